Background: an optimization exercise with open tools, aiming at small area, a short achievable clock period and few clock cycles. Do not read the settings as production practice. Where RTL was checked, it was by simulation tests only, not by an equivalence proof against the original. Runs are listed by start time; runs that overlapped did not see each other's results, and the first one shown may already differ from the original design. Some runs may be left out. An edit can pass the tests and still lose a function that they never use. No functional check of the RTL was part of runs 3 and 4. Power figures rest on the tool's default switching activity, not on a simulated workload.

<file path="flow/run.sh">
#!/bin/bash
# synth_recipe.tcl (not shown) runs the flow's synth.tcl, then flattens the netlist and writes it again
# the make line also repeats each setting of config.mk as NAME=value (left out here)
make -C /OpenROAD-flow-scripts/flow DESIGN_CONFIG=/design/flow/config.mk WORK_HOME=/design/flow/orfs CLKGATE_MAP_FILE= SYNTH_SCRIPT=/design/flow/synth_recipe.tcl finish
</file>
<file path="flow/config.mk">
export PLATFORM = sky130hd
export DESIGN_NAME = alu
export DESIGN_NICKNAME = alu
export VERILOG_FILES = /design/flow/design.v
export SDC_FILE = /design/flow/constraint.sdc
export NUM_CORES = 4
export LEC_CHECK = 0
export CAP_MARGIN = 20
export CORE_MARGIN = 2
export CORE_UTILIZATION = 40
export SLEW_MARGIN = 20
</file>
<file path="flow/constraint.sdc">
create_clock -name core_clock -period 11.0 [get_ports {clk}]
set_input_delay 2.2000 -clock core_clock [delete_from_list [all_inputs] [get_ports {clk}]]
set_output_delay 2.2000 -clock core_clock [all_outputs]
set_load 0.01 [all_outputs]
</file>
<file path="flow/design.v">
module alu(
    output[16 - 1:0] data_out,
	 output 							  valid_out,
	 output 							  cmd_out,
	 input [16 - 1:0] data_in,
	 input 							  valid_in,
	 input 							  cmd_in,
	 output 									 amm_read,
	 output[8 - 1:0] amm_address,
	 input [8 - 1:0] amm_readdata,
	 input 									 amm_waitrequest,
	 input[1:0] 							 amm_response,
	 input clk,
	 input rst_n
    );
	reg amm_read_reg;
	reg[8 - 1:0] amm_address_reg;
	reg[3:0] opcode;
	reg[1:0] mod[0:62];       
	reg error;
	reg[11:0] result;
	reg[16 - 1:0] data_out_reg;
	reg[7:0] operands[0:62];  
	reg[5:0] nr_Operands;
	reg[5:0] operand_in;
	reg[5:0] operand_proc;
	reg[5:0] operand_cal;
	reg valid_out_reg;
	reg cmd_out_reg;
	reg[3:0] state;
	wire[3:0] hdr_opcode = data_in[11:8];
	wire[5:0] hdr_nr     = data_in[5:0];
	wire hdr_error = (hdr_nr == 0) ||
	                 (hdr_opcode >= 4 && hdr_opcode <= 7 && hdr_nr != 1) ||
	                 (hdr_opcode >= 8 && hdr_opcode <= 9 && hdr_nr != 2) ||
	                 (hdr_opcode > 9);
	wire[7:0] op_a = operands[operand_cal];
	wire[7:0] op_b = operands[operand_cal + 6'd1];
	always @(posedge clk) begin
		if (rst_n == 0) begin
			state        <= 2;
			error        <= 0;
			opcode       <= 0;
			nr_Operands  <= 0;
			result       <= 0;
			operand_in   <= 0;
			operand_proc <= 0;
			operand_cal  <= 0;
		end
		else begin
			case (state)
			2: begin
				result       <= 0;
				error        <= 0;
				operand_in   <= 0;
				operand_proc <= 0;
				operand_cal  <= 0;
				if (valid_in == 1 && cmd_in == 1) begin
					opcode      <= hdr_opcode;
					nr_Operands <= hdr_nr;
					if (hdr_error) begin
						error <= 1;
						state <= 10;
					end
					else
						state <= 4;
				end
			end
			4: begin
				if (valid_in == 1) begin
					mod[operand_in]      <= data_in[9:8];
					operands[operand_in] <= data_in[7:0];
					operand_in           <= operand_in + 1;
				end
				else if (operand_in == nr_Operands)
					state <= 6;
			end
			6: begin
				if (operand_proc == nr_Operands)
					state <= 8;
				else if (mod[operand_proc] == 2'b01)
					state <= 6 + 1;
				else
					operand_proc <= operand_proc + 1;
			end
			6 + 1: begin
				if (amm_waitrequest == 0) begin
					if (amm_response == 2'b00) begin
						operands[operand_proc] <= amm_readdata;
						operand_proc           <= operand_proc + 1;
						state                  <= 6;
					end
					else begin
						error <= 1;
						state <= 10;
					end
				end
			end
			8: begin
				if (operand_cal == nr_Operands)
					state <= 10;
				else begin
					case (opcode)
					'h0: begin
						result      <= result + op_a;
						operand_cal <= operand_cal + 1;
					end
					'h1: begin
						if (operand_cal == 0)
							result[7:0] <= op_a;
						else
							result[7:0] <= result[7:0] & op_a;
						operand_cal <= operand_cal + 1;
					end
					'h2: begin
						result[7:0] <= result[7:0] | op_a;
						operand_cal <= operand_cal + 1;
					end
					'h3: begin
						result[7:0] <= result[7:0] ^ op_a;
						operand_cal <= operand_cal + 1;
					end
					'h4: begin
						result[7:0] <= ~op_a;
						operand_cal <= operand_cal + 1;
					end
					'h5: begin
						result[7:0] <= op_a + 8'd1;
						operand_cal <= operand_cal + 1;
					end
					'h6: begin
						result[7:0] <= op_a - 8'd1;
						operand_cal <= operand_cal + 1;
					end
					'h7: begin
						result[7:0] <= -op_a;
						operand_cal <= operand_cal + 1;
					end
					'h8: begin
						result[7:0] <= op_a >> op_b;
						operand_cal <= operand_cal + 2;
					end
					'h9: begin
						result[7:0] <= op_a << op_b;
						operand_cal <= operand_cal + 2;
					end
					default: ;
					endcase
				end
			end
			10:
				state <= 10 + 1;
			10 + 1:
				state <= 2;
			default:
				state <= 2;
			endcase
		end
	end
	always @(*) begin
		amm_read_reg    = 0;
		amm_address_reg = 0;
		data_out_reg    = 0;
		cmd_out_reg     = 0;
		valid_out_reg   = 0;
		case (state)
		6: begin
			if (operand_proc != nr_Operands && mod[operand_proc] == 2'b01) begin
				amm_read_reg    = 1;
				amm_address_reg = operands[operand_proc];
			end
		end
		6 + 1: begin
			amm_read_reg    = 1;
			amm_address_reg = operands[operand_proc];
		end
		10: begin
			valid_out_reg = 1;
			cmd_out_reg   = 1;
			data_out_reg  = {11'b0, error, opcode};
		end
		10 + 1: begin
			valid_out_reg = 1;
			if (error)
				data_out_reg = {4'b0, 12'hBAD};
			else
				data_out_reg = {4'b0, result};
		end
		default: ;
		endcase
	end
	assign amm_read    = amm_read_reg;
	assign amm_address = amm_address_reg;
	assign data_out  = data_out_reg;
	assign valid_out = valid_out_reg;
	assign cmd_out   = cmd_out_reg;
endmodule
</file>
==> results of run 1 <==
final cells by class:
type	count	area [sq um]	share of cell area, %
clock buffers	89	1970	4.79
well taps	1186	1480	3.61
inverters	74	283	0.687
repair buffers	92	831	2.02
multi-input cells	1550	15900	38.6
clock inverters	47	626	1.52
flip-flops and latches	687	20100	48.8
cell usage in the layout (no fill, tap or decap), types with 28 or more instances in the layout:
master	synthesis	layout
clkbuf_16	0	77
inv_1	65	65
mux4_2	369	369
buf_4	18	42
clkdlybuf4s50_1	0	47
edfxtp_1	630	630
a21oi_1	83	83
nor4_1	48	48
nand3_1	37	37
nor2_1	237	229
o21ai_0	59	59
o32a_1	31	31
nor3_1	28	28
dfxtp_1	57	49
nand2_1	173	173
mux2i_1	64	62
state kept, by name (all words and copies together) (netlist names), 4 cells and up, named ones only:
name and flops:
operand_in 6, opcode 4, operand_proc 6, mod 126, result 12, nr_Operands 6, operand_cal 6, state 4
operands 504
layer usage:
layer / up-vias / wire length [microns]
met2: 1669 / 53200
met5: - / 38
met1: 12800 / 43400
met3: 297 / 13700
li1: 10100 / -
met4: 6 / 4880
cells in the mapped netlist (5+ instances only):
cell,instances,area [sq um]
nand4_1,9,56.3
xor2_1,27,236
nand3_1,37,185
nor3_1,28,140
mux4_1,8,210
buf_4,18,135
a22oi_1,19,143
mux2i_1,64,641
edfxtp_1,630,18900
clkbuf_1,74,278
a31oi_1,17,106
or3_1,8,50.1
a21o_1,5,37.5
a21oi_1,83,415
a221oi_1,13,114
nor3b_1,6,45.0
a211oi_1,15,113
o32a_1,31,310
nand2_1,173,649
mux4_2,369,8310
mux2_2,23,259
o31ai_1,8,60.1
and3_1,10,62.6
nor2_1,237,890
buf_6,14,158
inv_1,65,244
ha_1,28,350
buf_1,22,82.6
o21ai_1,5,25.0
o22ai_1,8,50.1
o2111ai_1,6,52.6
or2_2,7,43.8
nand3b_1,8,60.1
nand2b_1,23,144
nor2b_1,28,175
o21ai_0,59,295
nor4_1,48,300
inv_2,6,22.5
xnor2_1,23,201
o221ai_1,10,87.6
buf_2,43,215
o211ai_1,12,90.1
dfxtp_1,57,1140
and2_1,11,68.8
worst max-delay path: stages (launching register included):
cell             delay [ps]
dfxtp_4                1010
buf_4                   710
buf_4                   620
mux4_2                  600
mux4_2                  600
mux4_2                  570
nor2b_1                 190
clkdlybuf4s50_1         490
worst min path at each step:
stage                          start         end  slack, ps  depth (start not counted)
after CTS                  result[8]   result[8]        550                          2
after floorplan           result[11]  result[11]        480                          2
final                     result[11]  result[11]        550                          2
after global routing       result[8]   result[8]        570                          2
after detailed placement  result[11]  result[11]        540                          2
after global placement    result[11]  result[11]        500                          2
power by group:
part / total [uW] / switching, uW / internal (uW) / leakage [uW]
clock network: 2670 / 1090 / 1580 / 0.00125
logic: 1190 / 667 / 527 / 0.00502
registers: 2950 / 88.9 / 2860 / 0.00613
total: 6820 / 1850 / 4970 / 0.0124
kinds of logic after synthesis:
family          Yosys count
xor+xnor                 53
mux                     465
compound gates          347
buf+inv                 247
fa+ha+maj                30
other cells               1
simple gates            651
flops                   687
metrics by stage:
stage                     hold WS (ps)  total power [uW]  util, %  setup slack, ps
after global placement             505              4170     42.0             3810
after floorplan                    480              3850        -             5610
final                              552              6820     44.9             3230
after CTS                          549              6830     44.8             3180
after global routing               574              7030     44.9             2970
after detailed placement           535              4180     42.0             3630
==> summary.txt, run 1 <==
Routing
  – DR vias/cell: 6.66
  – DR vias: 24.8k
  – Antenna-violating nets left: 0
  – DRT Wirelength: 115000 microns
  – Drt initial violations: between 3k and 4k
  – Pre-antenna DRT Iters: 6
  – Routed length per instance: 30.9 microns
  – DR DRC count: 0

Logic synthesis
  – Register bit total from synthesis: approximately 690
  – Top_reg_cell synth: edfxtp_1
  – Largest family of logic cells by synthesized area: multiplexers
  – Post-synthesis compound-gate area fraction: 6.65%
  – Synth Area in Adders: 1.05%
  – Post-synthesis simple-gate area fraction: 8.13%
  – Yosys warning total: 1
  – Post-synthesis mux area share: 25.5%
  – Post-synthesis async set-or-reset flop share: 0%
  – Yosys cell types: 92
  – Gate Count Post-Synth: 2481
  – Mapped Area: 0.0370 sq mm
  – Avg Inst Size Synth: 14.9 sq um
  – Seq/Total Area, Yosys: 54.2%
  – Post-synth EDFFs: 630
  – Xor/xnor share of the synthesized area: 1.31%

Global route
  – Gr ovfl total: 0
  – Met3 usage: 6.51%
  – Routing usage on met2: 37.9%
  – Overall global routing resource usage: 24.2%
  – GR Util met1: 32.5%
  – Initial antenna violation count: 2
  – First-pass GRT wire length: between 150000 and 200000 microns
  – GRT Max-Usage Layer: met2
  – Vias in the first global route: ~24k
  – Largest net degree at the start of global routing: between 100 and 150

Finish
  – Fillers: 7997
  – Final Non-Filler Cells: 3725
  – Synthesis-to-layout area growth: 11.1%
  – Fin area: 0.0411 sq mm
  – Ratio of cells with drive above 1 in the final layout: 23.4%
  – Diode count: 0
  – # nets final: roughly 2.5k

Placed design
  – # placed instances: 3588
  – Placed Area: 0.0385 sq mm
  – IO Port Bufs: 49
  – Final HPWL DP: 75400 microns
  – Routability congestion estimate: 0.951

Critical path
  – Reg2reg path depth: 16
  – Worst setup SP type: register
  – CP Class: register to primary output
  – Data required time of the worst path: 8800 ps
  – R2R Path End: result[5]
  – Crit. End Element: primary output
  – Worst Path Arrival: 5570 ps
  – FF-to-FF setup slack: 5150 ps
  – CP Capture Point: amm_address[3]
  – Max FO, Critical Path: 72

Run
  – Total of max-cap violations: 0

Power
  – LEAKAGE: 0.0124 uW
  – Max VDD drop: 0.110 mV
  – Power Dens Cells: about 170 mW/mm^2

STA
  – Worst-Margin Slew: 1230 ps
  – TNS Setup: 0 ps
  – Final Setup Violations: 0
  – Fmax: 129 MHz
  – Minimum clock period: 7770 ps
  – Max-slew violations: 0
  – Relative slew slack: ~18%
  – Clk_skew: 67.0 ps
  – RSZ-0062 raised after global routing: false
  – Hold Vio Cnt, Final: 0
  – Final Cycle Share: 70.6%

CTS
  – Cts repair resizes: 0
  – Total CTS buffers: 76
  – Clock transition at path regs: 70 ps
  – CTS tree: built
  – Later-pin clock latency in the skew report: 670 ps
  – Hold-fix buffers at CTS: 0
  – H-Tree Level Count: 3
  – Root buf cell: clkbuf_16
  – Num Clock Sinks: 687
  – Clk buf depth: 3
  – Postcts setup bufs: 0

Die
  – Die height: 308 microns
  – Core area: 0.0917 sq mm
  – Die Width: 308 microns
  – I/O pins: 58
  – Rows: 111
  – Die ar.: 0.0950 sq mm
  – Initial core utilization: 40.4%

Worst hold path
  – Worst hold path class: register to register

Outcome
  – Status: finished clean
Testbench counts, summed over its fixed seeds: cycles 21,528.
==> run 2, diff against run 1 <==
==> flow/design.v (replaced) <==
module alu(
    output [15:0] data_out,
    output        valid_out,
    output        cmd_out,
    input  [15:0] data_in,
    input         valid_in,
    input         cmd_in,
    output        amm_read,
    output [7:0]  amm_address,
    input  [7:0]  amm_readdata,
    input         amm_waitrequest,
    input  [1:0]  amm_response,
    input clk,
    input rst_n
    );
	localparam QD = 61;               
	localparam ST_IDLE = 2'd0;
	localparam ST_PAY  = 2'd1;
	localparam ST_RES  = 2'd2;
	reg [1:0]  st;
	reg [3:0]  opcode;
	reg [5:0]  cnt;                   
	reg        err;
	reg [11:0] acc;
	reg [7:0]  opd_r;                 
	reg [7:0]  rd_r;                  
	reg [3:0]  shamt;                 
	reg        pend_v0;               
	reg        rd_q;                  
	reg [7:0]  addr_q;                
	reg [7:0]  stg;                   
	reg        stg_v;
	reg [8*QD-1:0] qv;                
	reg [5:0]  qidx;                  
	reg        qempty;
	reg        vo_q, co_q;
	reg [11:0] do_q;
	wire op_and   = (opcode == 4'd1);
	wire op_or    = (opcode == 4'd2);
	wire op_xor   = (opcode == 4'd3);
	wire op_shr   = (opcode == 4'd8);
	wire op_shl   = (opcode == 4'd9);
	wire op_shift = op_shr | op_shl;
	wire op_inv   = op_and | (opcode == 4'd4) | (opcode == 4'd7);
	wire [3:0] h_op = data_in[11:8];
	wire [5:0] h_n  = data_in[5:0];
	wire h_err = (h_n == 6'd0) ||
	             (h_op >= 4'd4 && h_op <= 4'd7 && h_n != 6'd1) ||
	             (h_op >= 4'd8 && h_op <= 4'd9 && h_n != 6'd2) ||
	             (h_op > 4'd9);
	reg [11:0] h_init;
	always @(*) begin
		case (h_op)
		4'd5, 4'd7: h_init = 12'd1;       
		4'd6:       h_init = 12'd255;     
		default:    h_init = 12'd0;
		endcase
	end
	wire idle = (st == ST_IDLE);
	wire pay  = (st == ST_PAY);
	wire res  = (st == ST_RES);
	wire hdr  = idle & valid_in & cmd_in;
	wire beat = pay & valid_in;
	wire ind  = (data_in[9:8] == 2'b01);
	wire beat_ind = beat & ind;
	wire beat_dir = beat & ~ind;
	wire rd_free = ~rd_q | ~amm_waitrequest;
	wire rd_done = rd_q & ~amm_waitrequest;
	wire memerr  = rd_done & (amm_response != 2'b00);
	wire take_q   = rd_free & ~qempty;
	wire take_stg = rd_free & qempty & stg_v;
	wire take_in  = rd_free & qempty & ~stg_v & beat_ind;
	wire push     = stg_v & ~take_stg;
	wire pop      = take_q;
	wire [7:0] q_head = qv[qidx*8 +: 8];
	wire dir_sh = op_shift & (cnt == 6'd1);
	wire rd_sh  = op_shift & ~pend_v0;
	wire beats_done = (cnt == 6'd0) | ((cnt == 6'd1) & valid_in);
	wire reads_done = rd_free & qempty & ~stg_v & ~beat_ind;
	wire fin_go     = pay & (memerr | (beats_done & reads_done));
	wire hdr_go     = (hdr & h_err) | fin_go;
	wire [11:0] f_sum = acc + {4'd0, opd_r} + {4'd0, rd_r};
	wire [7:0]  f_or  = acc[7:0] | opd_r | rd_r;
	wire [7:0]  f_xor = acc[7:0] ^ opd_r ^ rd_r;
	wire [11:0] fold  = (op_and | op_or) ? {4'd0, f_or} :
	                    op_xor           ? {4'd0, f_xor} : f_sum;
	wire [7:0] b8  = op_and ? ~fold[7:0] : fold[7:0];
	wire [7:0] shr = shamt[3] ? 8'd0 : (fold[7:0] >> shamt[2:0]);
	wire [7:0] shl = shamt[3] ? 8'd0 : (fold[7:0] << shamt[2:0]);
	wire [11:0] R  = (opcode == 4'd0) ? fold :
	                 op_shr ? {4'd0, shr} :
	                 op_shl ? {4'd0, shl} : {4'd0, b8};
	always @(posedge clk) begin
		opd_r <= (beat_dir & ~dir_sh) ? (op_inv ? ~data_in[7:0] : data_in[7:0]) : 8'd0;
		rd_r  <= (rd_done & ~rd_sh) ? (op_inv ? ~amm_readdata : amm_readdata) : 8'd0;
		stg   <= data_in[7:0];
		do_q  <= res ? (err ? 12'hBAD : R) :
		         {7'd0, hdr ? h_err : memerr, hdr ? h_op : opcode};
		if (beat_dir & dir_sh)
			shamt <= {|data_in[7:3], data_in[2:0]};
		else if (rd_done & rd_sh)
			shamt <= {|amm_readdata[7:3], amm_readdata[2:0]};
		if (rd_free)
			addr_q <= ~qempty ? q_head : stg_v ? stg : data_in[7:0];
		if (push)
			qv <= {qv[8*QD-9:0], stg};
		if (!rst_n) begin
			st      <= ST_IDLE;
			opcode  <= 4'd0;
			cnt     <= 6'd0;
			err     <= 1'b0;
			acc     <= 12'd0;
			pend_v0 <= 1'b0;
			rd_q    <= 1'b0;
			stg_v   <= 1'b0;
			qidx    <= 6'd0;
			qempty  <= 1'b1;
			vo_q    <= 1'b0;
			co_q    <= 1'b0;
		end
		else begin
			vo_q <= hdr_go | res;
			co_q <= hdr_go;
			acc  <= hdr ? h_init : fold;
			if (hdr) begin
				opcode <= h_op;
				cnt    <= h_n;
				err    <= h_err;
			end
			else if (beat)
				cnt <= cnt - 6'd1;
			if (fin_go)
				err <= memerr;
			if (hdr)
				pend_v0 <= 1'b0;
			else if (beat_ind & (cnt == 6'd2))
				pend_v0 <= 1'b1;
			else if (rd_done)
				pend_v0 <= 1'b0;
			case (st)
			ST_IDLE: if (hdr) st <= h_err ? ST_RES : ST_PAY;
			ST_PAY:  if (fin_go) st <= ST_RES;
			default: st <= ST_IDLE;
			endcase
			if (memerr) begin
				rd_q   <= 1'b0;
				stg_v  <= 1'b0;
				qidx   <= 6'd0;
				qempty <= 1'b1;
			end
			else begin
				if (rd_free)
					rd_q <= take_q | take_stg | take_in;
				stg_v <= beat_ind & ~take_in;
				if (push & ~pop) begin
					if (!qempty)
						qidx <= qidx + 6'd1;
					qempty <= 1'b0;
				end
				else if (pop & ~push) begin
					if (qidx == 6'd0)
						qempty <= 1'b1;
					else
						qidx <= qidx - 6'd1;
				end
			end
		end
	end
	assign data_out    = {4'd0, do_q};
	assign valid_out   = vo_q;
	assign cmd_out     = co_q;
	assign amm_read    = rd_q;
	assign amm_address = addr_q;
endmodule
==> run 2 against run 1 <==
  * Still clean on timing, DRC and antenna
  * Power down 36%
  * Global-route usage down 9.1 points
  * Combinational power down about 90%
  * Non-clock buffer count down 29
  * Critical endpoint is now qv[197]
==> summary.txt, run 2 <==
STA
  – Clk_skew: 30.4 ps (-36.6 ps)
  – Final Setup Violations: 0 (unchanged)
  – RSZ-0062 raised after global routing: false
  – Final worst-path setup slack: 5370 ps (+2140 ps)
  – Relative slew slack: 25.8% (+7.9 points)
  – Max-slew violations: 0 (unchanged)
  – Fmax: 178 MHz (+38%)
  – TNS Setup: 0 ps (unchanged)
  – Hold Vio Cnt, Final: 0 (unchanged)
  – Worst-Margin Slew: 1110 ps (-117 ps)
  – Fin Hold WS: 431 ps (-121 ps)
  – Minimum clock period: 5630 ps (-2140 ps)
  – Final Cycle Share: 51.2% (-19 points)

CTS
  – Num Clock Sinks: 573 (-17%)
  – Hold-fix buffers at CTS: 0 (unchanged)
  – Cts repair resizes: 0 (unchanged)
  – CTS tree: built
  – Later-pin clock latency in the skew report: 620 ps (-50 ps)
  – Total CTS buffers: 57 (-25%)
  – Root buf cell: clkbuf_16
  – Clk buf depth: 3 (unchanged)
  – H-Tree Level Count: 2 (-1)
  – Clock transition at path regs: 60 ps (about the same)
  – Postcts setup bufs: 0 (unchanged)

Global route
  – Overall global routing resource usage: 15.2% (-9.1 points)
  – Gr ovfl total: 0 (unchanged)
  – Largest net degree at the start of global routing: 203 (+99%)
  – First-pass GRT wire length: 72700 microns (-57%)
  – Vias in the first global route: 12.3k (-49%)
  – Initial antenna violation count: 0 (-2)

Routing
  – Antenna-violating nets left: 0 (unchanged)
  – DRT Wirelength: 46400 microns (-60%)
  – DR vias/cell: 5.54 (-17%)
  – Drt initial violations: 1102 (-68%)
  – Routed length per instance: 20.9 microns (-32%)
  – Pre-antenna DRT Iters: 5 (-1)
  – DR vias: 12.3k (-50%)
  – DR DRC count: 0 (unchanged)

Finish
  – Final Non-Filler Cells: 2217 (-40%)
  – Most frequent cells in the layout: 500 x edfxtp_1, 150 x mux4_2, 70 x dfxtp_1
  – Top Registers: qv: 488 flops, acc: 12 flops, do_q: 12 flops
  – Synthesis-to-layout area growth: 13.0%
  – Largest register FFs: 488 (-3.2%)
  – Fin area: 0.0269 sq mm (-35%)
  – Largest Register: qv
  – # nets final: 1459 (-43%)
  – Ratio of cells with drive above 1 in the final layout: 18.1% (-5.3 points)
  – Commonest non-fill, non-tap cell in the layout: edfxtp_1

Critical path
  – Worst setup SP type: input port
  – CP cell instances: clkdlybuf4s50_1, nand2_1, nand2_1, and2_4, buf_6, buf_12, buf_12
  – Critical path buffer and inverter count: 4 (+1)
  – Delay-heaviest family, CP: buffers and inverters
  – CP Class: input port to register
  – Worst Path Arrival: 5850 ps (+280 ps)
  – Max FO, Critical Path: 202 (+180%)
  – Crit. End Element: register
  – Slowest-stage cell, CP: buf_12
  – Data required time of the worst path: 11220 ps (+2420 ps)
  – Critical Path Max Stage Delay: 790 ps (-220 ps)

Logic synthesis
  – Yosys top cell by area: edfxtp_1
  – Top-count cell post-synth: edfxtp_1
  – Yosys warning total: 1 (unchanged)
  – Register bit total from synthesis: 573 (-17%)
  – Dominant cells by area after synthesis: edfxtp_1 63%, mux4_2 14%, dfxtp_1 6.1%, ha_1 1.3%, nor2_1 1.1%
  – Yosys cell types: 76 (-17%)
  – Mapped Area: 0.0238 sq mm (-36%)
  – Gate Count Post-Synth: 1343 (-46%)
  – Post-synth EDFFs: 500 (-21%)
  – Yosys top cell area share: 63.1% (+12 points)
  – Seq/Total Area, Yosys: 69.2% (+15 points)
  – Post-synth top cells: 500 x edfxtp_1, 150 x mux4_2, 73 x dfxtp_1
  – Avg Inst Size Synth: 17.7 sq um (+19%)
  – Top_reg_cell synth: edfxtp_1
  – Post-synthesis async set-or-reset flop share: 0% (unchanged)

Placed design
  – Dpl ws: 4410 ps (+781 ps)
  – Routability congestion estimate: 0.882 (-7.3%)
  – IO Port Bufs: 49 (unchanged)
  – Final HPWL DP: 27500 microns (-64%)
  – Placed Area: 0.0250 sq mm (-35%)
  – # placed instances: 2108 (-41%)

Die
  – Die ar.: 0.0615 sq mm (-35%)
  – Die height: 248 microns (-20%)
  – Die Width: 248 microns (-20%)
  – Core area: 0.0589 sq mm (-36%)
  – Rows: 89 (-20%)
  – Initial core utilization: 40.4% (about the same)
  – I/O pins: 58 (unchanged)

Power
  – Power Dens Cells: 163 mW/mm^2 (-1.6%)
  – LEAKAGE: 0.00810 uW (-35%)
  – Max VDD drop: 0.132 mV (+21%)

Outcome
  – Status: finished clean

Run
  – Total of max-cap violations: 0 (unchanged)

Worst hold path
  – Worst hold path class: register to register
## run 2: cell count changes after synthesis, moves of 22 or more
cell,previous run,this run
mux4_2,369,150
nor2_1,237,69
edfxtp_1,630,500
nand2_1,173,63
a21oi_1,83,33
mux2i_1,64,19
nor4_1,48,5
o21ai_0,59,20
clkbuf_1,74,40
inv_1,65,34
o32a_1,31,1
nand3_1,37,12
buf_2,43,21
xor2_1,27,5
## run 2: report_power, final
part	internal [uW]	total, uW	leakage [uW]	switching (uW)
Sequential	2340	2350	0.00478	8.83
Clock	1100	1920	0.000899	816
Combinational	52.4	124	0.00242	71.1
Total	3490	4390	0.00810	896
## run 2: stage by stage
stage / power (uW) / util, %
after floorplan: 2470 / -
after CTS: 4450 / 45.7
after global placement: 2520 / 42.5
after detailed placement: 2520 / 42.5
after global routing: 4540 / 45.7
final: 4390 / 45.7
## run 2: final timing paths
check / start / endpoint / slack, ps / depth (start not counted)
min: stg[1] / qv[1] / 430 / 0
min reg2reg: stg[1] / qv[1] / 430 / 0
max: amm_waitrequest / qv[197] / 5370 / 7
max reg2reg: qidx[0] / addr_q[4] / 6650 / 8
## run 2: cell type report
class,count,area (sq um)
Fill cell,4995,32000
Multi-Input combinational cell,661,6830
Tap cell,773,967
Inverter,38,143
Clock inverter,27,263
Sequential cell,573,16500
Antenna cell,1,2.50
Clock buffer,81,1590
Timing Repair Buffer,63,624
## run 2: worst register-to-register path, delay by kind of cell, from the launching register on
kind                   cells  cell delay (ps)
flip-flops                 1              640
AND/OR/NAND/NOR            1              200
multiplexers               2             1120
AO/OA/AOI/OAI              3              780
buffers and inverters      2             1340
## run 2: cells by family after synthesis
kind of cell	Yosys count	share of synthesized area (%)
buffers and inverters	112	2.13
AND/OR/NAND/NOR	243	4.99
multiplexers	176	15.3
flip-flops	573	69.2
AO/OA/AOI/OAI	177	5.21
adder cells (fa/ha/maj)	34	2.10
other	1	0.0158
XOR/XNOR	27	0.994
## run 2: per-layer routing
layer | track usage (%) | vias to the layer above | share of wire (%) | routed length, microns
met3 | 2.41 | 87 | 4.5 | 2070
met1 | 22.5 | 6355 | 47 | 21900
met2 | 22.5 | 327 | 45 | 21000
met5 | 0 | - | 0 | 0
li1 | - | 5515 | - | -
met4 | 5.81 | 0 | 3.2 | 1470
Testbench counts for the RTL of run 2, summed over its fixed seeds: cycles 7,084.
==> run 3, diff against run 2 <==
--- a/flow/design.v
+++ b/flow/design.v
@@ -102,7 +102,7 @@
 			shamt <= {|amm_readdata[7:3], amm_readdata[2:0]};
 		if (rd_free)
 			addr_q <= ~qempty ? q_head : stg_v ? stg : data_in[7:0];
-		if (push)
+		if (stg_v)
 			qv <= {qv[8*QD-9:0], stg};
 		if (!rst_n) begin
 			st      <= ST_IDLE;
--- a/flow/config.mk
+++ b/flow/config.mk
@@ -5,7 +5,9 @@
 export SDC_FILE = /design/flow/constraint.sdc
 export NUM_CORES = 4
 export LEC_CHECK = 0
+export ABC_CLOCK_PERIOD_IN_PS = 3000
 export CAP_MARGIN = 20
 export CORE_MARGIN = 2
 export CORE_UTILIZATION = 40
+export SETUP_SLACK_MARGIN = 5
 export SLEW_MARGIN = 20
==> run 3 against run 2 <==
  * Still clean on timing, DRC and antenna
  * Clock skew decreased by 13 ps
  * Cell count about the same
  * First-iteration DRC count increased by 4.4%
  * Worst hold slack improved by 1.6 ps
  * Core utilization about the same
  * Critical path depth increased by 7
  * Clock power about the same
  * Sequential cell count unchanged
  * Combinational power about the same
  * Wire length increased by 0.20%
  * Critical path type unchanged
  * Critical endpoint is now qidx[5]
==> summary.txt, run 3 <==
Finish
  – Seq. cell area: 0.0165 sq mm (about the same)
  – Area of the multi-input gates: 0.00683 sq mm (about the same)
  – Largest register FFs: 488 (unchanged)
  – Fin area: 0.0269 sq mm (about the same)
  – Commonest non-fill, non-tap cell in the layout: edfxtp_1
  – Diode count: 0 (-1)
  – Largest Register: qv
  – Fillers: 4926 (-1.4%)
  – Ratio of cells with drive above 1 in the final layout: 18.3% (+0.24 points)
  – Most frequent cells in the layout: 500 x edfxtp_1, 150 x mux4_2, 69 x dfxtp_1
  – # nets final: 1462 (+0.21%)
  – Top Registers: qv: 488 flops, acc: 12 flops, do_q: 12 flops
  – Synthesis-to-layout area growth: 13.0% (about the same)

Logic synthesis
  – Post-synthesis async set-or-reset flop share: 0% (unchanged)
  – Post-synth EDFFs: 500 (unchanged)
  – Register bit total from synthesis: 573 (unchanged)
  – Yosys warning total: 1 (unchanged)
  – Top-count cell post-synth: edfxtp_1
  – Dominant cells by area after synthesis: edfxtp_1 63%, mux4_2 14%, dfxtp_1 6.1%, ha_1 1.3%, nor2_1 1.1%
  – Gate Count Post-Synth: 1343 (unchanged)
  – Yosys top cell by area: edfxtp_1
  – Yosys cell types: 76 (unchanged)
  – Yosys top cell area share: 63.1% (unchanged)
  – Seq/Total Area, Yosys: 69.2% (unchanged)
  – Top_reg_cell synth: edfxtp_1
  – Post-synth top cells: 500 x edfxtp_1, 150 x mux4_2, 73 x dfxtp_1
  – Mapped Area: 0.0238 sq mm (unchanged)
  – Avg Inst Size Synth: 17.7 sq um (unchanged)

STA
  – Final Cycle Share: 42.8% (-8.4 points)
  – Fmax: 213 MHz (+20%)
  – Clk_skew: 17.8 ps (-12.6 ps)
  – Worst-Margin Slew: 1000 ps (-112 ps)
  – Final Setup Violations: 0 (unchanged)
  – Relative slew slack: 33.1% (+7.2 points)
  – Minimum clock period: 4710 ps (-923 ps)
  – TNS Setup: 0 ps (unchanged)
  – Hold Vio Cnt, Final: 0 (unchanged)
  – RSZ-0062 raised after global routing: false
  – Max-slew violations: 0 (unchanged)

Placed design
  – IO Port Bufs: 49 (unchanged)
  – Final HPWL DP: 27500 microns (about the same)
  – Routability congestion estimate: 0.889 (+0.85%)
  – Placed Area: 0.0250 sq mm (about the same)

Die
  – Core area: 0.0589 sq mm (unchanged)
  – Die Width: 248 microns (unchanged)
  – Die height: 248 microns (unchanged)
  – Rows: 89 (unchanged)
  – I/O pins: 58 (unchanged)
  – Initial core utilization: 40.4% (unchanged)
  – Die ar.: 0.0615 sq mm (unchanged)

CTS
  – Root buf cell: clkbuf_16
  – Clock transition at path regs: 60 ps (about the same)
  – Total CTS buffers: 59 (+3.5%)
  – Later-pin clock latency in the skew report: 610 ps (about the same)
  – Hold-fix buffers at CTS: 0 (unchanged)
  – Clk buf depth: 3 (unchanged)
  – Num Clock Sinks: 573 (unchanged)
  – CTS tree: built
  – Cts repair resizes: 0 (unchanged)
  – H-Tree Level Count: 2 (unchanged)
  – Postcts setup bufs: 0 (unchanged)

Critical path
  – Max FO, Critical Path: 10 (-95%)
  – CP cell instances: clkdlybuf4s50_1, nand2_1, nand2_1, and2_1, ha_1, inv_1, ha_1, a21o_1, a21oi_2, o21bai_1, a21oi_1, xnor2_1, or3_1, a21oi_1
  – Critical Path Max Stage Delay: 430 ps (-360 ps)
  – Data required time of the worst path: 11530 ps (+310 ps)
  – Critical path origin: amm_waitrequest
  – CP Class: input port to register
  – Worst setup SP type: input port
  – Slowest-stage cell, CP: clkdlybuf4s50_1
  – Worst r2r src: qidx[0]
  – Reg2reg path depth: 7 (-1)
  – Worst Path Arrival: 5240 ps (-610 ps)
  – Crit. End Element: register

Routing
  – Drt initial violations: 1150 (+4.4%)
  – Routed length per instance: 21.0 microns (+0.11%)
  – DR DRC count: 0 (unchanged)
  – DR vias: 12.3k (+0.18%)
  – Pre-antenna DRT Iters: 5 (unchanged)
  – Antenna-violating nets left: 0 (unchanged)
  – DRT Wirelength: 46500 microns (+0.20%)
  – DR vias/cell: 5.55 (about the same)

Worst hold path
  – Hold Crit Depth: 0 (unchanged)
  – HP Start: qv[327]
  – Worst hold path class: register to register

Global route
  – Vias in the first global route: 12.3k (-0.22%)
  – Initial antenna violation count: 1 (+1)
  – First-pass GRT wire length: 72400 microns (-0.33%)
  – Largest net degree at the start of global routing: 214 (+5.4%)
  – Overall global routing resource usage: 15.2% (about the same)
  – Gr ovfl total: 0 (unchanged)

Power
  – LEAKAGE: 0.00811 uW (+0.16%)
  – Max VDD drop: 0.110 mV (-17%)
  – Power Dens Cells: 162 mW/mm^2 (-0.58%)

Run
  – Total of max-cap violations: 0 (unchanged)

Outcome
  – Status: finished clean
## run 3: cell count changes in the layout (fill, tap and decap cells not counted), moves of 5 or more
cell	change
clkbuf_1	-7
clkbuf_8	-5
clkinv_1	+7
clkinv_2	+8
## run 3: routing by layer
layer | vias up | part of all wire [%] | global-route usage (%)
met5 | - | 0 | 0
met4 | 0 | 2.5 | 5.14
met3 | 83 | 4.8 | 2.34
met2 | 328 | 46 | 22.9
met1 | 6389 | 47 | 22.6
li1 | 5506 | - | -
## run 3: worst paths after layout
| kind | slack (ps) | to |
|---|---|---|
| worst max-delay path | 6290 | qidx[5] |
| worst min-delay path | 430 | qv[335] |
| worst max register to register | 6930 | addr_q[3] |
| worst min register to register | 430 | qv[335] |
## run 3: logic make-up after synthesis
logic type	after synthesis	synth area share, %
and+or+nand+nor	243	4.99
buffers and inverters	112	2.13
other	1	0.0158
muxes	176	15.3
adders and majority gates	34	2.10
AOI/OAI and AO/OA	177	5.21
DFF	573	69.2
xor gates and xnor gates	27	0.994
## run 3: layout make-up
cell class,count,area share (%)
tap,773,3.60
timing repair buffer,64,2.38
sequential,573,61.3
inverter,38,0.530
multi-input combinational,661,25.4
clock inverter,40,1.14
clock buffer,70,5.64
## run 3: report_power, final
part           leakage (uW)  switching [uW]  internal, uW  total (uW)
sequential          0.00478            9.47          2340        2350
combinational       0.00243            70.1          52.4         122
clock              0.000903             814          1080        1890
## run 3: metrics by stage
| stage | cells | hold slack [ps] | utilization, % | setup WS, ps | power, uW |
|---|---|---|---|---|---|
| 2_1_floorplan | 1346 | 408 | - | 5010 | 2470 |
| 3_3_place_gp | 2108 | 414 | 42.5 | 5720 | 2520 |
| 3_5_place_dp | 2108 | 419 | 42.5 | 5710 | 2520 |
| 4_1_cts | 2218 | 428 | 45.6 | 6340 | 4430 |
| 5_1_grt | 2219 | 446 | 45.7 | 6100 | 4520 |
| 6_report | 2219 | 432 | 45.7 | 6290 | 4360 |
## run 3: critical path: cells and delay by family
family                   cells  cell delay, ps
AND/OR/NAND/NOR              4            1020
buffers and inverters        2             630
AO/OA/AOI/OAI                5             780
adder cells (fa/ha/maj)      2             500
XOR/XNOR                     1             100
==> run 4, diff against run 3 <==
--- a/flow/config.mk
+++ b/flow/config.mk
@@ -5,7 +5,6 @@
 export SDC_FILE = /design/flow/constraint.sdc
 export NUM_CORES = 4
 export LEC_CHECK = 0
-export ABC_CLOCK_PERIOD_IN_PS = 3000
 export CAP_MARGIN = 20
 export CORE_MARGIN = 2
 export CORE_UTILIZATION = 40
==> run 4 against run 3 <==
  * Still clean
  * Combinational power about the same
  * Worst hold slack unchanged
  * Cell count unchanged
  * Area after synthesis unchanged
  * Register-to-register slack about the same
  * Clock power about the same
  * Sequential cell count unchanged
  * First-iteration DRC count unchanged
  * Maximum frequency unchanged
  * Cell area unchanged
  * Critical path type unchanged
  * Largest cell class unchanged
==> summary.txt, run 4 <==
STA
  – Relative slew slack: 33.1% (unchanged)
  – TNS Setup: 0 ps (unchanged)
  – Fmax: 213 MHz (unchanged)
  – Max-slew violations: 0 (unchanged)
  – Clk_skew: 17.8 ps (unchanged)
  – Final Cycle Share: 42.8% (unchanged)
  – Final Setup Violations: 0 (unchanged)
  – Fin Hold WS: 432 ps (unchanged)
  – RSZ-0062 raised after global routing: false
  – Minimum clock period: 4710 ps (unchanged)
  – Hold Vio Cnt, Final: 0 (unchanged)
  – Worst-Margin Slew: 1000 ps (unchanged)

Power
  – Internal power: 3470 uW (unchanged)
  – Power Dens Cells: 162 mW/mm^2 (unchanged)
  – Switching share of power: 20.5% (unchanged)
  – Seq pwr share: 53.9% (about the same)
  – Comb pwr share: 2.8% (about the same)
  – LEAKAGE: 0.00811 uW (unchanged)
  – Max VDD drop: 0.110 mV (unchanged)
  – Clk pwr share: 43.3% (about the same)
  – NetSw: 893 uW (unchanged)

Routing
  – Pre-antenna DRT Iters: 5 (unchanged)
  – Routed length per instance: 21.0 microns (unchanged)
  – Antenna-violating nets left: 0 (unchanged)
  – DR vias: 12.3k (unchanged)
  – DRT Wirelength: 46500 microns (unchanged)
  – Drt initial violations: 1150 (unchanged)
  – DR vias/cell: 5.55 (unchanged)
  – DR DRC count: 0 (unchanged)

CTS
  – Root buf cell: clkbuf_16
  – Clk buf depth: 3 (unchanged)
  – H-Tree Level Count: 2 (unchanged)
  – CTS tree: built
  – Total CTS buffers: 59 (unchanged)
  – Clock transition at path regs: 60 ps (about the same)
  – Postcts setup bufs: 0 (unchanged)
  – Num Clock Sinks: 573 (unchanged)
  – Hold-fix buffers at CTS: 0 (unchanged)
  – Later-pin clock latency in the skew report: 610 ps (about the same)
  – Cts repair resizes: 0 (unchanged)

Finish
  – Most frequent cells in the layout: 500 x edfxtp_1, 150 x mux4_2, 69 x dfxtp_1
  – Final Non-Filler Cells: 2219 (unchanged)
  – Ratio of cells with drive above 1 in the final layout: 18.3% (unchanged)
  – # nets final: 1462 (unchanged)
  – Fin area: 0.0269 sq mm (unchanged)
  – Largest Register: qv
  – Synthesis-to-layout area growth: 13.0% (unchanged)
  – Final core area utilization: 45.7% (unchanged)
  – Largest register FFs: 488 (unchanged)
  – Fillers: 4926 (unchanged)
  – Commonest non-fill, non-tap cell in the layout: edfxtp_1
  – Top Registers: qv: 488 flops, acc: 12 flops, do_q: 12 flops
  – Diode count: 0 (unchanged)

Logic synthesis
  – Top-count cell post-synth: edfxtp_1
  – Post-synthesis async set-or-reset flop share: 0% (unchanged)
  – Dominant cells by area after synthesis: edfxtp_1 63%, mux4_2 14%, dfxtp_1 6.1%, ha_1 1.3%, nor2_1 1.1%
  – Register bit total from synthesis: 573 (unchanged)
  – Yosys top cell by area: edfxtp_1
  – Post-synth EDFFs: 500 (unchanged)
  – Seq/Total Area, Yosys: 69.2% (unchanged)
  – Mapped Area: 0.0238 sq mm (unchanged)
  – Yosys cell types: 76 (unchanged)
  – Gate Count Post-Synth: 1343 (unchanged)
  – Yosys warning total: 1 (unchanged)
  – Avg Inst Size Synth: 17.7 sq um (unchanged)
  – Post-synth top cells: 500 x edfxtp_1, 150 x mux4_2, 73 x dfxtp_1
  – Top_reg_cell synth: edfxtp_1
  – Yosys top cell area share: 63.1% (unchanged)

Critical path
  – Data required time of the worst path: 11530 ps (about the same)
  – Reg2reg path depth: 7 (unchanged)
  – Worst r2r src: qidx[0]
  – FF-to-FF setup slack: 6930 ps (about the same)
  – Max FO, Critical Path: 10 (unchanged)
  – R2R Path End: addr_q[3]
  – CP Capture Point: qidx[5]
  – Worst setup SP type: input port
  – CP Class: input port to register
  – Worst Path Arrival: 5240 ps (about the same)
  – Critical path origin: amm_waitrequest
  – Crit. End Element: register

Run
  – Total of max-cap violations: 0 (unchanged)

Worst hold path
  – Worst hold path class: register to register

Placed design
  – # placed instances: 2108 (unchanged)
  – Placed Area: 0.0250 sq mm (unchanged)
  – Routability congestion estimate: 0.889 (unchanged)
  – Final HPWL DP: 27500 microns (unchanged)
  – IO Port Bufs: 49 (unchanged)

Die
  – Die height: 248 microns (unchanged)
  – I/O pins: 58 (unchanged)
  – Die Width: 248 microns (unchanged)
  – Die ar.: 0.0615 sq mm (unchanged)
  – Rows: 89 (unchanged)
  – Core area: 0.0589 sq mm (unchanged)
  – Initial core utilization: 40.4% (unchanged)

Global route
  – Initial antenna violation count: 1 (unchanged)
  – Largest net degree at the start of global routing: 214 (unchanged)
  – Gr ovfl total: 0 (unchanged)
  – Overall global routing resource usage: 15.2% (unchanged)
  – Vias in the first global route: 12.3k (unchanged)
  – First-pass GRT wire length: 72400 microns (unchanged)

Outcome
  – Status: finished clean
[run 4: final cells by class]
type	instances	area (sq um)	share of cell area (%)
tap	773	967	3.60
inverter	38	143	0.530
sequential	573	16500	61.3
multi-input combinational	661	6830	25.4
clock buffer	70	1520	5.64
clock inverter	40	305	1.14
timing repair buffer	64	639	2.38
[run 4: metrics by stage]
stage	power (uW)	worst slack, ps
finish	4360	6290
global route	4520	6100
CTS	4430	6340
detailed placement	2520	5710
global placement	2520	5720
floorplan	2470	5010
[run 4: how the worst min path moves through the flow]
| stage | from | slack [ps] | cells after the start | to |
|---|---|---|---|---|
| 2_1_floorplan | stg[0] | 410 | 0 | qv[0] |
| 5_1_grt | stg[5] | 450 | 0 | qv[5] |
| 4_1_cts | qv[327] | 430 | 0 | qv[335] |
| 3_3_place_gp | stg[6] | 410 | 0 | qv[6] |
| 3_5_place_dp | stg[1] | 420 | 0 | qv[1] |
| 6_report | qv[327] | 430 | 0 | qv[335] |
[run 4: critical path: stages]
cell and delay [ps]:
clkdlybuf4s50_1 430, nand2_1 400, nand2_1 130, and2_1 190, ha_1 230, inv_1 200, ha_1 270, a21o_1 190
a21oi_2 170, o21bai_1 90, a21oi_1 200, xnor2_1 100, or3_1 300, a21oi_1 130
[run 4: metal layers]
metal | vias to the layer above | routed length (microns) | track usage, %
met2 | 328 | 21200 | 22.9
met1 | 6389 | 21900 | 22.6
li1 | 5506 | - | -
met5 | - | 0 | 0
met4 | 0 | 1180 | 5.14
met3 | 83 | 2220 | 2.34
[run 4: logic make-up (layout without fill, tap and decap cells)]
| family | Yosys count | count (layout) | synth area share (%) |
|---|---|---|---|
| flip-flops | 573 | 573 | 69.2 |
| adder cells (fa/ha/maj) | 34 | 34 | 2.10 |
| other | 1 | 4 | 0.0158 |
| buffers and inverters | 112 | 212 | 2.13 |
| AO/OA/AOI/OAI | 177 | 177 | 5.21 |
| XOR/XNOR | 27 | 27 | 0.994 |
| AND/OR/NAND/NOR | 243 | 243 | 4.99 |
| multiplexers | 176 | 176 | 15.3 |
[run 4: power groups by stage]
stage          Sequential [uW]  Combinational, uW  Clock (uW)
3_5_place_dp              2390                121           0
4_1_cts                   2350                122        1960
6_report                  2350                122        1890
5_1_grt                   2350                135        2030
3_3_place_gp              2390                121           0
2_1_floorplan             2390               77.3           0
==> run 5, diff against run 4 <==
==> flow/design.v (replaced) <==
module alu(
    output [15:0] data_out,
    output        valid_out,
    output        cmd_out,
    input  [15:0] data_in,
    input         valid_in,
    input         cmd_in,
    output        amm_read,
    output [7:0]  amm_address,
    input  [7:0]  amm_readdata,
    input         amm_waitrequest,
    input  [1:0]  amm_response,
    input clk,
    input rst_n
    );
	localparam QD = 62;               
	localparam ST_IDLE = 2'd0;
	localparam ST_PAY  = 2'd1;
	localparam ST_RES  = 2'd2;
	localparam [5:0] Q0 = 6'b000001;
	function [5:0] lfsr_fwd(input [5:0] s);
		lfsr_fwd = {s[4:0], s[5] ^ s[4]};
	endfunction
	function [5:0] lfsr_bwd(input [5:0] s);
		lfsr_bwd = {s[0] ^ s[5], s[5:1]};
	endfunction
	function [5:0] lfsr_at(input integer p);
		integer k;
		begin
			lfsr_at = Q0;
			for (k = 0; k < p; k = k + 1)
				lfsr_at = lfsr_fwd(lfsr_at);
		end
	endfunction
	reg [1:0]  st;
	reg [3:0]  opcode;
	reg [5:0]  cnt;                   
	reg        err;
	reg [11:0] acc;
	reg [7:0]  opd_r;                 
	reg [7:0]  rd_r;                  
	reg [3:0]  shamt;                 
	reg        pend_v0;               
	reg        first;                 
	reg        rd_q;                  
	reg [7:0]  addr_q;                
	reg [7:0]  addr_h;                
	reg [7:0]  stg;                   
	reg        stg_v;
	reg [8*QD-1:0] qv;                
	reg [5:0]  qidx;                  
	reg        qempty;
	reg        vo_q, co_q;
	reg [11:0] do_q;
	wire op_add   = (opcode == 4'd0);
	wire op_and   = (opcode == 4'd1);
	wire op_or    = (opcode == 4'd2);
	wire op_xor   = (opcode == 4'd3);
	wire op_shr   = (opcode == 4'd8);
	wire op_shl   = (opcode == 4'd9);
	wire op_shift = op_shr | op_shl;
	wire op_inv   = op_and | (opcode == 4'd4) | (opcode == 4'd7);
	wire [3:0] h_op = data_in[11:8];
	wire [5:0] h_n  = data_in[5:0];
	wire h_err = (cnt == 6'd0) ||
	             (opcode >= 4'd4 && opcode <= 4'd7 && cnt != 6'd1) ||
	             (opcode >= 4'd8 && opcode <= 4'd9 && cnt != 6'd2) ||
	             (opcode > 4'd9);
	wire bad_hdr = first & h_err;
	reg [11:0] h_init;
	always @(*) begin
		case (h_op)
		4'd5, 4'd7: h_init = 12'd1;       
		4'd6:       h_init = 12'd255;     
		default:    h_init = 12'd0;
		endcase
	end
	wire idle = (st == ST_IDLE);
	wire pay  = (st == ST_PAY);
	wire res  = (st == ST_RES);
	wire hdr  = idle & valid_in & cmd_in;
	wire beat = pay & valid_in & ~bad_hdr;
	wire ind  = (data_in[9:8] == 2'b01);
	wire beat_ind = beat & ind;
	wire beat_dir = beat & ~ind;
	wire rd_free = ~rd_q | ~amm_waitrequest;
	wire rd_done = rd_q & ~amm_waitrequest;
	wire memerr  = rd_done & (amm_response != 2'b00);
	wire push     = stg_v & ~(rd_free & qempty);
	wire pop      = rd_free & ~qempty;
	reg [8*64-1:0] qperm;
	integer p;
	always @(*) begin
		qperm = {8*64{1'b0}};
		for (p = 0; p < QD; p = p + 1)
			qperm[lfsr_at(p)*8 +: 8] = qv[p*8 +: 8];
	end
	wire [7:0] q_head = qperm[qidx*8 +: 8];
	wire       qidx_0   = (qidx == Q0);
	wire [5:0] qidx_f   = (qempty | stg_v | qidx_0) ? qidx : lfsr_bwd(qidx);
	wire       qempty_f = qempty | (~stg_v & qidx_0);
	wire [5:0] qidx_b   = (stg_v & ~qempty) ? lfsr_fwd(qidx) : qidx;
	wire       qempty_b = qempty & ~stg_v;
	wire dir_sh = op_shift & (cnt == 6'd1);
	wire rd_sh  = op_shift & ~pend_v0;
	wire q_idle  = pay & qempty & ~stg_v & ~bad_hdr;
	wire fin_a   = q_idle & (cnt == 6'd0);
	wire fin_b   = q_idle & (cnt == 6'd1);
	wire fin_go  = (pay & (memerr | bad_hdr)) |
	               (rd_free & (fin_a | (fin_b & valid_in & ~ind)));
	wire hdr_go  = fin_go;
	wire [11:0] f_sum = acc + {4'd0, opd_r} + {4'd0, rd_r};
	wire [7:0]  f_or  = acc[7:0] | opd_r | rd_r;
	wire [7:0]  f_xor = acc[7:0] ^ opd_r ^ rd_r;
	wire        or_fold = op_and | op_or | op_shift;
	wire [11:0] fold  = or_fold ? {4'd0, f_or} :
	                    op_xor  ? {4'd0, f_xor} : f_sum;
	wire [7:0] shr = shamt[3] ? 8'd0 : (f_or >> shamt[2:0]);
	wire [7:0] shl = shamt[3] ? 8'd0 : (f_or << shamt[2:0]);
	wire [11:0] R  = op_add ? f_sum :
	                 op_shr ? {4'd0, shr} :
	                 op_shl ? {4'd0, shl} :
	                 op_and ? {4'd0, ~f_or} :
	                 op_or  ? {4'd0, f_or} :
	                 op_xor ? {4'd0, f_xor} : {4'd0, f_sum[7:0]};
	wire [7:0] addr_n   = ~qempty ? q_head : stg_v ? stg : data_in[7:0];
	wire       rd_start = ~qempty | stg_v | beat_ind;
	always @(posedge clk) begin
		opd_r <= (beat_dir & ~dir_sh) ? (op_inv ? ~data_in[7:0] : data_in[7:0]) : 8'd0;
		rd_r  <= (rd_done & ~rd_sh) ? (op_inv ? ~amm_readdata : amm_readdata) : 8'd0;
		stg   <= data_in[7:0];
		do_q  <= res ? (err ? 12'hBAD : R) :
		         {7'd0, memerr | bad_hdr, opcode};
		addr_q <= rd_free ? addr_n : addr_h;
		if (rd_free & rd_start)
			addr_h <= addr_n;
		if (beat_dir & dir_sh)
			shamt <= {|data_in[7:3], data_in[2:0]};
		else if (rd_done & rd_sh)
			shamt <= {|amm_readdata[7:3], amm_readdata[2:0]};
		if (stg_v)
			qv <= {qv[8*QD-9:0], stg};
		if (!rst_n) begin
			st      <= ST_IDLE;
			opcode  <= 4'd0;
			cnt     <= 6'd0;
			err     <= 1'b0;
			acc     <= 12'd0;
			pend_v0 <= 1'b0;
			first   <= 1'b0;
			rd_q    <= 1'b0;
			stg_v   <= 1'b0;
			qidx    <= Q0;
			qempty  <= 1'b1;
			vo_q    <= 1'b0;
			co_q    <= 1'b0;
		end
		else begin
			vo_q <= hdr_go | res;
			co_q <= hdr_go;
			acc  <= hdr ? h_init : fold;
			first <= hdr;
			if (hdr) begin
				opcode <= h_op;
				cnt    <= h_n;
			end
			else if (beat)
				cnt <= cnt - 6'd1;
			if (fin_go)
				err <= memerr | bad_hdr;
			if (hdr)
				pend_v0 <= 1'b0;
			else if (beat_ind & (cnt == 6'd2))
				pend_v0 <= 1'b1;
			else if (rd_done)
				pend_v0 <= 1'b0;
			case (st)
			ST_IDLE: if (hdr) st <= ST_PAY;
			ST_PAY:  if (fin_go) st <= ST_RES;
			default: st <= ST_IDLE;
			endcase
			if (memerr) begin
				rd_q   <= 1'b0;
				stg_v  <= 1'b0;
				qidx   <= Q0;
				qempty <= 1'b1;
			end
			else begin
				rd_q   <= rd_free ? rd_start : 1'b1;
				stg_v  <= beat_ind & ~(rd_free & qempty & ~stg_v);
				qidx   <= rd_free ? qidx_f : qidx_b;
				qempty <= rd_free ? qempty_f : qempty_b;
			end
		end
	end
	assign data_out    = {4'd0, do_q};
	assign valid_out   = vo_q;
	assign cmd_out     = co_q;
	assign amm_read    = rd_q;
	assign amm_address = addr_q;
endmodule
==> flow/flow/run.sh (new file) <==
#!/bin/bash
set -euo pipefail
bash standard.sh finish SETUP_SLACK_MARGIN=8 > standard_flow.log 2>&1
==> flow/standard.sh (new file) <==
#!/bin/bash
# synth_recipe.tcl (not shown) runs the flow's synth.tcl, then flattens the netlist and writes it again
# the make line also repeats each setting of config.mk as NAME=value (left out here)
make -C /OpenROAD-flow-scripts/flow DESIGN_CONFIG=/design/flow/config.mk WORK_HOME=/design/flow/orfs CLKGATE_MAP_FILE= SYNTH_SCRIPT=/design/flow/synth_recipe.tcl "${@:-finish}"
--- a/flow/config.mk
+++ b/flow/config.mk
@@ -8,5 +8,6 @@
 export CAP_MARGIN = 20
 export CORE_MARGIN = 2
 export CORE_UTILIZATION = 40
-export SETUP_SLACK_MARGIN = 5
+export CTS_CLUSTER_DIAMETER = 100
+export CTS_CLUSTER_SIZE = 25
 export SLEW_MARGIN = 20
removed: flow/run.sh
==> run 5 against run 4 <==
  * Largest cell class unchanged
  * Register-to-register slack better by 1200 ps
  * Global-route usage is 2.3 points higher
  * Sequential power is 3% higher
  * Critical path depth is 13 lower
  * Wire length is 21% higher
  * Clock power is 37% lower
  * Power is 14% lower
  * Critical path type is now register to primary output
  * Cell count is 8.1% higher
  * Sequential share of layout area is 0.74 points higher
  * Clock skew is 25 ps higher
  * Worst setup slack better by 1400 ps
==> summary.txt, run 5 <==
Logic synthesis
  – Top_reg_cell synth: edfxtp_1
  – Register bit total from synthesis: 590 (+3.0%)
  – Mapped Area: 0.0247 sq mm (+3.9%)
  – Gate Count Post-Synth: 1558 (+16%)
  – Top-count cell post-synth: edfxtp_1
  – Post-synth top cells: 508 x edfxtp_1, 111 x mux2i_1, 88 x nor2_1
  – Yosys warning total: 1 (unchanged)
  – Yosys top cell by area: edfxtp_1
  – Post-synthesis async set-or-reset flop share: 0% (unchanged)
  – Yosys top cell area share: 61.7% (-1.4 points)
  – Yosys cell types: 75 (-1.3%)
  – Seq/Total Area, Yosys: 68.3% (-0.92 points)
  – Dominant cells by area after synthesis: edfxtp_1 62%, mux4_2 7.4%, dfxtp_1 6.6%, mux2i_1 4.5%, nor2_1 1.3%
  – Avg Inst Size Synth: 15.9 sq um (-10%)
  – Post-synth EDFFs: 508 (+1.6%)

Critical path
  – Critical path buffer and inverter count: 1 (-1)
  – Worst Path Arrival: 1120 ps (-4120 ps)
  – CP cell instances: buf_6
  – Max FO, Critical Path: 1 (-9)
  – Reg2reg path depth: 8 (+1)
  – FF-to-FF setup slack: 8100 ps (+1170 ps)
  – Worst setup SP type: register
  – Worst r2r src: qidx[0]
  – Delay-heaviest family, CP: flip-flops
  – Critical Path Max Stage Delay: 380 ps (-50 ps)
  – Slowest-stage cell, CP: dfxtp_4
  – R2R Path End: addr_q[0]
  – Data required time of the worst path: 8800 ps (-2730 ps)
  – CP Class: register to primary output
  – Crit. End Element: primary output

Run
  – Total of max-cap violations: 0 (unchanged)

Finish
  – Fillers: 5314 (+7.9%)
  – Ratio of cells with drive above 1 in the final layout: 16.4% (-1.9 points)
  – Most frequent cells in the layout: 508 x edfxtp_1, 111 x mux2i_1, 85 x nor2_1
  – Diode count: 0 (unchanged)
  – # nets final: 1647 (+13%)
  – Top Registers: qv: 496 flops, acc: 12 flops, do_q: 12 flops
  – Largest Register: qv
  – Commonest non-fill, non-tap cell in the layout: edfxtp_1
  – Final Non-Filler Cells: 2399 (+8.1%)
  – Synthesis-to-layout area growth: 10.4%
  – Largest register FFs: 496 (+1.6%)

Placed design
  – # placed instances: 2328 (+10%)
  – IO Port Bufs: 49 (unchanged)
  – Routability congestion estimate: 0.914 (+2.7%)
  – Final HPWL DP: 35700 microns (+30%)

STA
  – Minimum clock period: 3320 ps (-1380 ps)
  – Final Cycle Share: 30.2% (-13 points)
  – RSZ-0062 raised after global routing: true
  – Hold Vio Cnt, Final: 0 (unchanged)
  – Worst-Margin Slew: 1130 ps (+130 ps)
  – Relative slew slack: 24.6% (-8.5 points)
  – Max-slew violations: 0 (unchanged)
  – Final Setup Violations: 0 (unchanged)
  – TNS Setup: 0 ps (unchanged)
  – Fmax: 301 MHz (+42%)
  – Clk_skew: 43.2 ps (+25.3 ps)

Worst hold path
  – Worst hold path class: register to register
  – Endpoint, Worst Hold: qv[4]
  – Hold Crit Depth: 0 (unchanged)
  – HP Start: stg[4]

CTS
  – Num Clock Sinks: 590 (+3.0%)
  – CTS tree: built
  – Clock transition at path regs: 100 ps (+40 ps)
  – Later-pin clock latency in the skew report: 620 ps (about the same)
  – Total CTS buffers: 28 (-53%)
  – Root buf cell: clkbuf_16
  – H-Tree Level Count: 1 (-1)
  – Clk buf depth: 3 (unchanged)

Global route
  – Largest net degree at the start of global routing: 192 (-10%)
  – First-pass GRT wire length: 85400 microns (+18%)
  – Vias in the first global route: 13.8k (+12%)
  – Overall global routing resource usage: 17.5% (+2.3 points)
  – Gr ovfl total: 0 (unchanged)
  – Initial antenna violation count: 1 (unchanged)

Routing
  – DR DRC count: 0 (unchanged)
  – Routed length per instance: 23.4 microns (+12%)
  – DR vias: 13.8k (+12%)
  – DR vias/cell: 5.77 (+4.0%)
  – Pre-antenna DRT Iters: 6 (+1)
  – Drt initial violations: 1672 (+45%)
  – Antenna-violating nets left: 0 (unchanged)
  – DRT Wirelength: 56200 microns (+21%)

Power
  – LEAKAGE: 0.00869 uW (+7.1%)
  – Power Dens Cells: 138 mW/mm^2 (-15%)
  – Max VDD drop: 0.126 mV (+15%)

Die
  – Die ar.: 0.0638 sq mm (+3.9%)
  – Die height: 253 microns (+1.9%)
  – Initial core utilization: 40.3% (-0.094 points)
  – I/O pins: 58 (unchanged)
  – Die Width: 253 microns (+1.9%)
  – Rows: 91 (+2.2%)
  – Core area: 0.0614 sq mm (+4.2%)

Outcome
  – Status: finished clean
-- run 5: timing repair --
action,CTS,global route
gates cloned,0,2
setup buffers,16,1
resized for setup,175,36
endpoints found under the setup margin,177,59
pin swaps,7,7
hold buffers,0,0
-- run 5: final cells by class --
class                   count  area, sq um  area share [%]
repair buffers             89          960            3.52
multi-input cells         850         7460            27.3
inverters                  28          105           0.385
well taps                 790          988            3.62
clock buffers              46          768            2.81
clock inverters             6         76.3           0.280
flip-flops and latches    590        16900            62.1
-- run 5: logic make-up after synthesis --
logic type,after synthesis,share of synthesized area [%]
buf+inv,121,2.50
compound gates,264,7.18
simple gates,305,6.12
fa+ha+maj,29,1.74
mux,220,13.1
flops,590,68.3
other cells,1,0.0152
xor+xnor,28,0.991
-- run 5: how the worst max path moves through the flow --
stage                         start        endpoint  depth (start not counted)
floorplan                     stg_v         qidx[2]                          7
global placement    amm_waitrequest         qidx[5]                          7
detailed placement  amm_waitrequest         qidx[5]                          7
CTS                       addr_q[4]  amm_address[4]                          1
global route                   rd_q        amm_read                          1
finish                    addr_q[4]  amm_address[4]                          1
-- run 5: metal layers --
layer | vias up | part of all wire [%] | global-route usage (%)
met5 | - | 0 | 0
met4 | 0 | 1.8 | 3.47
met3 | 63 | 5.4 | 1.72
met2 | 466 | 47 | 27.7
met1 | 7176 | 46 | 26.4
li1 | 6132 | - | -
-- run 5: metrics by stage --
step | power [uW] | instance area [sq um] | util (%) | hold WS (ps) | setup WS (ps)
floorplan | 2560 | 24800 | - | 408 | 5890
global placement | 2610 | 26000 | 42.3 | 412 | 6190
detailed placement | 2610 | 26000 | 42.3 | 415 | 6160
CTS | 3790 | 27100 | 44.2 | 441 | 7650
global route | 3880 | 27300 | 44.5 | 456 | 7650
finish | 3760 | 27300 | 44.5 | 439 | 7680
-- run 5: report_power, final --
group | switching, uW | internal, uW
clock | 698 | 494
combinational | 90.6 | 61.1
sequential | 12.9 | 2400
Testbench counts for the RTL of run 5, summed over its fixed seeds: cycles 7,084.
==> run 6, diff against run 5 <==
--- a/flow/design.v
+++ b/flow/design.v
@@ -115,11 +115,16 @@
 	wire        or_fold = op_and | op_or | op_shift;
 	wire [11:0] fold  = or_fold ? {4'd0, f_or} :
 	                    op_xor  ? {4'd0, f_xor} : f_sum;
-	wire [7:0] shr = shamt[3] ? 8'd0 : (f_or >> shamt[2:0]);
-	wire [7:0] shl = shamt[3] ? 8'd0 : (f_or << shamt[2:0]);
+	function [7:0] rev8(input [7:0] x);
+		integer i;
+		for (i = 0; i < 8; i = i + 1)
+			rev8[i] = x[7-i];
+	endfunction
+	wire [7:0] sh_in  = op_shl ? rev8(f_or) : f_or;
+	wire [7:0] sh_r   = shamt[3] ? 8'd0 : (sh_in >> shamt[2:0]);
+	wire [7:0] sh_out = op_shl ? rev8(sh_r) : sh_r;
 	wire [11:0] R  = op_add ? f_sum :
-	                 op_shr ? {4'd0, shr} :
-	                 op_shl ? {4'd0, shl} :
+	                 op_shift ? {4'd0, sh_out} :
 	                 op_and ? {4'd0, ~f_or} :
 	                 op_or  ? {4'd0, f_or} :
 	                 op_xor ? {4'd0, f_xor} : {4'd0, f_sum[7:0]};
--- a/flow/config.mk
+++ b/flow/config.mk
@@ -7,7 +7,7 @@
 export LEC_CHECK = 0
 export CAP_MARGIN = 20
 export CORE_MARGIN = 2
-export CORE_UTILIZATION = 40
+export CORE_UTILIZATION = 70
 export CTS_CLUSTER_DIAMETER = 100
 export CTS_CLUSTER_SIZE = 25
 export SLEW_MARGIN = 20
==> run 6 against run 5 <==
  * Global-route usage increased by 12 points
  * First-iteration DRC count increased by 6.5%
  * Maximum frequency increased by 1.0%
  * Combinational power decreased by 9%
  * Area after synthesis decreased by 1.1%
  * Cell area decreased by 2.4%
  * Sequential share of layout area increased by 1.6 points
  * Die area decreased by 43%
  * Sequential power about the same
  * Sequential cell count unchanged
  * Clock skew decreased by 11 ps
  * Critical endpoint is now amm_address[3]
  * Highest routed layer unchanged
==> summary.txt, run 6 <==
Finish
  – Synthesis-to-layout area growth: 8.85%
  – Fillers: 1894 (-64%)
  – Largest Register: qv
  – Ratio of cells with drive above 1 in the final layout: 21.0% (+4.6 points)
  – Diode count: 0 (unchanged)
  – Seq. cell area: 0.0170 sq mm (about the same)
  – Final Non-Filler Cells: 1964 (-18%)
  – # nets final: 1548 (-6.0%)
  – Top Registers: qv: 496 flops, acc: 12 flops, do_q: 12 flops
  – Area of the multi-input gates: 0.00726 sq mm (-2.8%)
  – Most frequent cells in the layout: 508 x edfxtp_1, 103 x mux4_2, 63 x nand2_1
  – Largest register FFs: 496 (unchanged)
  – Commonest non-fill, non-tap cell in the layout: edfxtp_1

Critical path
  – Worst r2r src: qidx[3]
  – Critical Path Max Stage Delay: 370 ps (about the same)
  – R2R Path End: addr_q[4]
  – Worst setup SP type: register
  – Slowest-stage cell, CP: dfxtp_4
  – Worst Path Arrival: 1090 ps (-30 ps)
  – Critical path buffer and inverter count: 1 (unchanged)
  – CP cell instances: buf_6
  – Critical Path Stages: 1 (unchanged)
  – Data required time of the worst path: 8800 ps (about the same)
  – CP Class: register to primary output
  – Max FO, Critical Path: 1 (unchanged)
  – Reg2reg path depth: 7 (-1)
  – FF-to-FF setup slack: 8050 ps (-50 ps)
  – Delay-heaviest family, CP: flip-flops
  – Crit. End Element: primary output

Global route
  – Overall global routing resource usage: 29.8% (+12 points)
  – Largest net degree at the start of global routing: 178 (-7.3%)
  – Gr ovfl total: 0 (unchanged)
  – First-pass GRT wire length: 80400 microns (-5.9%)
  – Vias in the first global route: 13.2k (-4.2%)
  – Initial antenna violation count: 0 (-1)

Die
  – I/O pins: 58 (unchanged)
  – Core area: 0.0345 sq mm (-44%)
  – Rows: 68 (-25%)
  – Die height: 191 microns (-24%)
  – Initial core utilization: 71.0% (+31 points)
  – Die Width: 191 microns (-24%)
  – Die ar.: 0.0365 sq mm (-43%)

STA
  – Fmax: 304 MHz (+1.0%)
  – Max-slew violations: 0 (unchanged)
  – Clk_skew: 32.4 ps (-10.8 ps)
  – Final Cycle Share: 29.9% (-0.30 points)
  – Worst-Margin Slew: 1030 ps (-101 ps)
  – Final Setup Violations: 0 (unchanged)
  – RSZ-0062 raised after global routing: true
  – Minimum clock period: 3290 ps (-33.2 ps)
  – Hold Vio Cnt, Final: 0 (unchanged)
  – Relative slew slack: 31.3% (+6.7 points)
  – TNS Setup: 0 ps (unchanged)
  – Final worst-path setup slack: 7710 ps (+33.2 ps)
  – Fin Hold WS: 439 ps (-0.176 ps)

Worst hold path
  – HP Start: qv[58]
  – Hold Crit Depth: 0 (unchanged)
  – Endpoint, Worst Hold: qv[66]
  – Worst hold path class: register to register

Logic synthesis
  – Post-synthesis mux area share: 14.3% (+1.2 points)
  – Yosys top cell area share: 62.3% (+0.67 points)
  – Top-count cell post-synth: edfxtp_1
  – Gate Count Post-Synth: 1444 (-7.3%)
  – Dominant cells by area after synthesis: edfxtp_1 62%, mux4_2 9.5%, dfxtp_1 6.7%, mux2i_1 2.0%, mux2_2 1.7%
  – Post-synthesis async set-or-reset flop share: 0% (unchanged)
  – Xor/xnor share of the synthesized area: 0.931% (-0.061 points)
  – Register bit total from synthesis: 590 (unchanged)
  – Post-synthesis compound-gate area fraction: 6.56% (-0.63 points)
  – Yosys warning total: 1 (unchanged)
  – Avg Inst Size Synth: 16.9 sq um (+6.7%)
  – Largest family of logic cells by synthesized area: multiplexers
  – Seq/Total Area, Yosys: 69.0% (+0.74 points)
  – Mapped Area: 0.0245 sq mm (-1.1%)
  – Synth Area in Adders: 1.76% (+0.019 points)
  – Yosys cell types: 75 (unchanged)
  – Top_reg_cell synth: edfxtp_1
  – Post-synthesis simple-gate area fraction: 5.08% (-1.0 points)
  – Yosys top cell by area: edfxtp_1
  – Post-synth top cells: 508 x edfxtp_1, 103 x mux4_2, 82 x dfxtp_1
  – Post-synth EDFFs: 508 (unchanged)

Power
  – Switching share of power: 20.4% (-0.92 points)
  – Seq pwr share: 65.5% (+1.3 points)
  – Power Dens Cells: 138 mW/mm^2 (+0.49%)
  – NetSw: 752 uW (-6.2%)
  – Internal power: 2930 uW (-0.80%)
  – Comb pwr share: 3.7% (-0.3 points)
  – LEAKAGE: 0.00826 uW (-4.9%)
  – Clk pwr share: 30.7% (-1.0 points)
  – Max VDD drop: 0.205 mV (+63%)

Routing
  – Drt initial violations: 1780 (+6.5%)
  – DRT Wirelength: 53900 microns (-4.1%)
  – Pre-antenna DRT Iters: 5 (-1)
  – DR vias/cell: 6.93 (+20%)
  – DR DRC count: 0 (unchanged)
  – Routed length per instance: 27.4 microns (+17%)
  – DR vias: 13.6k (-1.6%)
  – Antenna-violating nets left: 0 (unchanged)

Placed design
  – # placed instances: 1884 (-19%)
  – Routability congestion estimate: 0.881 (-3.6%)
  – IO Port Bufs: 49 (unchanged)
  – Final HPWL DP: 33600 microns (-5.9%)
  – Dpl ws: 6470 ps (+313 ps)

CTS
  – Root buf cell: clkbuf_16
  – H-Tree Level Count: 1 (unchanged)
  – Num Clock Sinks: 590 (unchanged)
  – Clock transition at path regs: 110 ps (about the same)
  – Clk buf depth: 3 (unchanged)
  – Later-pin clock latency in the skew report: 590 ps (-30 ps)
  – CTS tree: built
  – Total CTS buffers: 27 (-3.6%)

Run
  – Total of max-cap violations: 0 (unchanged)

Outcome
  – Status: finished clean
run 6: changes by cell type after synthesis, moves of 20 or more:
cell / previous run / this run
mux4_2: 81 / 103
a21oi_1: 61 / 39
mux2_2: 17 / 37
a22oi_1: 35 / 11
mux2i_1: 111 / 50
nor2_1: 88 / 62
nor2b_1: 32 / 10
run 6: cells by family (layout without fill, tap and decap cells):
logic type | Yosys count | count (layout)
mux | 202 | 202
other cells | 1 | 4
buf+inv | 113 | 175
simple gates | 253 | 253
fa+ha+maj | 29 | 29
xor+xnor | 26 | 26
compound gates | 230 | 230
flops | 590 | 590
run 6: timing repair:
action	4_1_cts	5_1_grt
buffers inserted	21	8
gates resized for setup	171	43
cloned	0	1
pin swaps	5	8
hold buffers	0	0
endpoints found under the setup margin	98	152
run 6: stage by stage:
step	util [%]	total power, uW	cell area [sq um]
after floorplan	-	2550	24600
after global placement	73.5	2590	25300
after detailed placement	73.5	2590	25300
after CTS	76.6	3690	26400
after global routing	77.3	3790	26600
final	77.3	3690	26600
run 6: metal layers:
layer | global-route usage (%) | up-vias | share of wire [%]
met5 | 0 | - | 0
met4 | 5.55 | 0 | 1.6
met3 | 3.56 | 65 | 8.7
met2 | 46.7 | 717 | 48
met1 | 46.5 | 6973 | 42
li1 | - | 5856 | -
run 6: power groups by stage:
stage	sequential (uW)	clock [uW]	combinational [uW]
after floorplan	2460	0	87.0
after global placement	2470	0	125
after detailed placement	2470	0	128
after CTS	2410	1150	130
after global routing	2420	1220	149
final	2420	1130	138
run 6: cell type report:
| type | count | area share [%] |
|---|---|---|
| sequential | 590 | 63.6 |
| multi-input combinational | 744 | 27.2 |
| timing repair buffer | 94 | 3.63 |
| clock buffer | 48 | 2.83 |
| tap | 455 | 2.14 |
| inverter | 31 | 0.446 |
| clock inverter | 2 | 0.0752 |
run 6: worst max path at each step:
stage,from,endpoint,slack [ps]
floorplan,stg_v,qidx[2],6030
global placement,valid_in,addr_h[7],6540
detailed placement,valid_in,addr_h[7],6470
CTS,addr_q[3],amm_address[3],7690
global route,addr_q[3],amm_address[3],7680
finish,addr_q[3],amm_address[3],7710
run 6: worst reg2reg max path, stage by stage (launching register included):
cell       delay (ps)
dfxtp_1           390
buf_4             300
or3b_1            620
o221ai_1          290
a221oi_1           90
a2111oi_0         760
o31a_1            290
mux2_4            160
Testbench counts for the RTL of run 6, summed over its fixed seeds: cycles 7,084.
==> run 7, diff against run 6 <==
==> flow/flow/run.sh (replaced) <==
#!/bin/bash
set -euo pipefail
bash standard.sh finish SETUP_SLACK_MARGIN=7.7 > standard_flow.log 2>&1
==> run 7 against run 6 <==
  * Die area is the same
  * First-iteration DRC count is 12% lower
  * Register-to-register slack lost 200 ps
  * Sequential power is essentially flat
  * Global-route usage shrank 1.5 points
  * Cell count fell by 0.61%
  * Maximum frequency up 0.20%
  * Synthesized cell count unchanged
  * Worst setup slack better by 6.4 ps
  * Sequential share of layout area rose by 0.64 points
  * Wire length shrank 5.7%
  * Core utilization shrank 0.88 points
  * Largest cell class unchanged
  * Highest routed layer unchanged
==> summary.txt, run 7 <==
Power
  – Power Total: 3660 uW (-0.65%)
  – Power Dens Cells: 139 mW/mm^2 (+0.50%)
  – Max VDD drop: 0.145 mV (-29%)
  – LEAKAGE: 0.00814 uW (-1.5%)

Logic synthesis
  – Post-synth top cells: 508 x edfxtp_1, 103 x mux4_2, 82 x dfxtp_1
  – Dominant cells by area after synthesis: edfxtp_1 62%, mux4_2 9.5%, dfxtp_1 6.7%, mux2i_1 2.0%, mux2_2 1.7%
  – Top_reg_cell synth: edfxtp_1
  – Yosys warning total: 1 (unchanged)
  – Seq/Total Area, Yosys: 69.0% (unchanged)
  – Yosys top cell by area: edfxtp_1
  – Post-synthesis async set-or-reset flop share: 0% (unchanged)
  – Top-count cell post-synth: edfxtp_1
  – Yosys top cell area share: 62.3% (unchanged)
  – Register bit total from synthesis: 590 (unchanged)
  – Mapped Area: 0.0245 sq mm (unchanged)
  – Post-synth EDFFs: 508 (unchanged)
  – Avg Inst Size Synth: 16.9 sq um (unchanged)
  – Gate Count Post-Synth: 1444 (unchanged)
  – Yosys cell types: 75 (unchanged)

Critical path
  – CP cell instances: clkdlybuf4s50_1, nand2b_4, or2_1, a31oi_4, buf_4
  – Worst setup SP type: input port
  – CP Class: input port to register
  – Slowest-stage cell, CP: clkdlybuf4s50_1
  – Critical Path Max Stage Delay: 610 ps (+240 ps)
  – Crit. End Element: register
  – Data required time of the worst path: 11320 ps (+2520 ps)
  – Worst Path Arrival: 3600 ps (+2510 ps)
  – Max FO, Critical Path: 5 (+4)

CTS
  – Later-pin clock latency in the skew report: 590 ps (about the same)
  – CTS tree: built
  – Clock transition at path regs: 100 ps (about the same)
  – Clk buf depth: 3 (unchanged)
  – H-Tree Level Count: 1 (unchanged)
  – Total CTS buffers: 27 (unchanged)
  – Num Clock Sinks: 590 (unchanged)
  – Root buf cell: clkbuf_16

Global route
  – Vias in the first global route: 12.7k (-3.7%)
  – Largest net degree at the start of global routing: 203 (+14%)
  – First-pass GRT wire length: 76800 microns (-4.4%)
  – Gr ovfl total: 0 (unchanged)
  – Overall global routing resource usage: 28.2% (-1.5 points)
  – Initial antenna violation count: 0 (unchanged)
  – Met3 usage: 2.37% (-1.2 points)
  – Routing usage on met2: 44.2% (-2.5 points)
  – GRT Max-Usage Layer: met1
  – GR Util met1: 45.0% (-1.5 points)

Finish
  – Fin area: 0.0263 sq mm (-1.1%)
  – Commonest non-fill, non-tap cell in the layout: edfxtp_1
  – Synthesis-to-layout area growth: 7.61%
  – Most frequent cells in the layout: 508 x edfxtp_1, 103 x mux4_2, 70 x dfxtp_1
  – Final Non-Filler Cells: 1952 (-0.61%)
  – Largest register FFs: 496 (unchanged)
  – Ratio of cells with drive above 1 in the final layout: 17.9% (-3.1 points)
  – # nets final: 1536 (-0.78%)
  – Largest Register: qv
  – Diode count: 0 (unchanged)
  – Top Registers: qv: 496 flops, acc: 12 flops, do_q: 12 flops

Routing
  – DR vias: 13.5k (-0.73%)
  – Drt initial violations: 1559 (-12%)
  – DR vias/cell: 6.92 (-0.12%)
  – Routed length per instance: 26.0 microns (-5.1%)
  – Antenna-violating nets left: 0 (unchanged)
  – DRT Wirelength: 50800 microns (-5.7%)
  – DR DRC count: 0 (unchanged)
  – Pre-antenna DRT Iters: 6 (+1)

STA
  – Clk_skew: 25.0 ps (-7.33 ps)
  – Relative slew slack: 28.4% (-2.9 points)
  – TNS Setup: 0 ps (unchanged)
  – Fmax: 305 MHz (+0.20%)
  – Worst-Margin Slew: 1070 ps (+44.9 ps)
  – Final Cycle Share: 29.8% (-0.058 points)
  – Final Setup Violations: 0 (unchanged)
  – Fin Hold WS: 439 ps (-0.00900 ps)
  – Hold Vio Cnt, Final: 0 (unchanged)
  – Max-slew violations: 0 (unchanged)
  – Minimum clock period: 3280 ps (-6.42 ps)
  – RSZ-0062 raised after global routing: false

Die
  – Die height: 191 microns (unchanged)
  – I/O pins: 58 (unchanged)
  – Core area: 0.0345 sq mm (unchanged)
  – Initial core utilization: 71.0% (unchanged)
  – Die Width: 191 microns (unchanged)
  – Die ar.: 0.0365 sq mm (unchanged)
  – Rows: 68 (unchanged)

Placed design
  – Routability congestion estimate: 0.944 (+7.2%)
  – Placed Area: 0.0253 sq mm (-0.16%)
  – Final HPWL DP: 32300 microns (-3.7%)
  – # placed instances: 1886 (+0.11%)
  – IO Port Bufs: 49 (unchanged)

Worst hold path
  – Worst hold path class: register to register

Outcome
  – Status: finished clean

Run
  – Total of max-cap violations: 0 (unchanged)
-- run 7: cell count changes in the layout (fill, tap and decap cells not counted), sizes merged, moves of 2 or more --
| cell | change |
|---|---|
| clkdlybuf4s50 | +7 |
| clkbuf | -2 |
| clkdlybuf4s15 | -2 |
| buf | -14 |
-- run 7: timing repair --
action	CTS	global route
hold buffers	0	0
gates cloned	1	1
setup buffers	11	3
setup endpoints to repair	84	44
hold endpoints to repair	0	0
pin swaps	5	0
resized for setup	139	18
-- run 7: critical path: cells and delay by family --
| kind | cells | cell delay (ps) |
|---|---|---|
| AOI/OAI and AO/OA | 1 | 230 |
| buffers and inverters | 2 | 770 |
| and+or+nand+nor | 2 | 400 |
-- run 7: per-layer routing --
metal / share of wire [%] / routed length [microns]
met5: 0 / 0
met3: 7.9 / 4040
met1: 42 / 21600
met2: 48 / 24300
met4: 1.7 / 876
-- run 7: worst paths after layout --
path / slack [ps] / to / start / depth (start not counted)
worst min-delay path: 440 / qv[4] / stg[4] / 0
worst min register to register: 440 / qv[4] / stg[4] / 0
worst max-delay path: 7720 / addr_h[4] / data_in[8] / 5
worst max register to register: 7850 / addr_h[5] / qidx[1] / 8
-- run 7: final cells by class --
cell class	count	area (sq um)
clock inverters	2	20.0
flip-flops and latches	590	16900
fillers	1936	8130
multi-input cells	745	7160
clock buffers	48	754
repair buffers	81	786
well taps	455	569
inverters	31	116
-- run 7: power by group --
| part | total, uW | internal, uW | switching (uW) | leakage [uW] |
|---|---|---|---|---|
| registers | 2410 | 2400 | 12.1 | 0.00489 |
| clock network | 1120 | 472 | 647 | 0.000368 |
| logic | 129 | 53.9 | 74.6 | 0.00289 |
-- run 7: kinds of logic (layout without fill, tap and decap cells) --
family                     Yosys count  count (layout)  share of synthesized area (%)
DFF                                590             590                           69.0
AOI/OAI and AO/OA                  230             231                           6.56
xor gates and xnor gates            26              26                          0.931
other                                1               4                         0.0153
muxes                              202             202                           14.3
and+or+nand+nor                    253             253                           5.08
buffers and inverters              113             162                           2.29
adders and majority gates           29              29                           1.76
-- run 7: metrics by stage --
step                utilization [%]  worst slack [ps]
floorplan                         -              6030
global placement               73.4              6570
CTS                            76.0              7690
finish                         76.4              7720
detailed placement             73.4              6500
global route                   76.4              7700
==> run 8, diff against run 7 <==
==> flow/flow/run.sh (replaced) <==
#!/bin/bash
set -euo pipefail
bash standard.sh finish \
  SETUP_SLACK_MARGIN=7.7 \
  "BUFFER_PORTS_ARGS=-buffer_cell sky130_fd_sc_hd__buf_2" \
  "CTS_ARGS=-sink_clustering_enable -repair_clock_nets -sink_clustering_size 25 -sink_clustering_max_diameter 100 -dont_use_dummy_load" \
  > standard_flow.log 2>&1
--- a/flow/config.mk
+++ b/flow/config.mk
@@ -7,7 +7,7 @@
 export LEC_CHECK = 0
 export CAP_MARGIN = 20
 export CORE_MARGIN = 2
-export CORE_UTILIZATION = 70
+export CORE_UTILIZATION = 75
 export CTS_CLUSTER_DIAMETER = 100
 export CTS_CLUSTER_SIZE = 25
 export SLEW_MARGIN = 20
==> run 8 against run 7 <==
  * Cell area decreased by 1.7%
  * Worst setup slack got worse by 7.4 ps
  * Sequential power about the same
  * Non-clock buffer count decreased by 7
  * Cell count decreased by 2.3%
  * Synthesized cell count unchanged
  * Maximum frequency decreased by 0.23%
  * Sequential cell count unchanged
  * Register-to-register slack got worse by 130 ps
  * Critical path type is now register to primary output
  * Largest cell class unchanged
==> summary.txt, run 8 <==
Finish
  – Synthesis-to-layout area growth: 5.80%
  – # nets final: 1528 (-0.52%)
  – Largest Register: qv
  – Ratio of cells with drive above 1 in the final layout: 18.6% (+0.65 points)
  – Top Registers: qv: 496 flops, acc: 12 flops, do_q: 12 flops
  – Most frequent cells in the layout: 508 x edfxtp_1, 103 x mux4_2, 73 x dfxtp_1
  – Diode count: 0 (unchanged)
  – Commonest non-fill, non-tap cell in the layout: edfxtp_1
  – Largest register FFs: 496 (unchanged)

Critical path
  – CP cell instances: buf_4
  – Delay-heaviest family, CP: flip-flops
  – Data required time of the worst path: 8800 ps (-2520 ps)
  – CP Class: register to primary output
  – Critical Path Max Stage Delay: 380 ps (-230 ps)
  – Crit. End Element: primary output
  – Slowest-stage cell, CP: dfxtp_2
  – Worst setup SP type: register
  – Max FO, Critical Path: 6 (+1)
  – Critical path buffer and inverter count: 1 (-1)
  – Worst Path Arrival: 1090 ps (-2510 ps)

Global route
  – Largest net degree at the start of global routing: 91 (-55%)
  – First-pass GRT wire length: 79400 microns (+3.3%)
  – Initial antenna violation count: 0 (unchanged)
  – Overall global routing resource usage: 31.7% (+3.4 points)
  – Gr ovfl total: 0 (unchanged)
  – Vias in the first global route: 13.0k (+2.2%)

Worst hold path
  – Worst hold path class: register to register

STA
  – Worst-Margin Slew: 1050 ps (-22.1 ps)
  – Final Cycle Share: 29.9% (+0.068 points)
  – Max-slew violations: 0 (unchanged)
  – Relative slew slack: 29.8% (+1.4 points)
  – RSZ-0062 raised after global routing: true
  – Fmax: 304 MHz (-0.23%)
  – Clk_skew: 33.3 ps (+8.25 ps)
  – Final Setup Violations: 0 (unchanged)
  – TNS Setup: 0 ps (unchanged)
  – Minimum clock period: 3290 ps (+7.44 ps)
  – Hold Vio Cnt, Final: 0 (unchanged)

Routing
  – DR DRC count: 0 (unchanged)
  – DRT Wirelength: 53200 microns (+4.7%)
  – DR vias/cell: 7.15 (+3.3%)
  – Uppermost layer routed: met4
  – Met1 WL: 20800 microns (-3.6%)
  – Pre-antenna DRT Iters: 8 (+2)
  – DR vias: 13.6k (+1.0%)
  – Met3 Wirelength: 5260 microns (+30%)
  – Drt initial violations: 1739 (+12%)
  – Routed length per instance: 27.9 microns (+7.1%)
  – Antenna-violating nets left: 0 (unchanged)
  – Routed met2 length: 26100 microns (+7.3%)

CTS
  – H-Tree Level Count: 1 (unchanged)
  – Clock transition at path regs: 90 ps (about the same)
  – Clk buf depth: 3 (unchanged)
  – Root buf cell: clkbuf_16
  – Later-pin clock latency in the skew report: 580 ps (about the same)
  – Num Clock Sinks: 590 (unchanged)
  – Total CTS buffers: 27 (unchanged)
  – CTS tree: built

Die
  – Core area: 0.0324 sq mm (-6.1%)
  – Die ar.: 0.0341 sq mm (-6.5%)
  – Die Width: 185 microns (-3.3%)
  – I/O pins: 58 (unchanged)
  – Initial core utilization: 75.6% (+4.6 points)
  – Rows: 66 (-2.9%)
  – Die height: 185 microns (-3.3%)

Logic synthesis
  – Top-count cell post-synth: edfxtp_1
  – Seq/Total Area, Yosys: 69.0% (unchanged)
  – Top_reg_cell synth: edfxtp_1
  – Gate Count Post-Synth: 1444 (unchanged)
  – Mapped Area: 0.0245 sq mm (unchanged)
  – Yosys top cell by area: edfxtp_1
  – Dominant cells by area after synthesis: edfxtp_1 62%, mux4_2 9.5%, dfxtp_1 6.7%, mux2i_1 2.0%, mux2_2 1.7%
  – Post-synthesis async set-or-reset flop share: 0% (unchanged)
  – Post-synth top cells: 508 x edfxtp_1, 103 x mux4_2, 82 x dfxtp_1
  – Post-synth EDFFs: 508 (unchanged)
  – Yosys top cell area share: 62.3% (unchanged)
  – Yosys cell types: 75 (unchanged)
  – Avg Inst Size Synth: 16.9 sq um (unchanged)
  – Yosys warning total: 1 (unchanged)
  – Register bit total from synthesis: 590 (unchanged)

Placed design
  – IO Port Bufs: 49 (unchanged)
  – Final HPWL DP: 32800 microns (+1.5%)
  – Routability congestion estimate: 0.936 (-0.85%)

Outcome
  – Status: finished clean

Power
  – LEAKAGE: 0.00802 uW (-1.5%)
  – Power Dens Cells: 139 mW/mm^2 (-0.22%)
  – Power Total: 3590 uW (-1.9%)
  – Max VDD drop: 0.147 mV (+1.3%)

Run
  – Total of max-cap violations: 0 (unchanged)
run 8: cell counts after synthesis:
Identical to the previous run, type by type.
run 8: final cells by class:
| type | count | area, sq um |
|---|---|---|
| clock buffer | 27 | 676 |
| tap | 442 | 553 |
| sequential | 590 | 16900 |
| fill | 1707 | 6480 |
| timing repair buffer | 74 | 512 |
| inverter | 31 | 116 |
| multi-input combinational | 744 | 7120 |
run 8: logic make-up (layout without fill, tap and decap cells):
kind of cell / after synthesis / in the layout / synth area share, %
compound gates: 230 / 230 / 6.56
flops: 590 / 590 / 69.0
other cells: 1 / 4 / 0.0153
buf+inv: 113 / 132 / 2.29
xor+xnor: 26 / 26 / 0.931
fa+ha+maj: 29 / 29 / 1.76
simple gates: 253 / 253 / 5.08
mux: 202 / 202 / 14.3
run 8: through the flow:
step	instances	worst slack, ps	utilization [%]	area [sq um]	hold WS (ps)
floorplan	1447	6030	-	24500	408
global placement	1872	7030	77.2	25000	412
detailed placement	1872	6960	77.2	25000	414
CTS	1904	7630	79.7	25800	437
global route	1908	7670	80.0	25900	442
finish	1908	7710	80.0	25900	438
run 8: path summary, 6_finish.rpt:
path                              start        end  slack [ps]  cells after the start
worst min-delay path             stg[0]      qv[0]         440                      0
worst max register to register  qidx[2]  addr_q[4]        7720                      7
worst min register to register   stg[0]      qv[0]         440                      0
worst max-delay path               rd_q   amm_read        7710                      1
run 8: report_power, final:
part | switching, uW | leakage (uW) | internal [uW]
registers | 12.0 | 0.00489 | 2400
clock network | 618 | 0.000333 | 438
logic | 74.3 | 0.00280 | 47.4
total | 705 | 0.00802 | 2890
run 8: routing by layer:
| metal | track usage [%] | up-vias |
|---|---|---|
| met5 | 0 | - |
| li1 | - | 5786 |
| met4 | 7.33 | 0 |
| met3 | 3.97 | 92 |
| met2 | 50.8 | 873 |
| met1 | 47.8 | 6897 |
run 8: repair_timing:
item	4_1_cts	5_1_grt
endpoints found under the hold margin	0	0
pin swaps	1	0
resized for setup	13	12
hold buffers	0	0
endpoints found under the setup margin	36	26
buffers inserted	5	4

static timing again, ports no longer ideal:
No port has a modelled driver above. Below, the same layouts with a new extraction and two added sets of constraints. Step 1: set_driving_cell puts a clkbuf_16 on clk and a buf_2 on each other input, an assumption about the parent block. Step 2 also shifts input and output timing later by t, the mid clock arrival at the registers, as if the neighbouring blocks saw the same clock. Slacks: ideal ports / drivers / drivers and shift; pairs: ideal ports / drivers.
run	t (ns)	slack for setup (ns)	worst setup path after step 2
run 1	0.699	3.232 / 3.167 / 3.661	input to register
run 2	0.667	5.371 / 5.390 / 4.723	input to register
run 3	0.655	6.294 / 6.312 / 5.657	input to register
run 4	0.655	6.294 / 6.312 / 5.657	input to register
run 5	0.661	7.678 / 7.622 / 7.315	input to register
run 6	0.635	7.711 / 7.654 / 7.386	input to register
run 7	0.636	7.718 / 7.669 / 7.115	input to register
run 8	0.618	7.710 / 7.655 / 7.171	input to register
After both steps setup and hold are still met in every run listed. The setup slack of run 2, which loses most, moves by +0.019 ns with the drivers and by -0.648 ns with both steps.
